What follows belongs to an exercise in optimizing a design on an open flow for small area; a production flow would make more cautious choices. The RTL was checked by simulation tests, not by an equivalence proof against the original design. Runs are listed by start time; runs that overlapped did not see each other's results, and the first one shown may already differ from the original design. Not every run is shown, and edits may drop behaviour that the tests do not exercise. The clock cells of runs 5 to 12 come from the design's own scripts or RTL, not from TritonCTS. No driver is modelled on the clock port, so clock power and skew are understated where the tree is cut down; a real chip needs a root buffer or a tree. Power figures rest on the tool's default switching activity, not on a simulated workload.

--- run.sh ---
#!/bin/bash
# synth_recipe.tcl (not shown) runs the flow's synth.tcl, then flattens the netlist and writes it again
# the make line also repeats each setting of config.mk as NAME=value (left out here)
make -C /OpenROAD-flow-scripts/flow DESIGN_CONFIG=/design/flow/config.mk WORK_HOME=/design/flow/orfs CLKGATE_MAP_FILE= SYNTH_SCRIPT=/design/flow/synth_recipe.tcl finish
--- config.mk ---
export PLATFORM = sky130hd
export DESIGN_NAME = PadServo
export DESIGN_NICKNAME = PadServo
export VERILOG_FILES = /design/flow/design.v
export SDC_FILE = /design/flow/constraint.sdc
export NUM_CORES = 4
export LEC_CHECK = 0
export CAP_MARGIN = 20
export CORE_MARGIN = 2
export CORE_UTILIZATION = 40
export SLEW_MARGIN = 20
--- constraint.sdc ---
create_clock -name core_clock -period 10.0 [get_ports {clk_i}]
set_input_delay 2.0000 -clock core_clock [delete_from_list [all_inputs] [get_ports {clk_i}]]
set_output_delay 2.0000 -clock core_clock [all_outputs]
set_load 0.01 [all_outputs]
--- design.v ---
`timescale 1ns/1ps
module PadServo (
    input  clk_i,
    input  rst_i,
    output dclock_o,
    output dlatch_o,
    input  sdata_i,
    output srv_o
);
reg [13:0] h;
reg hp;
wire h_end = (h == 14'b01011011011101);
always @(posedge clk_i) begin
    if (rst_i)
        h <= 14'b10101011011011;
    else
        h <= {h[12:0], h[13] ^ h[12] ^ h[11] ^ h[1] ^ h_end};
    hp <= ~rst_i & h_end;
end
reg a;
reg [4:0] b;
always @(posedge clk_i)
    if (rst_i) begin
        a <= 1'b0;
        b <= 5'd0;
    end else if (hp) begin
        a <= ~a;
        if (a)
            b <= b[4] ? 5'd0 : b + 1'b1;
    end
assign dlatch_o = (b == 5'd0);
assign dclock_o = a & ~b[4] & (b != 5'd0);
reg s1, s2, t_dec, t_inc, v_inc, v_dec;
always @(posedge clk_i) begin
    s1 <= sdata_i;
    s2 <= s1;
    if (hp && a && b == 5'd6)
        t_dec <= s2;
    if (hp && a && b == 5'd7)
        t_inc <= s2;
end
always @(posedge clk_i)
    if (rst_i) begin
        v_inc <= 1'b0;
        v_dec <= 1'b0;
    end else if (hp && a && b[4]) begin
        v_inc <= t_inc;
        v_dec <= t_dec;
    end
wire en = v_inc ^ v_dec;
reg [23:0] c;
wire [23:0] e = c ^ {24{v_dec}};         
wire sat = &e;                           
wire [24:0] g;
assign g[0] = en & ~sat;
genvar i;
generate for (i = 0; i < 24; i = i + 1) begin : chain
    assign g[i+1] = g[i] & e[i];
end endgenerate
always @(posedge clk_i)
    if (rst_i)
        c <= 24'd0;
    else
        c <= c ^ g[23:0];
reg [6:0] lo;
reg [7:0] hi;
wire lo_end = (lo == 7'b1001100);
wire tick = (&hi) & lo[1] & lo[2];
always @(posedge clk_i)
    if (rst_i) begin
        hi <= 8'd255;
        lo <= 7'b0010100;
    end else begin
        if (lo_end | tick)
            hi <= hi + 1'b1;
        if (tick)
            lo <= 7'b0011000;
        else
            lo <= {lo[5:0], lo[6] ^ lo[5] ^ lo_end};
    end
reg [4:0] ph;
reg on;
wire ph_top = ph[4] & ph[1] & ph[0];     
always @(posedge clk_i)
    if (rst_i) begin
        ph <= 5'd17;
        on <= 1'b0;
    end else begin
        if (tick)
            ph <= ph_top ? 5'd0 : ph + 1'b1;
        on <= tick ? ph_top : (on & (hi < c[23:16]));
    end
assign srv_o = ph_top | on;
endmodule
==> results of run 1 <==
[per-stage QoR]
| step | instances | hold WS, ns |
|---|---|---|
| after floorplan | 391 | 0.3096 |
| after global placement | 486 | 0.3123 |
| after detailed placement | 486 | 0.3144 |
| after CTS | 502 | 0.3326 |
| after global routing | 502 | 0.3422 |
| final | 502 | 0.3313 |
[worst paths after layout]
path	start	endpoint	slack, ns	cells past startpoint
worst max register to register	v_dec$_SDFFE_PP0P_	c[13]$_SDFF_PP0_	7.02	7
worst max-delay path	b[0]$_SDFFE_PP0P_	dclock_o	6.08	5
worst min-delay path	s1$_DFF_P_	s2$_DFF_P_	0.33	0
worst min register to register	s1$_DFF_P_	s2$_DFF_P_	0.33	0
[cell families after synthesis]
kind of cell / share of synthesized area
buf+inv: 0.04209
simple gates: 0.2697
fa+ha+maj: 0.04560
mux: 0.02420
flops: 0.4097
compound gates: 0.1129
xor+xnor: 0.09576
[cell type report]
class	count	area, sq um	area share
multi-input combinational	285	1956	0.5057
timing repair buffer	7	60.06	0.01553
tap	108	135.1	0.03494
clock inverter	7	78.83	0.02038
clock buffer	9	123.9	0.03203
sequential	72	1461	0.3779
inverter	14	52.55	0.01359
[report_power, final]
group	leakage, nW	internal, mW	switching, mW
Sequential	0.590	0.298	0.00753
Combinational	0.739	0.0175	0.0164
Clock	0.106	0.118	0.116
Total	1.43	0.434	0.140
[metal layers]
metal / wire length (microns) / GRT usage / vias up
met3: 126 / 0.02837 / 10
met5: 0 / 0 / -
met1: 2999 / 0.1670 / 1222
met4: 101 / 0.05374 / 0
met2: 2676 / 0.2151 / 17
li1: - / - / 1342
[cells in the mapped netlist (5+ instances only)]
master | instances | area share
o21ai_0 | 7 | 0.0098
nor3_1 | 8 | 0.011
nand3b_1 | 5 | 0.011
ha_1 | 13 | 0.046
a21oi_1 | 25 | 0.035
nand2_1 | 17 | 0.018
dfxtp_1 | 70 | 0.39
nor2_1 | 45 | 0.047
xnor2_1 | 30 | 0.074
nand3_1 | 11 | 0.015
clkbuf_1 | 12 | 0.013
nor2b_1 | 10 | 0.018
inv_1 | 14 | 0.015
and3_1 | 10 | 0.018
nand2b_1 | 12 | 0.021
or2_2 | 11 | 0.019
xor2_1 | 9 | 0.022
[registers in the layout, indices dropped and copies added, names as in the netlist]
signal	flops
c	24
h	14
hi	8
lo	7
b	5
ph	5
a	1
hp	1
on	1
s1	1
s2	1
t_dec	1
t_inc	1
v_dec	1
v_inc	1
==> results.txt, run 1 <==
status=no timing/DRC/antenna violations; Fmax achieved=255.0 MHz; Core Rows=34; Die Ht=98.44 microns; setup TNS=0 ns; maximum VDD drop=0.00008355 V; HP Class=reg2reg; vias in the first global route=2453; Synth Net Count=407; Post-synth EDFFs=2; CTS tree=done; PwrDens=148.3 nW/um^2; post-layout net count=405; die width=98.44 microns; clk slew on worst S/H paths=0.08 ns; max_cap viols=0; Period minus WS final=3.921 ns; First-pass DRT Iterations=4; worst path bufs/invs=2; ys flop type=dfxtp_1; async set-reset flop share out of synthesis=0; Iter 0 DRT Violations=111; first-pass GRT wire length=10600 microns; CP Launch Type=flop; # clock sinks=72; most frequent cells in the layout=70 x dfxtp_1, 45 x nor2_1, 30 x xnor2_1; relative slew slack=0.4853; diodes inserted=0; sequential area share after synthesis=0.4097; fin crit share=0.3921; worst slew pin tran=0.7721 ns; Setup WS pre-CTS=6.458 ns; Placer Congestion=0.7476; via count=2591; Final Max Tran Viols=0; aggregate global-route resource usage=0.1307; Clk Latency, worst-skew pair=0.34 ns; H-tree depth=3; Max FO, Critical Path=5; # DRC=0; Tot Pwr=573.5 uW; core area=8678 sq um; DP HPWL=3879 microns; port bufs=5; largest net degree at the start of global routing=70; # hold bufs at CTS=0; CP top delay family=buffers and inverters; Worst Slack Setup Final=6.079 ns; FF+latch count, synth=72; Finished Core Util=0.4456; io pins=6; initial core utilization=0.4110; CP Capture Type=primary output; endpoints failing setup=0; fin area=3867 sq um; clk root buf=clkbuf_8; max incr delay on CP=0.56 ns; cell area after placement=3665 sq um; most common cell after layout, fill and taps aside=dfxtp_1; grt ovf=0; unrepaired setup endpoints after global routing=no; Final Skew=0.008055 ns; clk buf depth=2; Crit-path slowest cell=clkdlybuf4s50_1; Setup Crit Path Kind=reg2out; Final Hold Viols=0; synth warn=1; layout cells sized above 1=0.1294; cells along the critical path=inv_1, ha_1, nor4b_1, nor3b_1, clkdlybuf4s50_1; Routed Antenna Nets=0; Synth Instances=391; WL final=5905 microns; LEAKAGE=1.435 nW; Worst EP arrival=1.92 ns; filler instances=899; die area=9689 sq um; routed vias/inst=5.161; initial antenna violation count=0; Post-Syn Area per Cell=9.123 sq um; post-synthesis cell area=3567 sq um; wire length per cell=11.76 microns; CTS buffer count=9; synth unique cells=60; area delta synth->final=8.418%; PostCTS Resize Cnt=0; setup bufs post-CTS=0; Critical Path RT=8.00 ns
==> run 2: changes to the inputs <==
==> flow/run.sh (new file) <==
#!/bin/bash
# Own layout flow: the standard flow (standard.sh), with two changes:
#  - synthesis maps the logic with an area-oriented ABC script (flow/area.abc)
#    instead of the delay-oriented one; everything before ABC (and so every
#    register, its name and its cell) is the standard synthesis unchanged;
#  - clock tree synthesis uses smaller buffers and no dummy loads (flow/cts_args).
# Each tool's output is kept in flow_*.log in the work folder.
set -euo pipefail
W="$(cd "$(dirname "$0")/.." && pwd)"
F="$W/flow"
{
cat <<EOT
proc abc {args} {
  set i [lsearch -exact \$args -script]
  if {\$i >= 0} { set args [lreplace \$args [expr {\$i+1}] [expr {\$i+1}] {$F/area.abc}] }
  set j [lsearch -exact \$args -D]
  if {\$j >= 0} { set args [lreplace \$args \$j [expr {\$j+1}]] }
  yosys abc {*}\$args
}
EOT
cat "$W/synth_recipe.tcl"
} > "$W/area_synth.tcl"
CTS_ARGS="$(cat "$F/cts_args")"
sed -e "s#SYNTH_SCRIPT=[^ ]*#SYNTH_SCRIPT=$W/area_synth.tcl 'CTS_ARGS=$CTS_ARGS'#" "$W/standard.sh" > "$W/area_standard.sh"
cd "$W"
bash "$W/area_standard.sh" > "$W/flow_make.log" 2>&1
==> flow/area.abc (new file) <==
strash; dc2; dch -f; amap; topo
==> flow/cts_args (new file) <==
-sink_clustering_enable -repair_clock_nets -dont_use_dummy_load -buf_list sky130_fd_sc_hd__clkbuf_4
==> standard.sh (new file) <==
#!/bin/bash
# synth_recipe.tcl (not shown) runs the flow's synth.tcl, then flattens the netlist and writes it again
# the make line also repeats each setting of config.mk as NAME=value (left out here)
make -C /OpenROAD-flow-scripts/flow DESIGN_CONFIG=/design/flow/config.mk WORK_HOME=/design/flow/orfs CLKGATE_MAP_FILE= SYNTH_SCRIPT=/design/flow/synth_recipe.tcl "${@:-finish}"
removed: run.sh
==> run 2 against run 1 <==
Compared with the run above:
- non-clock buffer count down 1
- wire length down 7.3%
- global-route usage up 1.3 points
- register-to-register slack worse by 3.0 ns
- first-iteration DRC count down 19%
- final area down 15%
- combinational power down 29%
- worst setup slack worse by 2.0 ns
- synthesized cell count down 5.1%
- via count down 5.7%
- largest power group unchanged
- highest routed layer unchanged
==> results.txt, run 2 <==
core area=7331 sq um (was 8678 sq um); CP most frequent cell=clkinv_1; diodes inserted=0 (unchanged); async set-reset flop share out of synthesis=0 (unchanged); first-pass GRT wire length=9729 microns (was 10600 microns); worst path bufs/invs=13 (was 2); initial core utilization=0.4168 (was 0.4110); initial antenna violation count=0 (unchanged); filler instances=747 (was 899); most frequent cells in the layout=73 x nor2_1, 70 x dfxtp_1, 59 x clkinv_1 (was 70 x dfxtp_1, 45 x nor2_1, 30 x xnor2_1); clk slew on worst S/H paths=0.10 ns (was 0.08 ns); FF+latch count, synth=72 (unchanged); area delta synth->final=7.985% (was 8.418%); Placer Congestion=0.7468 (was 0.7476); clk buf depth=2 (unchanged); routed vias/inst=5.037 (was 5.161); biggest regs=c x24, h x14, hi x8 (unchanged); CP top delay family=simple AND/OR/NAND/NOR gates (was buffers and inverters); post-layout net count=404 (was 405); fin area=3299 sq um (was 3867 sq um); Fmax achieved=168.2 MHz (was 255.0 MHz); LEAKAGE=1.124 nW (was 1.435 nW); vias in the first global route=2244 (was 2453); Critical Path RT=10.31 ns (was 8.00 ns); Max FO, Critical Path=17 (was 5); status=no timing/DRC/antenna violations (unchanged); top-count cell post-synth=nor2_1 (was dfxtp_1); Synth Net Count=387 (was 407); io pins=6 (unchanged); PostCTS Resize Cnt=0 (unchanged); max_cap viols=0 (unchanged); unrepaired setup endpoints after global routing=no (unchanged); Int Power=347.5 uW (was 434.0 uW); cell area after placement=3232 sq um (was 3665 sq um); Core Rows=31 (was 34); power share of the sequential group=0.666 (was 0.533); maximum VDD drop=0.00009070 V (was 0.00008355 V); HP Class=reg2reg (unchanged); largest net degree at the start of global routing=51 (was 70); die width=91.40 microns (was 98.44 microns); sequential area share after synthesis=0.4783 (was 0.4097); Die Ht=91.40 microns (was 98.44 microns); WL final=5475 microns (was 5905 microns); Final Skew=0.02328 ns (was 0.008055 ns); First-pass DRT Iterations=4 (unchanged); Setup Crit Path Kind=reg2reg (was reg2out); Clock Power Share=0.281 (was 0.408); Post-Syn Area per Cell=8.236 sq um (was 9.123 sq um); Post-synth EDFFs=2 (unchanged); worst hold margin=0.3375 ns (was 0.3313 ns); Reg area=1461 sq um (unchanged); Net Sw Frac=0.2318 (was 0.2433); CTS tree=done (unchanged); H-tree depth=3 (unchanged); # DRC=0 (unchanged); relative slew slack=0.3865 (was 0.4853); grt ovf=0 (unchanged); Biggest register=c (unchanged); # hold bufs at CTS=0 (unchanged); layout cells sized above 1=0.02850 (was 0.1294); setup TNS=0 ns (unchanged); post-synth top area share=0.4586 (was 0.3928); cell taking the most area after synthesis=dfxtp_1 (unchanged); fin crit share=0.5944 (was 0.3921); DP HPWL=3889 microns (was 3879 microns); synth unique cells=33 (was 60); CP Capture Type=flop (was primary output); Synth Instances=371 (was 391); setup bufs post-CTS=0 (unchanged); Routed Antenna Nets=0 (unchanged); max incr delay on CP=0.70 ns (was 0.56 ns); die area=8354 sq um (was 9689 sq um); post-synthesis cell area=3055 sq um (was 3567 sq um); worst slew pin tran=0.9202 ns (was 0.7721 ns); aggregate global-route resource usage=0.1438 (was 0.1307); Period minus WS final=5.944 ns (was 3.921 ns); port bufs=5 (unchanged); synth warn=1 (unchanged); endpoints failing setup=0 (unchanged); Clk Latency, worst-skew pair=0.40 ns (was 0.34 ns); clk root buf=clkbuf_4 (was clkbuf_8); Post-synth top cells=73 x nor2_1, 70 x dfxtp_1, 59 x clkinv_1 (was 70 x dfxtp_1, 45 x nor2_1, 30 x xnor2_1); area of the multi-input gates=1373 sq um (was 1956 sq um); CP Launch Type=flop (unchanged); PwrDens=137.1 nW/um^2 (was 148.3 nW/um^2); ys flop type=dfxtp_1 (unchanged); Final Max Tran Viols=0 (unchanged); Iter 0 DRT Violations=90 (was 111); Sw Pwr=104.9 uW (was 139.5 uW); CTS buffer count=9 (unchanged); Final Hold Viols=0 (unchanged); Gate power share=0.053 (was 0.059); Worst EP arrival=6.25 ns (was 1.92 ns); max FFs per register=24 (unchanged); # clock sinks=72 (unchanged); most common cell after layout, fill and taps aside=nor2_1 (was dfxtp_1); wire length per cell=11.29 microns (was 11.76 microns); via count=2443 (was 2591); Crit-path slowest cell=dfxtp_1 (was clkdlybuf4s50_1); top cells by area, synth=dfxtp_1 46%, nor2_1 9.0%, clkinv_1 7.2% (was dfxtp_1 39%, xnor2_1 7.4%, nor2_1 4.7%)
run 2: cell count changes after synthesis, sizes merged, moves of 11 or more:
cell    before  now
a211oi       1   16
clkbuf      12    0
nor2        45   73
o21ai        8   19
inv         14    0
a221oi       0   11
clkinv       0   59
a21oi       28   12
xnor2       30    0
nand2b      12    1
run 2: cell type report:
type | count | area share
Clock buffer | 9 | 0.02048
Inverter | 59 | 0.06712
Multi-Input combinational cell | 240 | 0.4160
Sequential cell | 72 | 0.4429
Tap cell | 99 | 0.03754
Timing Repair Buffer | 6 | 0.01593
run 2: worst register-to-register path: cells and delay by family (launching register included):
family	cells	cell delay, ns
AO/OA/AOI/OAI	4	0.87
buffers and inverters	13	1.91
flip-flops	1	0.70
AND/OR/NAND/NOR	15	2.37
run 2: worst paths after layout:
path | start | end | slack [ns] | cells past startpoint
max | v_dec$_SDFFE_PP0P_ | c[23]$_SDFF_PP0_ | 4.06 | 32
min | s1$_DFF_P_ | s2$_DFF_P_ | 0.34 | 0
min reg2reg | s1$_DFF_P_ | s2$_DFF_P_ | 0.34 | 0
max reg2reg | v_dec$_SDFFE_PP0P_ | c[23]$_SDFF_PP0_ | 4.06 | 32
run 2: per-stage QoR:
step,power (mW),cells,util,setup slack (ns)
final,0.4524,485,0.4501,4.056
after global routing,0.4760,485,0.4501,3.071
after CTS,0.4601,485,0.4501,4.067
after detailed placement,0.3322,476,0.4409,4.172
after global placement,0.3315,476,0.4409,4.456
after floorplan,0.3231,371,-,5.201
run 2: power by group through the flow:
stage | registers [mW] | logic [mW] | clock network (mW)
floorplan | 0.307 | 0.0165 | 0
global placement | 0.308 | 0.0236 | 0
detailed placement | 0.308 | 0.0243 | 0
CTS | 0.301 | 0.0244 | 0.134
global route | 0.302 | 0.0284 | 0.145
finish | 0.301 | 0.0240 | 0.127
run 2: kinds of logic after synthesis:
kind of cell / after synthesis / synth area share
fa+ha+maj: 13 / 0.05324
simple gates: 136 / 0.1962
buf+inv: 59 / 0.07248
compound gates: 91 / 0.1998
flops: 72 / 0.4783
run 2: metal layers:
layer  global-route usage  vias to the layer above  part of all wire
li1                     -                     1333                 -
met3              0.02739                        9             0.030
met5                    0                        -                 0
met2               0.2145                       33              0.41
met4              0.07955                        0             0.020
met1               0.1946                     1068              0.53
==> run 3: changes to the inputs <==
==> flow/cts_args (replaced) <==
-sink_clustering_enable -repair_clock_nets -dont_use_dummy_load -sink_clustering_size 100 -sink_clustering_max_diameter 500 -buf_list sky130_fd_sc_hd__clkbuf_16
==> run 3 against run 2 <==
Compared with the run above:
- sequential power about the same
- clock skew down 0.011 ns
- sequential share of layout area decreased by 2.0 points
- power rose by 30%
- clock-buffer cell count stayed put
- via count up 0.16%
- synthesized cell count is the same
- synthesized area unchanged
- non-clock buffer count unchanged
- worst setup slack worse by 0.0027 ns
- core utilization grew 2.2 points
- critical path type unchanged
- critical endpoint unchanged
- highest routed layer unchanged
==> results.txt, run 3 <==
synth unique cells=33 (unchanged); hold endpoint=s2$_DFF_P_ (unchanged); setup TNS=0 ns (unchanged); setup bufs post-CTS=0 (unchanged); reg2reg end=c[23]$_SDFF_PP0_ (unchanged); CP most frequent cell=clkinv_1 (unchanged); Post-synth EDFFs=2 (unchanged); Post-Syn Area per Cell=8.236 sq um (unchanged); Adder-Cell Fraction of Synth Area=0.05324 (unchanged); endpoints failing setup=0 (unchanged); Tot Pwr=586.3 uW (was 452.4 uW); sequential area share after synthesis=0.4783 (unchanged); port bufs=5 (unchanged); first-pass GRT wire length=9798 microns (was 9729 microns); cell area after placement=3232 sq um (unchanged); # DRC=0 (unchanged); First-pass DRT Iterations=4 (unchanged); fin cells=485 (unchanged); unrepaired setup endpoints after global routing=no (unchanged); top cells by area, synth=dfxtp_1 46%, nor2_1 9.0%, clkinv_1 7.2% (unchanged); Placer Congestion=0.7468 (unchanged); fin crit share=0.5947 (was 0.5944); wire length per cell=11.51 microns (was 11.29 microns); diodes inserted=0 (unchanged); status=no timing/DRC/antenna violations (unchanged); post-synthesis cell area=3055 sq um (unchanged); Core Rows=31 (unchanged); ys flop type=dfxtp_1 (unchanged); setup slack, reg-to-reg=4.05 ns (was 4.06 ns); aggregate global-route resource usage=0.1443 (was 0.1438); Compound-Gate Fraction of Synth Area=0.1998 (unchanged); async set-reset flop share out of synthesis=0 (unchanged); Setup WS pre-CTS=4.172 ns (unchanged); die area=8354 sq um (unchanged); die width=91.40 microns (unchanged); CP Capture Type=flop (unchanged); initial core utilization=0.4168 (unchanged); Critical Path RT=10.23 ns (was 10.31 ns); post-layout net count=404 (unchanged); CTS tree=done (unchanged); post-synth top area share=0.4586 (unchanged); CP top delay family=simple AND/OR/NAND/NOR gates (unchanged); most common cell after layout, fill and taps aside=nor2_1 (unchanged); HP Class=reg2reg (unchanged); Post-Synth Simple-Gate Area=0.1962 (unchanged); Synth Area in XOR/XNOR=0 (unchanged); Synth Instances=371 (unchanged); cell taking the most area after synthesis=dfxtp_1 (unchanged); grt ovf=0 (unchanged); FF+latch count, synth=72 (unchanged); main combinational cell family by area after synthesis=compound AO/OA/AOI/OAI gates (unchanged); Clk Latency, worst-skew pair=0.32 ns (was 0.40 ns); clk slew on worst S/H paths=0.06 ns (was 0.10 ns); max FFs per register=24 (unchanged); PwrDens=169.6 nW/um^2 (was 137.1 nW/um^2); initial antenna violation count=0 (unchanged); Final Max Tran Viols=0 (unchanged); CP Launch Type=flop (unchanged); Synth Net Count=387 (unchanged); CTS buffer count=9 (unchanged); Iter 0 DRT Violations=127 (was 90); Period minus WS final=5.947 ns (was 5.944 ns); worst flop-to-flop path startpoint=v_dec$_SDFFE_PP0P_ (unchanged); DP HPWL=3889 microns (unchanged); via count=2447 (was 2443); Hold Startpoint=s1$_DFF_P_ (unchanged); biggest regs=c x24, h x14, hi x8 (unchanged); H-tree depth=3 (unchanged); synth warn=1 (unchanged); filler instances=737 (was 747); vias in the first global route=2248 (was 2244); PostCTS Resize Cnt=0 (unchanged); top-count cell post-synth=nor2_1 (unchanged); Routed Antenna Nets=0 (unchanged); post-synthesis mux area share=0 (unchanged); max_cap viols=0 (unchanged); relative slew slack=0.3786 (was 0.3865); worst path bufs/invs=13 (unchanged); Final Hold Viols=0 (unchanged); clk root buf=clkbuf_16 (was clkbuf_4); Worst Slack Setup Final=4.053 ns (was 4.056 ns); io pins=6 (unchanged); Max FO, Critical Path=17 (unchanged); Crit-path slowest cell=dfxtp_1 (unchanged); Die Ht=91.40 microns (unchanged); maximum VDD drop=0.00009339 V (was 0.00009070 V); # hold bufs at CTS=0 (unchanged); Post-synth top cells=73 x nor2_1, 70 x dfxtp_1, 59 x clkinv_1 (unchanged); area delta synth->final=13.15% (was 7.985%); clk buf depth=2 (unchanged); max incr delay on CP=0.69 ns (was 0.70 ns); Biggest register=c (unchanged); Final Skew=0.01257 ns (was 0.02328 ns); WL final=5583 microns (was 5475 microns); Setup Crit Path Kind=reg2reg (unchanged); Worst EP arrival=6.17 ns (was 6.25 ns); largest net degree at the start of global routing=51 (unchanged); most frequent cells in the layout=73 x nor2_1, 70 x dfxtp_1, 59 x clkinv_1 (unchanged); fin area=3457 sq um (was 3299 sq um); core area=7331 sq um (unchanged); routed vias/inst=5.045 (was 5.037); worst slew pin tran=0.9322 ns (was 0.9202 ns); # clock sinks=72 (unchanged); Placed Cells=476 (unchanged); layout cells sized above 1=0.02850 (unchanged); Fmax achieved=168.2 MHz (about the same); WHS Path Cells=0 (unchanged); R2R depth=32 (unchanged); LEAKAGE=1.194 nW (was 1.124 nW)
## run 3: report_power, final
| group | internal, mW | total, mW | switching, mW |
|---|---|---|---|
| combinational | 0.00936 | 0.0241 | 0.0147 |
| sequential | 0.297 | 0.302 | 0.00499 |
| clock | 0.157 | 0.260 | 0.103 |
## run 3: worst max-delay path by stage
| stage | startpoint | to | slack [ns] | cells past startpoint |
|---|---|---|---|---|
| after floorplan | v_dec$_SDFFE_PP0P_ | c[23]$_SDFF_PP0_ | 5.20 | 32 |
| after global placement | v_dec$_SDFFE_PP0P_ | c[23]$_SDFF_PP0_ | 4.46 | 32 |
| after detailed placement | v_dec$_SDFFE_PP0P_ | c[23]$_SDFF_PP0_ | 4.17 | 32 |
| after CTS | v_dec$_SDFFE_PP0P_ | c[23]$_SDFF_PP0_ | 4.11 | 32 |
| after global routing | v_dec$_SDFFE_PP0P_ | c[23]$_SDFF_PP0_ | 3.10 | 32 |
| final | v_dec$_SDFFE_PP0P_ | c[23]$_SDFF_PP0_ | 4.05 | 32 |
## run 3: metrics by stage
stage,hold slack [ns],util
after floorplan,0.3096,-
after detailed placement,0.3128,0.4409
after global routing,0.3543,0.4716
after CTS,0.3416,0.4716
after global placement,0.3131,0.4409
final,0.3546,0.4716
## run 3: final cells by class
cell class | count | area, sq um | share of cell area
clock buffers | 9 | 225.2 | 0.06515
inverters | 59 | 221.5 | 0.06406
multi-input cells | 240 | 1373 | 0.3970
flip-flops and latches | 72 | 1461 | 0.4227
well taps | 99 | 123.9 | 0.03583
repair buffers | 6 | 52.55 | 0.01520
## run 3: cell families after synthesis
family	count (synthesis)
flops	72
simple gates	136
buf+inv	59
compound gates	91
fa+ha+maj	13
## run 3: per-layer routing
metal / vias up / routed length, microns / global-route usage / share of wire
met5: - / 0 / 0 / 0
met4: 0 / 42 / 0.05682 / 0.0075
met3: 7 / 176 / 0.03734 / 0.032
met2: 32 / 2349 / 0.2151 / 0.42
met1: 1075 / 3015 / 0.1989 / 0.54
li1: 1333 / - / - / -
==> run 4: changes to the inputs <==
--- a/design.v
+++ b/design.v
@@ -26,18 +26,17 @@
     end else if (hp) begin
         a <= ~a;
         if (a)
-            b <= b[4] ? 5'd0 : b + 1'b1;
+            b <= b[4] ? 5'd0 : b ^ {&b[3:0], &b[2:0], &b[1:0], b[0], 1'b1};
     end
 assign dlatch_o = (b == 5'd0);
 assign dclock_o = a & ~b[4] & (b != 5'd0);
-reg s1, s2, t_dec, t_inc, v_inc, v_dec;
+reg s1, t_dec, t_inc, v_inc, v_dec;
 always @(posedge clk_i) begin
     s1 <= sdata_i;
-    s2 <= s1;
-    if (hp && a && b == 5'd6)
-        t_dec <= s2;
-    if (hp && a && b == 5'd7)
-        t_inc <= s2;
+    if (h_end && a && b == 5'd6)
+        t_dec <= s1;
+    if (h_end && a && b == 5'd7)
+        t_inc <= s1;
 end
 always @(posedge clk_i)
     if (rst_i) begin
@@ -66,13 +65,17 @@
 reg [7:0] hi;
 wire lo_end = (lo == 7'b1001100);
 wire tick = (&hi) & lo[1] & lo[2];
+wire [7:0] hi_t;                         
+assign hi_t[0] = lo_end | tick;
+generate for (i = 1; i < 8; i = i + 1) begin : hinc
+    assign hi_t[i] = hi_t[i-1] & hi[i-1];
+end endgenerate
 always @(posedge clk_i)
     if (rst_i) begin
         hi <= 8'd255;
         lo <= 7'b0010100;
     end else begin
-        if (lo_end | tick)
-            hi <= hi + 1'b1;
+        hi <= hi ^ hi_t;
         if (tick)
             lo <= 7'b0011000;
         else
@@ -87,7 +90,7 @@
         on <= 1'b0;
     end else begin
         if (tick)
-            ph <= ph_top ? 5'd0 : ph + 1'b1;
+            ph <= ph_top ? 5'd0 : ph ^ {&ph[3:0], &ph[2:0], &ph[1:0], ph[0], 1'b1};
         on <= tick ? ph_top : (on & (hi < c[23:16]));
     end
 assign srv_o = ph_top | on;
==> flow/run.sh (replaced) <==
#!/bin/bash
# Own layout flow: the standard flow (standard.sh) with these changes:
#  - synthesis maps the logic with an area-oriented ABC script (flow/area.abc)
#    and without the half/full-adder cell extraction, so ABC sees all of the
#    logic; everything that creates or maps registers is the standard
#    synthesis unchanged, so every register keeps its name and cell;
#  - clock tree synthesis uses small buffers and no dummy loads (flow/cts_args),
#    and a clock buffer whose registers would see a slow clock edge is then
#    upsized (flow/post_cts.tcl);
#  - the port buffers are the smallest buffer cell.
# The make output is kept in flow_make.log in the work folder; ORFS keeps each
# tool's log under orfs/logs/.
set -euo pipefail
W="$(cd "$(dirname "$0")/.." && pwd)"
F="$W/flow"
{
cat <<EOT
proc abc {args} {
  set i [lsearch -exact \$args -script]
  if {\$i >= 0} { set args [lreplace \$args [expr {\$i+1}] [expr {\$i+1}] {$F/area.abc}] }
  set j [lsearch -exact \$args -D]
  if {\$j >= 0} { set args [lreplace \$args \$j [expr {\$j+1}]] }
  yosys abc {*}\$args
}
proc extract_fa {args} {}
EOT
cat "$W/synth_recipe.tcl"
} > "$W/area_synth.tcl"
CTS_ARGS="$(cat "$F/cts_args")"
sed -e "s#SYNTH_SCRIPT=[^ ]*#SYNTH_SCRIPT=$W/area_synth.tcl 'CTS_ARGS=$CTS_ARGS' 'POST_CTS_TCL=$F/post_cts.tcl' 'BUFFER_PORTS_ARGS=-buffer_cell sky130_fd_sc_hd__buf_1'#" "$W/standard.sh" > "$W/area_standard.sh"
cd "$W"
bash "$W/area_standard.sh" > "$W/flow_make.log" 2>&1
==> flow/area.abc (replaced) <==
strash; dc2; dch -f; amap -F 3 -A 10; topo
==> flow/cts_args (replaced) <==
-sink_clustering_enable -repair_clock_nets -dont_use_dummy_load -buf_list sky130_fd_sc_hd__clkbuf_4
==> flow/post_cts.tcl (new file) <==
# Sourced by ORFS's cts.tcl after clock tree synthesis (POST_CTS_TCL): a
# clock buffer whose registers would see a clock edge slower than about
# 105 ps (placement estimate) is replaced by the next larger clock buffer.
set_propagated_clock [all_clocks]
estimate_parasitics -placement
set clock_fix_changed 0
foreach pin [get_pins -hierarchical */CLK] {
  set s [get_property $pin slew_max]
  if {$s > 0.105} {
    set net [get_nets -of_objects $pin]
    foreach d [get_pins -of_objects $net -filter "direction == output"] {
      set inst [get_cells -of_objects $d]
      set ref [get_property $inst ref_name]
      set big ""
      if {$ref eq "sky130_fd_sc_hd__clkbuf_2"} { set big sky130_fd_sc_hd__clkbuf_4 }
      if {$ref eq "sky130_fd_sc_hd__clkbuf_4"} { set big sky130_fd_sc_hd__clkbuf_8 }
      if {$ref eq "sky130_fd_sc_hd__clkbuf_8"} { set big sky130_fd_sc_hd__clkbuf_16 }
      if {$big ne ""} {
        replace_cell $inst $big
        incr clock_fix_changed
        puts "post_cts: [get_full_name $inst] $ref -> $big (clock pin slew [format %.3f $s] ns)"
      }
    }
  }
}
if {$clock_fix_changed > 0} {
  detailed_placement
  estimate_parasitics -placement
}
==> run 4 against run 3 <==
Compared with the run above:
- sequential share of layout area grew 4.3 points
- still clean on timing, DRC and antenna
- core utilization shrank 2.1 points
- register-to-register slack better by 0.32 ns
- worst setup slack improved by 0.32 ns
- clock-buffer cell count stayed put
- flip-flop and latch count fell by 1
- die area shrank 5.7%
- wire length decreased by 6.4%
- clock skew up 0.0028 ns
- global-route usage grew 0.84 points
- non-clock buffer count unchanged
==> results.txt, run 4 <==
area delta synth->final=7.709% (was 13.15%); Synth Instances=354 (was 371); maximum VDD drop=0.00009511 V (was 0.00009339 V); port bufs=5 (unchanged); core area=6869 sq um (was 7331 sq um); highest routed layer=met4 (unchanged); Fmax achieved=177.6 MHz (was 168.2 MHz); vias in the first global route=2146 (was 2248); fin crit share=0.5630 (was 0.5947); Core Rows=30 (was 31); max incr delay on CP=0.68 ns (was 0.69 ns); initial core utilization=0.4182 (was 0.4168); biggest regs=c x24, h x14, hi x8 (unchanged); Setup WS pre-CTS=4.402 ns (was 4.172 ns); Worst Slack Setup Final=4.370 ns (was 4.053 ns); top cells by area, synth=dfxtp_1 48%, nor2_1 9.1%, clkinv_1 8.8% (was dfxtp_1 46%, nor2_1 9.0%, clkinv_1 7.2%); layout cells sized above 1=0.02981 (was 0.02850); worst hold margin=0.4224 ns (was 0.3546 ns); CP Capture Type=flop (unchanged); most common cell after layout, fill and taps aside=nor2_1 (unchanged); fin area=3094 sq um (was 3457 sq um); setup TNS=0 ns (unchanged); Biggest register=c (unchanged); # clock sinks=71 (was 72); Worst EP arrival=5.90 ns (was 6.17 ns); Final Skew=0.01533 ns (was 0.01257 ns); HP Class=reg2reg (unchanged); Worst Setup EP=c[23]$_SDFF_PP0_ (unchanged); cell area after placement=3020 sq um (was 3232 sq um); FF+latch count, synth=71 (was 72); post-synthesis cell area=2873 sq um (was 3055 sq um); relative slew slack=0.4615 (was 0.3786); first-pass GRT wire length=9259 microns (was 9798 microns); Synth Net Count=357 (was 387); die width=88.75 microns (was 91.40 microns); aggregate global-route resource usage=0.1527 (was 0.1443); unrepaired setup endpoints after global routing=no (unchanged); CTS tree=done (unchanged); worst flop-to-flop path startpoint=v_dec$_SDFFE_PP0P_ (unchanged); met2 wire length=2184 microns (was 2349 microns); routed length on met3=232 microns (was 176 microns); Final Max Tran Viols=0 (unchanged); R2R depth=28 (was 32); synth unique cells=33 (unchanged); post-layout net count=374 (was 404); sequential area share after synthesis=0.5017 (was 0.4783); Crit. Startpoint=v_dec$_SDFFE_PP0P_ (unchanged); # DRC=0 (unchanged); CP most frequent cell=clkinv_1 (unchanged); First-pass DRT Iterations=4 (unchanged); routed vias/inst=5.116 (was 5.045); die area=7876 sq um (was 8354 sq um); Post-synth top cells=70 x nor2_1, 69 x dfxtp_1, 67 x clkinv_1 (was 73 x nor2_1, 70 x dfxtp_1, 59 x clkinv_1); max_cap viols=0 (unchanged); async set-reset flop share out of synthesis=0 (unchanged); diodes inserted=0 (unchanged); Final Hold Viols=0 (unchanged); Placer Congestion=0.7810 (was 0.7468); Critical Path RT=10.27 ns (was 10.23 ns); largest net degree at the start of global routing=50 (was 51); Post-Syn Area per Cell=8.115 sq um (was 8.236 sq um); most frequent cells in the layout=70 x nor2_1, 69 x dfxtp_1, 67 x clkinv_1 (was 73 x nor2_1, 70 x dfxtp_1, 59 x clkinv_1); top-count cell post-synth=nor2_1 (unchanged); max FFs per register=24 (unchanged); Iter 0 DRT Violations=104 (was 127); Setup Crit Path Kind=reg2reg (unchanged); via count=2379 (was 2447); WL final=5225 microns (was 5583 microns); met1 WL=2727 microns (was 3015 microns); Max FO, Critical Path=17 (unchanged); reg2reg end=c[23]$_SDFF_PP0_ (unchanged); status=no timing/DRC/antenna violations (unchanged); setup slack, reg-to-reg=4.37 ns (was 4.05 ns); ys flop type=dfxtp_1 (unchanged); endpoints failing setup=0 (unchanged); io pins=6 (unchanged); Die Ht=88.75 microns (was 91.40 microns); Crit-path slowest cell=dfxtp_1 (unchanged); wire length per cell=11.24 microns (was 11.51 microns); Period minus WS final=5.630 ns (was 5.947 ns); LEAKAGE=1.039 nW (was 1.194 nW); post-synth top area share=0.4808 (was 0.4586); Routed Antenna Nets=0 (unchanged); PwrDens=144.2 nW/um^2 (was 169.6 nW/um^2); cell taking the most area after synthesis=dfxtp_1 (unchanged); grt ovf=0 (unchanged); initial antenna violation count=0 (unchanged); Hold Startpoint=s1$_DFF_P_ (unchanged); synth warn=1 (unchanged); worst slew pin tran=0.8004 ns (was 0.9322 ns); Clk Latency, worst-skew pair=0.39 ns (was 0.32 ns); clk slew on worst S/H paths=0.09 ns (was 0.06 ns); Post-synth EDFFs=2 (unchanged); DP HPWL=3682 microns (was 3889 microns); CP Launch Type=flop (unchanged)
-- run 4: cell count changes in the layout (fill, tap and decap cells not counted), sizes merged, moves of 7 or more --
| cell | change |
|---|---|
| o21ai | +11 |
| o21a | -7 |
| a21oi | -7 |
| nand2 | -7 |
| ha | -13 |
| clkinv | +8 |
-- run 4: worst max-delay path: cells and delay by family, from the launching register on --
| family | cells | cell delay [ns] |
|---|---|---|
| buffers and inverters | 12 | 1.77 |
| and+or+nand+nor | 12 | 1.92 |
| DFF | 1 | 0.68 |
| AOI/OAI and AO/OA | 4 | 1.14 |
-- run 4: metrics by stage --
stage / util / total power [mW] / cells
2_1_floorplan: - / 0.3148 / 354
3_3_place_gp: 0.4397 / 0.3221 / 456
3_5_place_dp: 0.4397 / 0.3224 / 456
5_1_grt: 0.4505 / 0.4708 / 465
6_report: 0.4505 / 0.4462 / 465
-- run 4: area by class of cell --
cell class,instances,area (sq um)
Fill cell,670,3775
Sequential cell,71,1441
Multi-Input combinational cell,216,1180
Inverter,67,251.5
Tap cell,96,120.1
Clock buffer,9,73.82
Timing Repair Buffer,6,27.53
-- run 4: worst min-delay path by stage --
| stage | slack [ns] | end | cells past startpoint |
|---|---|---|---|
| 2_1_floorplan | 0.40 | h[10]$_SDFF_PP0_ | 2 |
| 3_3_place_gp | 0.42 | h[5]$_SDFF_PP0_ | 2 |
| 3_5_place_dp | 0.41 | h[10]$_SDFF_PP0_ | 2 |
| 5_1_grt | 0.45 | h[10]$_SDFF_PP0_ | 2 |
| 6_report | 0.42 | t_dec$_DFFE_PP_ | 0 |
-- run 4: per-layer routing --
layer  track usage  up-vias
li1              -     1289
met1        0.2024     1046
met2        0.2293       36
met3       0.05317        8
met4       0.05785        0
met5             0        -
-- run 4: kinds of logic (layout without fill, tap and decap cells) --
family / Yosys count / count (layout) / share of synthesized area
and+or+nand+nor: 121 / 121 / 0.1851
AOI/OAI and AO/OA: 95 / 95 / 0.2256
buffers and inverters: 67 / 82 / 0.08754
DFF: 71 / 71 / 0.5017
-- run 4: power breakdown --
part	total (mW)	internal [mW]	switching (mW)	leakage, nW
logic	0.0189	0.00648	0.0124	0.414
clock network	0.131	0.0462	0.0845	0.0440
registers	0.297	0.292	0.00481	0.581
==> run 5: changes to the inputs <==
--- a/flow/run.sh
+++ b/flow/run.sh
@@ -4,9 +4,9 @@
 #    and without the half/full-adder cell extraction, so ABC sees all of the
 #    logic; everything that creates or maps registers is the standard
 #    synthesis unchanged, so every register keeps its name and cell;
-#  - clock tree synthesis uses small buffers and no dummy loads (flow/cts_args),
-#    and a clock buffer whose registers would see a slow clock edge is then
-#    upsized (flow/post_cts.tcl);
+#  - the clock tree is one level of four clock buffers, one per quarter of
+#    the registers (flow/pre_cts.tcl); a clock buffer whose registers would
+#    see a slow clock edge is then upsized (flow/post_cts.tcl);
 #  - the port buffers are the smallest buffer cell.
 # The make output is kept in flow_make.log in the work folder; ORFS keeps each
 # tool's log under orfs/logs/.
@@ -26,7 +26,6 @@
 EOT
 cat "$W/synth_recipe.tcl"
 } > "$W/area_synth.tcl"
-CTS_ARGS="$(cat "$F/cts_args")"
-sed -e "s#SYNTH_SCRIPT=[^ ]*#SYNTH_SCRIPT=$W/area_synth.tcl 'CTS_ARGS=$CTS_ARGS' 'POST_CTS_TCL=$F/post_cts.tcl' 'BUFFER_PORTS_ARGS=-buffer_cell sky130_fd_sc_hd__buf_1'#" "$W/standard.sh" > "$W/area_standard.sh"
+sed -e "s#SYNTH_SCRIPT=[^ ]*#SYNTH_SCRIPT=$W/area_synth.tcl 'PRE_CTS_TCL=$F/pre_cts.tcl' 'POST_CTS_TCL=$F/post_cts.tcl' 'BUFFER_PORTS_ARGS=-buffer_cell sky130_fd_sc_hd__buf_1'#" "$W/standard.sh" > "$W/area_standard.sh"
 cd "$W"
 bash "$W/area_standard.sh" > "$W/flow_make.log" 2>&1
--- a/flow/post_cts.tcl
+++ b/flow/post_cts.tcl
@@ -1,12 +1,12 @@
 # Sourced by ORFS's cts.tcl after clock tree synthesis (POST_CTS_TCL): a
 # clock buffer whose registers would see a clock edge slower than about
-# 105 ps (placement estimate) is replaced by the next larger clock buffer.
+# 120 ps (placement estimate) is replaced by the next larger clock buffer.
 set_propagated_clock [all_clocks]
 estimate_parasitics -placement
 set clock_fix_changed 0
 foreach pin [get_pins -hierarchical */CLK] {
   set s [get_property $pin slew_max]
-  if {$s > 0.105} {
+  if {$s > 0.120} {
     set net [get_nets -of_objects $pin]
     foreach d [get_pins -of_objects $net -filter "direction == output"] {
       set inst [get_cells -of_objects $d]
==> flow/pre_cts.tcl (new file) <==
# Sourced by ORFS's cts.tcl before clock tree synthesis (PRE_CTS_TCL).
# The design has few registers, so the clock tree is a single level: the
# clock port drives four clock buffers, each placed at the centre of a
# quarter of the registers (split at the median x, then each half at its
# median y) and driving that quarter.  This replaces the tool's H-tree, whose
# root buffer and eight leaf buffers take more area.
proc quad_clock {clk_port cell} {
  set block [ord::get_db_block]
  set clk_net [[$block findBTerm $clk_port] getNet]
  set master [[ord::get_db] findMaster $cell]
  set sinks {}
  foreach iterm [$clk_net getITerms] {
    set box [[$iterm getInst] getBBox]
    lappend sinks [list $iterm [expr {([$box xMin] + [$box xMax]) / 2}] \
      [expr {([$box yMin] + [$box yMax]) / 2}]]
  }
  set n [llength $sinks]
  set byx [lsort -integer -index 1 $sinks]
  set h [expr {$n / 2}]
  set groups {}
  foreach half [list [lrange $byx 0 [expr {$h - 1}]] [lrange $byx $h end]] {
    set byy [lsort -integer -index 2 $half]
    set q [expr {[llength $byy] / 2}]
    lappend groups [lrange $byy 0 [expr {$q - 1}]] [lrange $byy $q end]
  }
  set k 0
  foreach g $groups {
    set buf [odb::dbInst_create $block $master clkbuf_q$k]
    set net [odb::dbNet_create $block clknet_q$k]
    $net setSigType CLOCK
    [$buf findITerm A] connect $clk_net
    [$buf findITerm X] connect $net
    set xs 0
    set ys 0
    foreach s $g {
      [lindex $s 0] disconnect
      [lindex $s 0] connect $net
      set xs [expr {$xs + [lindex $s 1]}]
      set ys [expr {$ys + [lindex $s 2]}]
    }
    set c [llength $g]
    $buf setLocation [expr {$xs / $c}] [expr {$ys / $c}]
    $buf setPlacementStatus PLACED
    puts "quad_clock: clkbuf_q$k ($cell) drives $c registers"
    incr k
  }
  set_propagated_clock [all_clocks]
}
proc clock_tree_synthesis {args} {
  quad_clock clk_i sky130_fd_sc_hd__clkbuf_8
}
removed: flow/cts_args
==> run 5 against run 4 <==
Compared with the run above:
- still clean
- wire length fell by 0.94%
- core utilization fell by 0.27 points
- synthesized area did not move
- maximum frequency rose by 0.16%
- sequential power barely moved
- clock power fell by 18%
- hold slack improved by 0.0040 ns
- final area fell by 0.61%
- clock skew fell by 0.0063 ns
- critical path type unchanged
- largest cell class unchanged
==> results.txt, run 5 <==
status=no timing/DRC/antenna violations (unchanged); top cells by area, synth=dfxtp_1 48%, nor2_1 9.1%, clkinv_1 8.8% (unchanged); Post-synth EDFFs=2 (unchanged); Net Sw Frac=0.2067 (was 0.2278); fin crit share=0.5621 (was 0.5630); fin cells=460 (was 465); First-pass DRT Iterations=4 (unchanged); area delta synth->final=7.056% (was 7.709%); Synth Instances=354 (unchanged); sequential area share after synthesis=0.5017 (unchanged); Crit-path slowest cell=dfxtp_1 (unchanged); ys flop type=dfxtp_1 (unchanged); via count=2347 (was 2379); Clock Power Share=0.254 (was 0.293); most frequent cells in the layout=70 x nor2_1, 69 x dfxtp_1, 67 x clkinv_1 (unchanged); Core Rows=30 (unchanged); Post-synth top cells=70 x nor2_1, 69 x dfxtp_1, 67 x clkinv_1 (unchanged); maximum VDD drop=0.0001115 V (was 0.00009511 V); worst slew pin tran=0.8273 ns (was 0.8004 ns); Setup Crit Path Kind=reg2reg (unchanged); DP HPWL=3682 microns (unchanged); CP top delay family=simple AND/OR/NAND/NOR gates (unchanged); endpoints failing setup=0 (unchanged); vias in the first global route=2131 (was 2146); area of the multi-input gates=1180 sq um (unchanged); Final Hold Viols=0 (unchanged); Routed Antenna Nets=0 (unchanged); Compound-Gate Fraction of Synth Area=0.2256 (unchanged); layout cells sized above 1=0.01648 (was 0.02981); CP Capture Type=flop (unchanged); Placed Cells=456 (unchanged); Adder-Cell Fraction of Synth Area=0 (unchanged); post-layout net count=369 (was 374); largest net degree at the start of global routing=50 (unchanged); Synth Area in XOR/XNOR=0 (unchanged); max FFs per register=24 (unchanged); initial antenna violation count=0 (unchanged); Max FO, Critical Path=17 (unchanged); cell taking the most area after synthesis=dfxtp_1 (unchanged); port bufs=5 (unchanged); main combinational cell family by area after synthesis=compound AO/OA/AOI/OAI gates (unchanged); Final Max Tran Viols=0 (unchanged); diodes inserted=0 (unchanged); # DRC=0 (unchanged); post-synthesis mux area share=0 (unchanged); LEAKAGE=1.024 nW (was 1.039 nW); most common cell after layout, fill and taps aside=nor2_1 (unchanged); Die Ht=88.75 microns (unchanged); relative slew slack=0.4434 (was 0.4615); Int Power=335.8 uW (was 344.5 uW); Fmax achieved=177.9 MHz (was 177.6 MHz); Synth Net Count=357 (unchanged); Iter 0 DRT Violations=92 (was 104); wire length per cell=11.25 microns (was 11.24 microns); biggest regs=c x24, h x14, hi x8 (unchanged); initial core utilization=0.4182 (unchanged); CP most frequent cell=clkinv_1 (unchanged); Gate power share=0.045 (was 0.042); clk slew on worst S/H paths=0.11 ns (was 0.09 ns); Reg area=1441 sq um (unchanged); Tot Pwr=423.3 uW (was 446.2 uW); Critical Path RT=10.07 ns (was 10.27 ns); Clk Latency, worst-skew pair=0.17 ns (was 0.39 ns); power share of the sequential group=0.701 (was 0.665); WL final=5176 microns (was 5225 microns); post-synthesis cell area=2873 sq um (unchanged); Post-Syn Area per Cell=8.115 sq um (unchanged); Post-Synth Simple-Gate Area=0.1851 (unchanged); synth warn=1 (unchanged); Finished Core Util=0.4477 (was 0.4505); CP Launch Type=flop (unchanged); first-pass GRT wire length=9190 microns (was 9259 microns); fin area=3075 sq um (was 3094 sq um); Worst Slack Setup Final=4.379 ns (was 4.370 ns); Sw Pwr=87.51 uW (was 101.6 uW); Biggest register=c (unchanged); io pins=6 (unchanged); filler instances=667 (was 670); Final Skew=0.009082 ns (was 0.01533 ns); die area=7876 sq um (unchanged); grt ovf=0 (unchanged); worst hold margin=0.4264 ns (was 0.4224 ns); setup TNS=0 ns (unchanged); max incr delay on CP=0.69 ns (was 0.68 ns); post-synth top area share=0.4808 (unchanged); unrepaired setup endpoints after global routing=no (unchanged); worst path bufs/invs=12 (unchanged); synth unique cells=33 (unchanged); core area=6869 sq um (unchanged); routed vias/inst=5.102 (was 5.116); Setup WS pre-CTS=4.402 ns (unchanged); aggregate global-route resource usage=0.1388 (was 0.1527); FF+latch count, synth=71 (unchanged); Worst EP arrival=5.69 ns (was 5.90 ns); Placer Congestion=0.7810 (unchanged); cell area after placement=3020 sq um (unchanged); max_cap viols=0 (unchanged); die width=88.75 microns (unchanged); HP Class=reg2reg (unchanged); async set-reset flop share out of synthesis=0 (unchanged); top-count cell post-synth=nor2_1 (unchanged); PwrDens=137.6 nW/um^2 (was 144.2 nW/um^2); Period minus WS final=5.621 ns (was 5.630 ns)
run 5: layout make-up:
| type | count | share of cell area |
|---|---|---|
| tap | 96 | 0.03906 |
| multi-input combinational | 216 | 0.3836 |
| sequential | 71 | 0.4687 |
| buffer | 4 | 0.01790 |
| timing repair buffer | 6 | 0.008950 |
| inverter | 67 | 0.08177 |
run 5: cells by family (layout without fill, tap and decap cells):
| kind of cell | count (synthesis) | after routing |
|---|---|---|
| and+or+nand+nor | 121 | 121 |
| AOI/OAI and AO/OA | 95 | 95 |
| DFF | 71 | 71 |
| buffers and inverters | 67 | 77 |
run 5: per-layer routing:
| metal | routed length, microns | vias to the layer above | part of all wire | track usage |
|---|---|---|---|---|
| met1 | 2691 | 1032 | 0.52 | 0.1955 |
| met5 | 0 | - | 0 | 0 |
| met3 | 194 | 8 | 0.037 | 0.01213 |
| met4 | 94 | 0 | 0.018 | 0.02066 |
| li1 | - | 1272 | - | - |
| met2 | 2196 | 35 | 0.42 | 0.2368 |
run 5: worst paths after layout:
check	to	startpoint	cells after the start	slack [ns]
worst min-delay path	h[5]$_SDFF_PP0_	h[4]$_SDFF_PP1_	2	0.43
worst max-delay path	c[23]$_SDFF_PP0_	v_dec$_SDFFE_PP0P_	28	4.38
worst min register to register	h[5]$_SDFF_PP0_	h[4]$_SDFF_PP1_	2	0.43
worst max register to register	c[23]$_SDFF_PP0_	v_dec$_SDFFE_PP0P_	28	4.38
run 5: power by group through the flow:
stage	registers [mW]	clock network (mW)	logic [mW]
floorplan	0.302	0	0.0127
global placement	0.303	0	0.0188
detailed placement	0.303	0	0.0191
global route	0.298	0.123	0.0223
finish	0.297	0.108	0.0189
run 5: worst register-to-register path, delay by kind of cell (launching register included):
family          cells  cell delay (ns)
simple gates       12             1.94
flops               1             0.69
buf+inv            12             1.79
compound gates      4             1.14
==> run 6: changes to the inputs <==
==> flow/run.sh (replaced) <==
#!/bin/bash
# Own layout flow: the standard flow (standard.sh) with these changes:
#  - synthesis maps the logic with area-oriented ABC scripts and keeps the
#    smallest mapping, and skips the half/full-adder cell extraction so that
#    ABC sees all of the logic (flow/synth_abc.tcl, flow/abc_scripts.txt);
#    everything that creates or maps registers is the standard synthesis
#    unchanged, so every register keeps its name and cell;
#  - the clock tree is one level of four clock buffers, one per quarter of
#    the registers (flow/pre_cts.tcl); a clock buffer whose registers would
#    see a slow clock edge is then upsized (flow/post_cts.tcl);
#  - the port buffers are the smallest buffer cell.
# The make output is kept in flow_make.log in the work folder; ORFS keeps each
# tool's log under orfs/logs/.
set -euo pipefail
W="$(cd "$(dirname "$0")/.." && pwd)"
F="$W/flow"
{
  echo "set ::area_abc_dir {$F}"
  echo "source {$F/synth_abc.tcl}"
  cat "$W/synth_recipe.tcl"
} > "$W/area_synth.tcl"
sed -e "s#SYNTH_SCRIPT=[^ ]*#SYNTH_SCRIPT=$W/area_synth.tcl 'PRE_CTS_TCL=$F/pre_cts.tcl' 'POST_CTS_TCL=$F/post_cts.tcl' 'BUFFER_PORTS_ARGS=-buffer_cell sky130_fd_sc_hd__buf_1'#" "$W/standard.sh" > "$W/area_standard.sh"
cd "$W"
bash "$W/area_standard.sh" > "$W/flow_make.log" 2>&1
==> flow/abc_scripts.txt (new file) <==
strash; dc2; dch -f; amap -F 3 -A 10; topo
strash; dc2; dch -f -p; amap -m; topo
strash; dc2; dch -f; amap -m -F 2 -A 8; topo
strash; dc2; dch -f; map -a; topo; amap; topo
strash; dc2; dch; amap -Q 0.1; topo
strash; dc2; dc2; dch -f; amap -F 3 -A 10; topo
strash; dc2; dc2; dch -f -p; amap -m; topo
strash; dc2; dc2; dch -f; amap -m -F 2 -A 8; topo
strash; dc2; dc2; dch -f; map -a; topo; amap; topo
strash; dc2; dc2; dch; amap -Q 0.1; topo
strash; resub; rewrite; refactor; balance; dch -f; amap -F 3 -A 10; topo
strash; resub; rewrite; refactor; balance; dch -f -p; amap -m; topo
strash; resub; rewrite; refactor; balance; dch -f; amap -m -F 2 -A 8; topo
strash; resub; rewrite; refactor; balance; dch -f; map -a; topo; amap; topo
strash; resub; rewrite; refactor; balance; dch; amap -Q 0.1; topo
strash; dch -f; dch -f; amap -F 3 -A 10; topo
strash; dch -f; dch -f -p; amap -m; topo
strash; dch -f; dch -f; amap -m -F 2 -A 8; topo
strash; dch -f; dch -f; map -a; topo; amap; topo
strash; dch -f; dch; amap -Q 0.1; topo
strash; &get -n; &st; &syn2; &put; dch -f; amap -F 3 -A 10; topo
strash; &get -n; &st; &syn2; &put; dch -f -p; amap -m; topo
strash; &get -n; &st; &syn2; &put; dch -f; amap -m -F 2 -A 8; topo
strash; &get -n; &st; &syn2; &put; dch -f; map -a; topo; amap; topo
strash; &get -n; &st; &syn2; &put; dch; amap -Q 0.1; topo
strash; &get -n; &st; &dc2; &put; dch -f; amap -F 3 -A 10; topo
strash; &get -n; &st; &dc2; &put; dch -f -p; amap -m; topo
strash; &get -n; &st; &dc2; &put; dch -f; amap -m -F 2 -A 8; topo
strash; &get -n; &st; &dc2; &put; dch -f; map -a; topo; amap; topo
strash; &get -n; &st; &dc2; &put; dch; amap -Q 0.1; topo
strash; ifraig; dc2; dch -f; amap -F 3 -A 10; topo
strash; ifraig; dc2; dch -f -p; amap -m; topo
strash; ifraig; dc2; dch -f; amap -m -F 2 -A 8; topo
strash; ifraig; dc2; dch -f; map -a; topo; amap; topo
strash; ifraig; dc2; dch; amap -Q 0.1; topo
==> flow/synth_abc.tcl (new file) <==
# Sourced by the synthesis script before ORFS's synth.tcl.
# abc: ORFS calls it once, to map the combinational logic to cells. Here it
# maps the logic with each area-oriented ABC script in flow/abc_scripts.txt
# (one per line) in turn, without ORFS's delay target, and keeps the
# smallest result. Registers are
# not touched by ABC.
# extract_fa: skipped, so that ABC sees all of the logic (no half/full-adder
# cells fixed before mapping).
proc abc {args} {
  set i [lsearch -exact $args -script]
  if {$i >= 0} { set args [lreplace $args $i [expr {$i+1}]] }
  set j [lsearch -exact $args -D]
  if {$j >= 0} { set args [lreplace $args $j [expr {$j+1}]] }
  set libs {}
  set k [lsearch -exact $args -liberty]
  if {$k >= 0} { set libs [lindex $args [expr {$k+1}]] }
  yosys design -save my_pre_abc
  set best_area ""
  set best_script ""
  set fh [open $::area_abc_dir/abc_scripts.txt r]
  set lines [split [string trim [read $fh]] "\n"]
  close $fh
  set n 0
  foreach line $lines {
    incr n
    set scr [file join $::env(OBJECTS_DIR) area_abc_$n.abc]
    set fo [open $scr w]
    puts $fo $line
    close $fo
    yosys design -load my_pre_abc
    yosys abc -script $scr {*}$args
    set out [yosys tee -q -s result.string stat -liberty $libs]
    regexp {Chip area for module[^:]*:\s*([0-9.]+)} $out -> area
    puts "abc script $n ($line): area $area"
    if {$best_area eq "" || $area < $best_area} {
      set best_area $area
      set best_script $n
      yosys design -save my_best_abc
    }
  }
  puts "abc: kept script $best_script (area $best_area)"
  yosys design -load my_best_abc
}
proc extract_fa {args} {}
removed: flow/area.abc
==> run 6 against run 5 <==
Compared with the run above:
- sequential power barely moved
- hold slack lost 0.010 ns
- via count grew 0.43%
- largest power group unchanged
==> results.txt, run 6 <==
top-count cell post-synth=nor2_1 (unchanged); biggest regs=c x24, h x14, hi x8 (unchanged); cell area after placement=2989 sq um (was 3020 sq um); Post-synth top cells=70 x nor2_1, 69 x dfxtp_1, 61 x clkinv_1 (was 70 x nor2_1, 69 x dfxtp_1, 67 x clkinv_1); wire length per cell=11.34 microns (was 11.25 microns); Clk Latency, worst-skew pair=0.16 ns (was 0.17 ns); WHS Path Cells=2 (unchanged); Final Hold Viols=0 (unchanged); Routed Antenna Nets=0 (unchanged); initial core utilization=0.4161 (was 0.4182); sequential area share after synthesis=0.5070 (was 0.5017); Iter 0 DRT Violations=138 (was 92); Placed Cells=457 (was 456); Post-synth EDFFs=2 (unchanged); First-pass DRT Iterations=4 (unchanged); maximum VDD drop=0.0001084 V (was 0.0001115 V); Die Ht=88.30 microns (was 88.75 microns); initial antenna violation count=0 (unchanged); post-layout net count=370 (was 369); die width=88.30 microns (was 88.75 microns); post-synthesis cell area=2843 sq um (was 2873 sq um); CP Launch Type=flop (unchanged); max FFs per register=24 (unchanged); synth unique cells=27 (was 33); Biggest register=c (unchanged); fin crit share=0.5569 (was 0.5621); PwrDens=139.3 nW/um^2 (was 137.6 nW/um^2); fin area=3044 sq um (was 3075 sq um); cell taking the most area after synthesis=dfxtp_1 (unchanged); CP Capture Type=flop (unchanged); setup TNS=0 ns (unchanged); max_cap viols=0 (unchanged); Synth Net Count=358 (was 357); FF+latch count, synth=71 (unchanged); LEAKAGE=1.022 nW (was 1.024 nW); async set-reset flop share out of synthesis=0 (unchanged); ys flop type=dfxtp_1 (unchanged); Critical Path RT=10.06 ns (was 10.07 ns); Worst EP arrival=5.63 ns (was 5.69 ns); Post-Syn Area per Cell=8.008 sq um (was 8.115 sq um); relative slew slack=0.5051 (was 0.4434); max incr delay on CP=0.66 ns (was 0.69 ns); diodes inserted=0 (unchanged); DP HPWL=3649 microns (was 3682 microns); Crit-path slowest cell=dfxtp_1 (unchanged); largest net degree at the start of global routing=42 (was 50); Tot Pwr=424.0 uW (was 423.3 uW); most frequent cells in the layout=70 x nor2_1, 69 x dfxtp_1, 61 x clkinv_1 (was 70 x nor2_1, 69 x dfxtp_1, 67 x clkinv_1); most common cell after layout, fill and taps aside=nor2_1 (unchanged); routed vias/inst=5.113 (was 5.102); top cells by area, synth=dfxtp_1 49%, nor2_1 9.2%, clkinv_1 8.1% (was dfxtp_1 48%, nor2_1 9.1%, clkinv_1 8.8%); first-pass GRT wire length=9363 microns (was 9190 microns); R2R depth=28 (unchanged); port bufs=5 (unchanged); Period minus WS final=5.569 ns (was 5.621 ns); Finished Core Util=0.4456 (was 0.4477); filler instances=706 (was 667); endpoints failing setup=0 (unchanged); area delta synth->final=7.086% (was 7.056%); unrepaired setup endpoints after global routing=no (unchanged); worst hold margin=0.4160 ns (was 0.4264 ns); worst slew pin tran=0.7378 ns (was 0.8273 ns); die area=7797 sq um (was 7876 sq um); core area=6832 sq um (was 6869 sq um); HP Class=reg2reg (unchanged); via count=2357 (was 2347); Core Rows=30 (unchanged); clk slew on worst S/H paths=0.11 ns (about the same); Max FO, Critical Path=15 (was 17); Final Max Tran Viols=0 (unchanged); fin cells=461 (was 460); io pins=6 (unchanged); Worst Slack Setup Final=4.431 ns (was 4.379 ns); Setup Crit Path Kind=reg2reg (unchanged); layout cells sized above 1=0.01370 (was 0.01648); Placer Congestion=0.7901 (was 0.7810); vias in the first global route=2184 (was 2131); Final Skew=0.01193 ns (was 0.009082 ns); # DRC=0 (unchanged); WL final=5226 microns (was 5176 microns); post-synth top area share=0.4859 (was 0.4808); aggregate global-route resource usage=0.1410 (was 0.1388); synth warn=1 (unchanged); Setup WS pre-CTS=4.505 ns (was 4.402 ns); status=no timing/DRC/antenna violations (unchanged); grt ovf=0 (unchanged); Synth Instances=355 (was 354); Fmax achieved=179.6 MHz (was 177.9 MHz)
==> run 6: changes by cell type after synthesis, moves of 5 or more <==
cell      delta
and3_1       +5
a21oi_1      +7
clkinv_1     -6
o21ai_0      +7
a22oi_1      -6
a211oi_1     -6
==> run 6: worst paths after layout <==
path / slack (ns) / end / from
worst min-delay path: 0.42 / h[10]$_SDFF_PP0_ / h[9]$_SDFF_PP1_
worst min register to register: 0.42 / h[10]$_SDFF_PP0_ / h[9]$_SDFF_PP1_
worst max register to register: 4.43 / c[23]$_SDFF_PP0_ / v_dec$_SDFFE_PP0P_
worst max-delay path: 4.43 / c[23]$_SDFF_PP0_ / v_dec$_SDFFE_PP0P_
==> run 6: where the power goes <==
group	switching, mW	internal, mW	leakage [nW]
registers	0.00499	0.292	0.581
clock network	0.0700	0.0373	0.0288
logic	0.0126	0.00707	0.412
==> run 6: per-layer routing <==
layer  wire, microns  global-route usage
met1            2753              0.2042
met2            2245              0.2351
met3             156             0.01213
met4              70             0.02204
met5               0                   0
==> run 6: worst max-delay path: cells and delay by family (launching register included) <==
family | cells | cell delay, ns
AND/OR/NAND/NOR | 13 | 2.17
flip-flops | 1 | 0.66
AO/OA/AOI/OAI | 4 | 0.98
buffers and inverters | 11 | 1.64
==> run 6: kinds of logic (layout without fill, tap and decap cells) <==
group | count (synthesis) | count (layout) | synth area share
AND/OR/NAND/NOR | 128 | 128 | 0.2011
AO/OA/AOI/OAI | 95 | 95 | 0.2113
flip-flops | 71 | 71 | 0.5070
buffers and inverters | 61 | 71 | 0.08055
==> run 6: layout make-up <==
cell class	count	area (sq um)	area share
timing repair buffer	6	26.28	0.008631
tap	96	120.1	0.03946
multi-input combinational	223	1172	0.3851
sequential	71	1441	0.4735
inverter	61	229.0	0.07522
buffer	4	55.05	0.01808
==> run 7: changes to the inputs <==
--- a/design.v
+++ b/design.v
@@ -8,15 +8,12 @@
     output srv_o
 );
 reg [13:0] h;
-reg hp;
-wire h_end = (h == 14'b01011011011101);
-always @(posedge clk_i) begin
+wire hp = (h == 14'b01011011011101);
+always @(posedge clk_i)
     if (rst_i)
-        h <= 14'b10101011011011;
+        h <= 14'b01010101101101;
     else
-        h <= {h[12:0], h[13] ^ h[12] ^ h[11] ^ h[1] ^ h_end};
-    hp <= ~rst_i & h_end;
-end
+        h <= {h[12:0], h[13] ^ h[12] ^ h[11] ^ h[1] ^ hp};
 reg a;
 reg [4:0] b;
 always @(posedge clk_i)
@@ -30,13 +27,14 @@
     end
 assign dlatch_o = (b == 5'd0);
 assign dclock_o = a & ~b[4] & (b != 5'd0);
-reg s1, t_dec, t_inc, v_inc, v_dec;
+reg s1, s2, t_dec, t_inc, v_inc, v_dec;
 always @(posedge clk_i) begin
     s1 <= sdata_i;
-    if (h_end && a && b == 5'd6)
-        t_dec <= s1;
-    if (h_end && a && b == 5'd7)
-        t_inc <= s1;
+    s2 <= s1;
+    if (hp && a && b == 5'd6)
+        t_dec <= s2;
+    if (hp && a && b == 5'd7)
+        t_inc <= s2;
 end
 always @(posedge clk_i)
     if (rst_i) begin
==> run 7 against run 6 <==
Compared with the run above:
- synthesized cell count is 1.1% lower
- final cell count shrank 0.87%
- power up 2.2%
- synthesized area unchanged
- global-route usage is essentially flat
- hold slack got worse by 0.086 ns
- critical path depth up 2
- worst setup slack lost 0.17 ns
- clock power up 8%
- sequential share of layout area is 0.19 points lower
- die area is the same
- still clean
==> results.txt, run 7 <==
synth warn=1 (unchanged); synth unique cells=31 (was 27); endpoints failing setup=0 (unchanged); Fmax achieved=174.3 MHz (was 179.6 MHz); Synth Net Count=354 (was 358); CP Launch Type=flop (unchanged); PwrDens=141.7 nW/um^2 (was 139.3 nW/um^2); Crit-path slowest cell=dfxtp_1 (unchanged); Die Ht=88.30 microns (unchanged); maximum VDD drop=0.0001003 V (was 0.0001084 V); Setup WS pre-CTS=4.345 ns (was 4.505 ns); post-synth top area share=0.4859 (unchanged); fin crit share=0.5738 (was 0.5569); routed vias/inst=5.085 (was 5.113); die width=88.30 microns (unchanged); Post-synth EDFFs=2 (unchanged); diodes inserted=0 (unchanged); Critical Path RT=10.08 ns (was 10.06 ns); clk slew on worst S/H paths=0.11 ns (about the same); Clock Power Share=0.268 (was 0.253); FF+latch count, synth=71 (unchanged); initial core utilization=0.4161 (unchanged); LEAKAGE=1.014 nW (was 1.022 nW); area of the multi-input gates=1176 sq um (was 1172 sq um); Clk Latency, worst-skew pair=0.16 ns (about the same); filler instances=730 (was 706); top-count cell post-synth=nor2_1 (unchanged); async set-reset flop share out of synthesis=0 (unchanged); relative slew slack=0.3540 (was 0.5051); Biggest register=c (unchanged); initial antenna violation count=0 (unchanged); power share of the sequential group=0.687 (was 0.701); highest routed layer=met4 (unchanged); Final Skew=0.02006 ns (was 0.01193 ns); post-synthesis cell area=2843 sq um (unchanged); HP Class=reg2reg (unchanged); post-layout net count=366 (was 370); port bufs=5 (unchanged); vias in the first global route=2197 (was 2184); DP HPWL=3652 microns (was 3649 microns); Post-synth top cells=76 x nor2_1, 69 x dfxtp_1, 60 x clkinv_1 (was 70 x nor2_1, 69 x dfxtp_1, 61 x clkinv_1); layout cells sized above 1=0.01662 (was 0.01370); # DRC=0 (unchanged); worst flop-to-flop path startpoint=v_dec$_SDFFE_PP0P_ (unchanged); met2 wire length=2279 microns (was 2245 microns); status=no timing/DRC/antenna violations (unchanged); met1 WL=2638 microns (was 2753 microns); Period minus WS final=5.738 ns (was 5.569 ns); max FFs per register=24 (unchanged); Reg area=1441 sq um (unchanged); First-pass DRT Iterations=6 (was 4); Final Hold Viols=0 (unchanged); worst path bufs/invs=12 (was 11); biggest regs=c x24, h x14, hi x8 (unchanged); most common cell after layout, fill and taps aside=nor2_1 (unchanged); area delta synth->final=7.526% (was 7.086%); wire length per cell=11.37 microns (was 11.34 microns); Core Rows=30 (unchanged); core area=6832 sq um (unchanged); sequential area share after synthesis=0.5070 (unchanged); Net Sw Frac=0.2011 (was 0.2065); Sw Pwr=87.13 uW (was 87.55 uW); top cells by area, synth=dfxtp_1 49%, nor2_1 10%, clkinv_1 7.9% (was dfxtp_1 49%, nor2_1 9.2%, clkinv_1 8.1%); Final Max Tran Viols=0 (unchanged); CP Capture Type=flop (unchanged); Worst Slack Setup Final=4.262 ns (was 4.431 ns); Routed Antenna Nets=0 (unchanged); io pins=6 (unchanged); Post-Syn Area per Cell=8.099 sq um (was 8.008 sq um); setup TNS=0 ns (unchanged); aggregate global-route resource usage=0.1412 (was 0.1410); first-pass GRT wire length=9411 microns (was 9363 microns); Int Power=346.0 uW (was 336.4 uW); via count=2324 (was 2357); Placer Congestion=0.7877 (was 0.7901); Max FO, Critical Path=19 (was 15); Hold Startpoint=s1$_DFF_P_ (was h[9]$_SDFF_PP1_); Worst EP arrival=5.82 ns (was 5.63 ns); grt ovf=0 (unchanged); max incr delay on CP=0.74 ns (was 0.66 ns); routed length on met3=164 microns (was 156 microns); die area=7797 sq um (unchanged); Synth Instances=351 (was 355); worst slew pin tran=0.9602 ns (was 0.7378 ns); max_cap viols=0 (unchanged); largest net degree at the start of global routing=50 (was 42); ys flop type=dfxtp_1 (unchanged); unrepaired setup endpoints after global routing=no (unchanged); most frequent cells in the layout=76 x nor2_1, 69 x dfxtp_1, 60 x clkinv_1 (was 70 x nor2_1, 69 x dfxtp_1, 61 x clkinv_1); Crit. Startpoint=v_dec$_SDFFE_PP0P_ (unchanged); cell taking the most area after synthesis=dfxtp_1 (unchanged); WL final=5194 microns (was 5226 microns); Iter 0 DRT Violations=93 (was 138); CP top delay family=simple AND/OR/NAND/NOR gates (unchanged); Gate power share=0.045 (was 0.046); Setup Crit Path Kind=reg2reg (unchanged)
run 7: power by group through the flow:
stage | combinational [mW] | clock [mW] | sequential, mW
detailed placement | 0.0198 | 0 | 0.304
global placement | 0.0195 | 0 | 0.304
floorplan | 0.0133 | 0 | 0.303
finish | 0.0195 | 0.116 | 0.297
global route | 0.0232 | 0.132 | 0.299
run 7: final cells by class:
class,count,share of cell area
flip-flops and latches,71,0.4716
plain buffers,4,0.02169
multi-input cells,220,0.3848
repair buffers,6,0.009005
inverters,60,0.07368
well taps,96,0.03930
run 7: kinds of logic (layout without fill, tap and decap cells):
family,Yosys count,count (layout),share of synthesized area
DFF,71,71,0.5070
AOI/OAI and AO/OA,83,83,0.1954
and+or+nand+nor,136,136,0.2152
buffers and inverters,60,70,0.07923
xor gates and xnor gates,1,1,0.003082
run 7: worst reg2reg max path: cells and delay by family (launching register included):
family / cells / cell delay [ns]
compound gates: 5 / 0.95
buf+inv: 12 / 1.87
simple gates: 13 / 2.09
flops: 1 / 0.74
run 7: metrics by stage:
step           std cells  hold slack [ns]    util  instance area, sq um  power [mW]
3_3_place_gp         453           0.3136  0.4377                  2990      0.3234
2_1_floorplan        351           0.3096       -                  2843      0.3161
3_5_place_dp         453           0.3128  0.4377                  2990      0.3239
5_1_grt              457           0.3441  0.4474                  3057      0.4539
6_report             457           0.3296  0.4474                  3057      0.4332
run 7: worst paths after layout:
| kind | cells after the start | to | slack, ns |
|---|---|---|---|
| hold / removal | 0 | s2$_DFF_P_ | 0.33 |
| setup / recovery | 30 | c[23]$_SDFF_PP0_ | 4.26 |
| setup reg to reg | 30 | c[23]$_SDFF_PP0_ | 4.26 |
| hold reg to reg | 0 | s2$_DFF_P_ | 0.33 |
run 7: per-layer routing:
metal  up-vias  global-route usage
met1      1037              0.2067
met5         -                   0
met4         0             0.03030
met2        33              0.2310
li1       1246                   -
met3         8            0.008396
==> run 8: changes to the inputs <==
--- a/flow/abc_scripts.txt
+++ b/flow/abc_scripts.txt
@@ -33,3 +33,180 @@
 strash; ifraig; dc2; dch -f; amap -m -F 2 -A 8; topo
 strash; ifraig; dc2; dch -f; map -a; topo; amap; topo
 strash; ifraig; dc2; dch; amap -Q 0.1; topo
+strash; dc2; dch -f; amap -F 5 -A 20; topo
+strash; dc2; dch -f; amap -F 3 -A 10 -Q 0.2; topo
+strash; dc2; dch -f -x; amap; topo
+strash; dc2; dch -f; amap -m -F 3 -A 10; topo
+strash; dc2; dc2; dch -f; amap -F 5 -A 20; topo
+strash; dc2; dc2; dch -f; amap -F 3 -A 10 -Q 0.2; topo
+strash; dc2; dc2; dch -f -x; amap; topo
+strash; dc2; dc2; dch -f; amap -m -F 3 -A 10; topo
+strash; dc2; dc2; dc2; dch -f; amap -F 3 -A 10; topo
+strash; dc2; dc2; dc2; dch -f; amap -F 5 -A 20; topo
+strash; dc2; dc2; dc2; dch -f -p; amap -m; topo
+strash; dc2; dc2; dc2; dch -f; amap -F 3 -A 10 -Q 0.2; topo
+strash; dc2; dc2; dc2; dch -f -x; amap; topo
+strash; dc2; dc2; dc2; dch -f; amap -m -F 3 -A 10; topo
+strash; dch -f; dc2; dch -f; amap -F 3 -A 10; topo
+strash; dch -f; dc2; dch -f; amap -F 5 -A 20; topo
+strash; dch -f; dc2; dch -f -p; amap -m; topo
+strash; dch -f; dc2; dch -f; amap -F 3 -A 10 -Q 0.2; topo
+strash; dch -f; dc2; dch -f -x; amap; topo
+strash; dch -f; dc2; dch -f; amap -m -F 3 -A 10; topo
+strash; balance; dc2; dc2; dch -f; amap -F 3 -A 10; topo
+strash; balance; dc2; dc2; dch -f; amap -F 5 -A 20; topo
+strash; balance; dc2; dc2; dch -f -p; amap -m; topo
+strash; balance; dc2; dc2; dch -f; amap -F 3 -A 10 -Q 0.2; topo
+strash; balance; dc2; dc2; dch -f -x; amap; topo
+strash; balance; dc2; dc2; dch -f; amap -m -F 3 -A 10; topo
+strash; &get -n; &st; &dc2; &dc2; &put; dch -f; amap -F 3 -A 10; topo
+strash; &get -n; &st; &dc2; &dc2; &put; dch -f; amap -F 5 -A 20; topo
+strash; &get -n; &st; &dc2; &dc2; &put; dch -f -p; amap -m; topo
+strash; &get -n; &st; &dc2; &dc2; &put; dch -f; amap -F 3 -A 10 -Q 0.2; topo
+strash; &get -n; &st; &dc2; &dc2; &put; dch -f -x; amap; topo
+strash; &get -n; &st; &dc2; &dc2; &put; dch -f; amap -m -F 3 -A 10; topo
+strash; dc2; resub -K 8; dc2; dch -f; amap -F 3 -A 10; topo
+strash; dc2; resub -K 8; dc2; dch -f; amap -F 5 -A 20; topo
+strash; dc2; resub -K 8; dc2; dch -f -p; amap -m; topo
+strash; dc2; resub -K 8; dc2; dch -f; amap -F 3 -A 10 -Q 0.2; topo
+strash; dc2; resub -K 8; dc2; dch -f -x; amap; topo
+strash; dc2; resub -K 8; dc2; dch -f; amap -m -F 3 -A 10; topo
+strash; dc2; rewrite -z; refactor -z; dc2; dch -f; amap -F 3 -A 10; topo
+strash; dc2; rewrite -z; refactor -z; dc2; dch -f; amap -F 5 -A 20; topo
+strash; dc2; rewrite -z; refactor -z; dc2; dch -f -p; amap -m; topo
+strash; dc2; rewrite -z; refactor -z; dc2; dch -f; amap -F 3 -A 10 -Q 0.2; topo
+strash; dc2; rewrite -z; refactor -z; dc2; dch -f -x; amap; topo
+strash; dc2; rewrite -z; refactor -z; dc2; dch -f; amap -m -F 3 -A 10; topo
+strash; ifraig; dc2; dc2; dch -f; amap -F 3 -A 10; topo
+strash; ifraig; dc2; dc2; dch -f; amap -F 5 -A 20; topo
+strash; ifraig; dc2; dc2; dch -f -p; amap -m; topo
+strash; ifraig; dc2; dc2; dch -f; amap -F 3 -A 10 -Q 0.2; topo
+strash; ifraig; dc2; dc2; dch -f -x; amap; topo
+strash; ifraig; dc2; dc2; dch -f; amap -m -F 3 -A 10; topo
+strash; dc2; dc2; balance; dch -f; amap -F 3 -A 10; topo
+strash; dc2; dc2; balance; dch -f; amap -F 5 -A 20; topo
+strash; dc2; dc2; balance; dch -f -p; amap -m; topo
+strash; dc2; dc2; balance; dch -f; amap -F 3 -A 10 -Q 0.2; topo
+strash; dc2; dc2; balance; dch -f -x; amap; topo
+strash; dc2; dc2; balance; dch -f; amap -m -F 3 -A 10; topo
+strash; dch -f -x; amap; topo
+strash; dch -f -x; amap -F 3 -A 10; topo
+strash; dch -f -x; amap -m; topo
+strash; dch -f -x -p; amap; topo
+strash; dch -x; amap; topo
+strash; dch -f -x; amap -F 2 -A 6; topo
+strash; dch -f -x; amap -Q 0.1; topo
+strash; dch -f -x -p; amap -m -F 3 -A 10; topo
+strash; dc2; dch -f -x; amap -F 3 -A 10; topo
+strash; dc2; dch -f -x; amap -m; topo
+strash; dc2; dch -f -x -p; amap; topo
+strash; dc2; dch -x; amap; topo
+strash; dc2; dch -f -x; amap -F 2 -A 6; topo
+strash; dc2; dch -f -x; amap -Q 0.1; topo
+strash; dc2; dch -f -x -p; amap -m -F 3 -A 10; topo
+strash; dc2; dc2; dch -f -x; amap -F 3 -A 10; topo
+strash; dc2; dc2; dch -f -x; amap -m; topo
+strash; dc2; dc2; dch -f -x -p; amap; topo
+strash; dc2; dc2; dch -x; amap; topo
+strash; dc2; dc2; dch -f -x; amap -F 2 -A 6; topo
+strash; dc2; dc2; dch -f -x; amap -Q 0.1; topo
+strash; dc2; dc2; dch -f -x -p; amap -m -F 3 -A 10; topo
+strash; ifraig; dc2; dc2; dch -f -x; amap -F 3 -A 10; topo
+strash; ifraig; dc2; dc2; dch -f -x; amap -m; topo
+strash; ifraig; dc2; dc2; dch -f -x -p; amap; topo
+strash; ifraig; dc2; dc2; dch -x; amap; topo
+strash; ifraig; dc2; dc2; dch -f -x; amap -F 2 -A 6; topo
+strash; ifraig; dc2; dc2; dch -f -x; amap -Q 0.1; topo
+strash; ifraig; dc2; dc2; dch -f -x -p; amap -m -F 3 -A 10; topo
+strash; ifraig; dc2; dch -f -x; amap; topo
+strash; ifraig; dc2; dch -f -x; amap -F 3 -A 10; topo
+strash; ifraig; dc2; dch -f -x; amap -m; topo
+strash; ifraig; dc2; dch -f -x -p; amap; topo
+strash; ifraig; dc2; dch -x; amap; topo
+strash; ifraig; dc2; dch -f -x; amap -F 2 -A 6; topo
+strash; ifraig; dc2; dch -f -x; amap -Q 0.1; topo
+strash; ifraig; dc2; dch -f -x -p; amap -m -F 3 -A 10; topo
+strash; balance; dc2; dch -f -x; amap; topo
+strash; balance; dc2; dch -f -x; amap -F 3 -A 10; topo
+strash; balance; dc2; dch -f -x; amap -m; topo
+strash; balance; dc2; dch -f -x -p; amap; topo
+strash; balance; dc2; dch -x; amap; topo
+strash; balance; dc2; dch -f -x; amap -F 2 -A 6; topo
+strash; balance; dc2; dch -f -x; amap -Q 0.1; topo
+strash; balance; dc2; dch -f -x -p; amap -m -F 3 -A 10; topo
+strash; &get -n; &st; &dc2; &put; dch -f -x; amap; topo
+strash; &get -n; &st; &dc2; &put; dch -f -x; amap -F 3 -A 10; topo
+strash; &get -n; &st; &dc2; &put; dch -f -x; amap -m; topo
+strash; &get -n; &st; &dc2; &put; dch -f -x -p; amap; topo
+strash; &get -n; &st; &dc2; &put; dch -x; amap; topo
+strash; &get -n; &st; &dc2; &put; dch -f -x; amap -F 2 -A 6; topo
+strash; &get -n; &st; &dc2; &put; dch -f -x; amap -Q 0.1; topo
+strash; &get -n; &st; &dc2; &put; dch -f -x -p; amap -m -F 3 -A 10; topo
+strash; dc2; dc2; dc2; dch -f -x; amap -F 3 -A 10; topo
+strash; dc2; dc2; dc2; dch -f -x; amap -m; topo
+strash; dc2; dc2; dc2; dch -f -x -p; amap; topo
+strash; dc2; dc2; dc2; dch -x; amap; topo
+strash; dc2; dc2; dc2; dch -f -x; amap -F 2 -A 6; topo
+strash; dc2; dc2; dc2; dch -f -x; amap -Q 0.1; topo
+strash; dc2; dc2; dc2; dch -f -x -p; amap -m -F 3 -A 10; topo
+strash; ifraig; dc2; dc2; dch -f -x; amap -F 4 -A 15; topo
+strash; ifraig; dc2; dc2; dch -f -x; amap -F 3 -A 10 -m; topo
+strash; ifraig; dc2; dc2; dch -f -x -p; amap -F 3 -A 10; topo
+strash; ifraig; dc2; dc2; dch -f -x; amap -F 6 -A 30; topo
+strash; ifraig; dc2; dc2; dch -f -x -C 2000; amap -F 3 -A 10; topo
+strash; ifraig; dc2; dc2; dch -f -x -W 16; amap -F 3 -A 10; topo
+strash; dc2; dc2; dch -f -x; amap -F 4 -A 15; topo
+strash; dc2; dc2; dch -f -x; amap -F 3 -A 10 -m; topo
+strash; dc2; dc2; dch -f -x -p; amap -F 3 -A 10; topo
+strash; dc2; dc2; dch -f -x; amap -F 6 -A 30; topo
+strash; dc2; dc2; dch -f -x -C 2000; amap -F 3 -A 10; topo
+strash; dc2; dc2; dch -f -x -W 16; amap -F 3 -A 10; topo
+strash; ifraig; dc2; dc2; dc2; dch -f -x; amap -F 3 -A 10; topo
+strash; ifraig; dc2; dc2; dc2; dch -f -x; amap -F 4 -A 15; topo
+strash; ifraig; dc2; dc2; dc2; dch -f -x; amap -F 3 -A 10 -m; topo
+strash; ifraig; dc2; dc2; dc2; dch -f -x -p; amap -F 3 -A 10; topo
+strash; ifraig; dc2; dc2; dc2; dch -f -x; amap -F 6 -A 30; topo
+strash; ifraig; dc2; dc2; dc2; dch -f -x -C 2000; amap -F 3 -A 10; topo
+strash; ifraig; dc2; dc2; dc2; dch -f -x -W 16; amap -F 3 -A 10; topo
+strash; ifraig; dc2; dc2; dc2; dc2; dch -f -x; amap -F 3 -A 10; topo
+strash; ifraig; dc2; dc2; dc2; dc2; dch -f -x; amap -F 4 -A 15; topo
+strash; ifraig; dc2; dc2; dc2; dc2; dch -f -x; amap -F 3 -A 10 -m; topo
+strash; ifraig; dc2; dc2; dc2; dc2; dch -f -x -p; amap -F 3 -A 10; topo
+strash; ifraig; dc2; dc2; dc2; dc2; dch -f -x; amap -F 6 -A 30; topo
+strash; ifraig; dc2; dc2; dc2; dc2; dch -f -x -C 2000; amap -F 3 -A 10; topo
+strash; ifraig; dc2; dc2; dc2; dc2; dch -f -x -W 16; amap -F 3 -A 10; topo
+strash; ifraig; dc2; ifraig; dc2; dch -f -x; amap -F 3 -A 10; topo
+strash; ifraig; dc2; ifraig; dc2; dch -f -x; amap -F 4 -A 15; topo
+strash; ifraig; dc2; ifraig; dc2; dch -f -x; amap -F 3 -A 10 -m; topo
+strash; ifraig; dc2; ifraig; dc2; dch -f -x -p; amap -F 3 -A 10; topo
+strash; ifraig; dc2; ifraig; dc2; dch -f -x; amap -F 6 -A 30; topo
+strash; ifraig; dc2; ifraig; dc2; dch -f -x -C 2000; amap -F 3 -A 10; topo
+strash; ifraig; dc2; ifraig; dc2; dch -f -x -W 16; amap -F 3 -A 10; topo
+strash; ifraig; dc2; dc2; balance; dc2; dch -f -x; amap -F 3 -A 10; topo
+strash; ifraig; dc2; dc2; balance; dc2; dch -f -x; amap -F 4 -A 15; topo
+strash; ifraig; dc2; dc2; balance; dc2; dch -f -x; amap -F 3 -A 10 -m; topo
+strash; ifraig; dc2; dc2; balance; dc2; dch -f -x -p; amap -F 3 -A 10; topo
+strash; ifraig; dc2; dc2; balance; dc2; dch -f -x; amap -F 6 -A 30; topo
+strash; ifraig; dc2; dc2; balance; dc2; dch -f -x -C 2000; amap -F 3 -A 10; topo
+strash; ifraig; dc2; dc2; balance; dc2; dch -f -x -W 16; amap -F 3 -A 10; topo
+strash; ifraig; rewrite; dc2; dc2; dch -f -x; amap -F 3 -A 10; topo
+strash; ifraig; rewrite; dc2; dc2; dch -f -x; amap -F 4 -A 15; topo
+strash; ifraig; rewrite; dc2; dc2; dch -f -x; amap -F 3 -A 10 -m; topo
+strash; ifraig; rewrite; dc2; dc2; dch -f -x -p; amap -F 3 -A 10; topo
+strash; ifraig; rewrite; dc2; dc2; dch -f -x; amap -F 6 -A 30; topo
+strash; ifraig; rewrite; dc2; dc2; dch -f -x -C 2000; amap -F 3 -A 10; topo
+strash; ifraig; rewrite; dc2; dc2; dch -f -x -W 16; amap -F 3 -A 10; topo
+strash; ifraig; dc2; resub; dc2; dch -f -x; amap -F 3 -A 10; topo
+strash; ifraig; dc2; resub; dc2; dch -f -x; amap -F 4 -A 15; topo
+strash; ifraig; dc2; resub; dc2; dch -f -x; amap -F 3 -A 10 -m; topo
+strash; ifraig; dc2; resub; dc2; dch -f -x -p; amap -F 3 -A 10; topo
+strash; ifraig; dc2; resub; dc2; dch -f -x; amap -F 6 -A 30; topo
+strash; ifraig; dc2; resub; dc2; dch -f -x -C 2000; amap -F 3 -A 10; topo
+strash; ifraig; dc2; resub; dc2; dch -f -x -W 16; amap -F 3 -A 10; topo
+strash; dc2; ifraig; dc2; dch -f -x; amap -F 3 -A 10; topo
+strash; dc2; ifraig; dc2; dch -f -x; amap -F 4 -A 15; topo
+strash; dc2; ifraig; dc2; dch -f -x; amap -F 3 -A 10 -m; topo
+strash; dc2; ifraig; dc2; dch -f -x -p; amap -F 3 -A 10; topo
+strash; dc2; ifraig; dc2; dch -f -x; amap -F 6 -A 30; topo
+strash; dc2; ifraig; dc2; dch -f -x -C 2000; amap -F 3 -A 10; topo
+strash; dc2; ifraig; dc2; dch -f -x -W 16; amap -F 3 -A 10; topo
--- a/flow/post_cts.tcl
+++ b/flow/post_cts.tcl
@@ -1,12 +1,12 @@
 # Sourced by ORFS's cts.tcl after clock tree synthesis (POST_CTS_TCL): a
 # clock buffer whose registers would see a clock edge slower than about
-# 120 ps (placement estimate) is replaced by the next larger clock buffer.
+# 125 ps (placement estimate) is replaced by the next larger clock buffer.
 set_propagated_clock [all_clocks]
 estimate_parasitics -placement
 set clock_fix_changed 0
 foreach pin [get_pins -hierarchical */CLK] {
   set s [get_property $pin slew_max]
-  if {$s > 0.120} {
+  if {$s > 0.125} {
     set net [get_nets -of_objects $pin]
     foreach d [get_pins -of_objects $net -filter "direction == output"] {
       set inst [get_cells -of_objects $d]
==> run 8 against run 7 <==
Compared with the run above:
- synthesized area down 1.4%
- hold slack better by 0.0084 ns
- core utilization down 0.51 points
- first-iteration DRC count up 12%
- largest power group unchanged
- largest cell class unchanged
- via count down 2.2%
- final cell count down 1.5%
- wire length down 2.1%
==> results.txt, run 8 <==
CP most frequent cell=clkinv_1; post-layout net count=359 (was 366); Net Sw Frac=0.2060 (was 0.2011); wire length per cell=11.30 microns (was 11.37 microns); first-pass GRT wire length=9287 microns (was 9411 microns); grt ovf=0 (unchanged); worst slew pin tran=0.8293 ns (was 0.9602 ns); aggregate global-route resource usage=0.1413 (was 0.1412); FF+latch count, synth=71 (unchanged); Sw Pwr=87.32 uW (was 87.13 uW); clk slew on worst S/H paths=0.12 ns (was 0.11 ns); layout cells sized above 1=0.01412 (was 0.01662); max_cap viols=0 (unchanged); Int Power=336.5 uW (was 346.0 uW); Biggest register=c (unchanged); hold endpoint=s2$_DFF_P_ (unchanged); largest net degree at the start of global routing=36 (was 50); filler instances=680 (was 730); vias in the first global route=2150 (was 2197); Final Skew=0.01338 ns (was 0.02006 ns); ys flop type=dfxtp_1 (unchanged); synth warn=1 (unchanged); cell taking the most area after synthesis=dfxtp_1 (unchanged); Post-synth top cells=69 x dfxtp_1, 59 x nor2_1, 56 x clkinv_1 (was 76 x nor2_1, 69 x dfxtp_1, 60 x clkinv_1); core area=6794 sq um (was 6832 sq um); async set-reset flop share out of synthesis=0 (unchanged); Placed Cells=446 (was 453); diodes inserted=0 (unchanged); initial core utilization=0.4127 (was 0.4161); routed vias/inst=5.049 (was 5.085); Final Max Tran Viols=0 (unchanged); CP Capture Type=flop (unchanged); Final Hold Viols=0 (unchanged); Period minus WS final=5.260 ns (was 5.738 ns); fin crit share=0.5260 (was 0.5738); biggest regs=c x24, h x14, hi x8 (unchanged); Die Ht=87.73 microns (was 88.30 microns); synth unique cells=29 (was 31); Iter 0 DRT Violations=104 (was 93); Reg area=1441 sq um (unchanged); Core Rows=30 (unchanged); CP top delay family=simple AND/OR/NAND/NOR gates (unchanged); io pins=6 (unchanged); Synth Instances=344 (was 351); endpoints failing setup=0 (unchanged); CP Launch Type=flop (unchanged); power share of the sequential group=0.701 (was 0.687); top cells by area, synth=dfxtp_1 49%, nor2_1 7.9%, clkinv_1 7.5% (was dfxtp_1 49%, nor2_1 10%, clkinv_1 7.9%); initial antenna violation count=0 (unchanged); # DRC=0 (unchanged); LEAKAGE=1.012 nW (was 1.014 nW); Gate power share=0.044 (was 0.045); PwrDens=141.0 nW/um^2 (was 141.7 nW/um^2); HP Class=reg2reg (unchanged); WL final=5083 microns (was 5194 microns); fin cells=450 (was 457); Max FO, Critical Path=17 (was 19); Post-Syn Area per Cell=8.151 sq um (was 8.099 sq um); most common cell after layout, fill and taps aside=dfxtp_1 (was nor2_1); Post-synth EDFFs=2 (unchanged); Setup Crit Path Kind=reg2reg (unchanged); post-synth top area share=0.4926 (was 0.4859); max incr delay on CP=0.68 ns (was 0.74 ns); die area=7696 sq um (was 7797 sq um); area delta synth->final=7.184% (was 7.526%); Crit path depth=23 (was 30); cells along the critical path=clkinv_1, a31oi_1, clkinv_1, o221ai_1, nor4_1, a221oi_1, nor2b_1, clkinv_1, nor2_1, clkinv_1, nor2_1, clkinv_1, nor2_1, nand2_1, nor2_1, o21ai_0, nor2_1, clkinv_1, nor2_1, clkinv_1, nor2_1, clkinv_1, o311a_1; setup slack, reg-to-reg=4.74 ns (was 4.26 ns); worst path bufs/invs=8 (was 12); reg2reg end=c[23]$_SDFF_PP0_ (unchanged); most frequent cells in the layout=69 x dfxtp_1, 59 x nor2_1, 56 x clkinv_1 (was 76 x nor2_1, 69 x dfxtp_1, 60 x clkinv_1); First-pass DRT Iterations=4 (was 6); Critical Path RT=10.07 ns (was 10.08 ns); worst flop-to-flop path startpoint=v_dec$_SDFFE_PP0P_ (unchanged); Placer Congestion=0.7735 (was 0.7877); maximum VDD drop=0.00009693 V (was 0.0001003 V); die width=87.73 microns (was 88.30 microns); DP HPWL=3562 microns (was 3652 microns); status=no timing/DRC/antenna violations (unchanged); setup TNS=0 ns (unchanged); Fmax achieved=190.1 MHz (was 174.3 MHz); Synth Net Count=347 (was 354); max FFs per register=24 (unchanged); Clk Latency, worst-skew pair=0.17 ns (was 0.16 ns); WHS Path Cells=0 (unchanged); Hold Startpoint=s1$_DFF_P_ (unchanged); Crit-path slowest cell=dfxtp_1 (unchanged); relative slew slack=0.4437 (was 0.3540); via count=2272 (was 2324); unrepaired setup endpoints after global routing=no (unchanged); Worst EP arrival=5.33 ns (was 5.82 ns); port bufs=5 (unchanged); sequential area share after synthesis=0.5141 (was 0.5070); Routed Antenna Nets=0 (unchanged); post-synthesis cell area=2804 sq um (was 2843 sq um); Clock Power Share=0.255 (was 0.268); area of the multi-input gates=1152 sq um (was 1176 sq um); R2R depth=23 (was 30); top-count cell post-synth=dfxtp_1 (was nor2_1)
[run 8: kinds of logic (layout without fill, tap and decap cells)]
group                  after synthesis  in the layout  share of synthesized area
and+or+nand+nor                    117            117                     0.1905
DFF                                 71             71                     0.5141
AOI/OAI and AO/OA                  100            100                     0.2204
buffers and inverters               56             66                    0.07497
[run 8: layout make-up]
type,instances,share of cell area
flip-flops and latches,71,0.4796
multi-input cells,217,0.3834
inverters,56,0.06994
well taps,96,0.03997
plain buffers,4,0.01832
repair buffers,6,0.008743
[run 8: per-stage QoR]
step	area, sq um	utilization	hold slack [ns]	power, mW	setup slack (ns)
floorplan	2804	-	0.3096	0.3155	5.744
global placement	2950	0.4343	0.3153	0.3222	5.036
detailed placement	2950	0.4343	0.3164	0.3227	4.850
global route	3005	0.4424	0.3467	0.4411	3.973
finish	3005	0.4424	0.3380	0.4238	4.740
[run 8: worst max path at each step]
stage                       endpoint          startpoint  slack [ns]
floorplan           c[23]$_SDFF_PP0_  v_dec$_SDFFE_PP0P_        5.74
global placement    c[23]$_SDFF_PP0_  v_dec$_SDFFE_PP0P_        5.04
detailed placement  c[23]$_SDFF_PP0_  v_dec$_SDFFE_PP0P_        4.85
global route        c[23]$_SDFF_PP0_  v_dec$_SDFFE_PP0P_        3.97
finish              c[23]$_SDFF_PP0_  v_dec$_SDFFE_PP0P_        4.74
[run 8: worst reg2reg max path, stage by stage, from the launching register on]
cell and delay [ns]:
dfxtp_1 0.68, clkinv_1 0.57, a31oi_1 0.35, clkinv_1 0.09
o221ai_1 0.11, nor4_1 0.10, a221oi_1 0.39, nor2b_1 0.24
clkinv_1 0.14, nor2_1 0.19, clkinv_1 0.11, nor2_1 0.18
clkinv_1 0.11, nor2_1 0.22, nand2_1 0.14, nor2_1 0.16
o21ai_0 0.19, nor2_1 0.23, clkinv_1 0.11, nor2_1 0.17
clkinv_1 0.11, nor2_1 0.14, clkinv_1 0.11, o311a_1 0.33
[run 8: power groups by stage]
| stage | registers, mW | logic, mW | clock network [mW] |
|---|---|---|---|
| final | 0.297 | 0.0186 | 0.108 |
| after floorplan | 0.303 | 0.0129 | 0 |
| after global routing | 0.299 | 0.0218 | 0.121 |
| after detailed placement | 0.304 | 0.0188 | 0 |
| after global placement | 0.304 | 0.0184 | 0 |
[run 8: metal layers]
metal	part of all wire	global-route usage	vias to the layer above	routed length, microns
met2	0.46	0.2528	18	2348
met1	0.50	0.1944	1022	2547
met5	0	0	-	0
met4	0.017	0.01818	0	84
li1	-	-	1226	-
met3	0.020	0.006598	6	102
==> run 9: changes to the inputs <==
--- a/design.v
+++ b/design.v
@@ -8,12 +8,13 @@
     output srv_o
 );
 reg [13:0] h;
-wire hp = (h == 14'b01011011011101);
+wire [13:0] hx = h ^ 14'b10101010101010;
+wire hp = (hx == 14'b01011011011101);
 always @(posedge clk_i)
     if (rst_i)
-        h <= 14'b01010101101101;
+        h <= 14'b11111111000111;
     else
-        h <= {h[12:0], h[13] ^ h[12] ^ h[11] ^ h[1] ^ hp};
+        h <= {hx[12:0], hx[13] ^ hx[12] ^ hx[11] ^ hx[1] ^ hp} ^ 14'b10101010101010;
 reg a;
 reg [4:0] b;
 always @(posedge clk_i)
@@ -59,10 +60,11 @@
         c <= 24'd0;
     else
         c <= c ^ g[23:0];
-reg [6:0] lo;
+reg [6:0] lo;                            
+wire [6:0] lx = lo ^ 7'b1010101;
 reg [7:0] hi;
-wire lo_end = (lo == 7'b1001100);
-wire tick = (&hi) & lo[1] & lo[2];
+wire lo_end = (lx == 7'b1001100);
+wire tick = (&hi) & lx[1] & lx[2];
 wire [7:0] hi_t;                         
 assign hi_t[0] = lo_end | tick;
 generate for (i = 1; i < 8; i = i + 1) begin : hinc
@@ -71,13 +73,13 @@
 always @(posedge clk_i)
     if (rst_i) begin
         hi <= 8'd255;
-        lo <= 7'b0010100;
+        lo <= 7'b1000001;
     end else begin
         hi <= hi ^ hi_t;
         if (tick)
-            lo <= 7'b0011000;
+            lo <= 7'b1001101;
         else
-            lo <= {lo[5:0], lo[6] ^ lo[5] ^ lo_end};
+            lo <= {lx[5:0], lx[6] ^ lx[5] ^ lo_end} ^ 7'b1010101;
     end
 reg [4:0] ph;
 reg on;
==> run 9 against run 8 <==
Compared with the run above:
- worst setup slack worse by 0.51 ns
- hold slack better by 0.0022 ns
- critical path depth is 8 higher
- synthesized area is 1.5% lower
- flip-flop and latch count stayed put
- synthesized cell count is 1.7% lower
- combinational power is 9% lower
- final area is 2.1% lower
- critical path type unchanged
- critical endpoint unchanged
==> results.txt, run 9 <==
Sw Pwr=85.93 uW (was 87.32 uW); Post-Syn Area per Cell=8.170 sq um (was 8.151 sq um); cell area after placement=2888 sq um (was 2950 sq um); FF+latch count, synth=71 (unchanged); setup slack, reg-to-reg=4.23 ns (was 4.74 ns); Routed Antenna Nets=0 (unchanged); endpoints failing setup=0 (unchanged); post-synth top area share=0.5002 (was 0.4926); layout cells sized above 1=0.01437 (was 0.01412); aggregate global-route resource usage=0.1411 (was 0.1413); Die Ht=87.09 microns (was 87.73 microns); top cells by area, synth=dfxtp_1 50%, nor2_1 9.8%, clkinv_1 6.1% (was dfxtp_1 49%, nor2_1 7.9%, clkinv_1 7.5%); WL final=5082 microns (was 5083 microns); Finished Core Util=0.4380 (was 0.4424); Placed Cells=424 (was 446); Fmax achieved=173.4 MHz (was 190.1 MHz); synth warn=1 (unchanged); CP Launch Type=flop (unchanged); max_cap viols=0 (unchanged); worst slew pin tran=0.7361 ns (was 0.8293 ns); Max FO, Critical Path=18 (was 17); sequential area share after synthesis=0.5220 (was 0.5141); initial antenna violation count=0 (unchanged); die width=87.09 microns (was 87.73 microns); # DRC=0 (unchanged); routed vias/inst=5.250 (was 5.049); cell taking the most area after synthesis=dfxtp_1 (unchanged); die area=7584 sq um (was 7696 sq um); Clk Latency, worst-skew pair=0.17 ns (about the same); First-pass DRT Iterations=4 (unchanged); LEAKAGE=0.9933 nW (was 1.012 nW); fin cells=428 (was 450); status=no timing/DRC/antenna violations (unchanged); Core Rows=30 (unchanged); HP Class=reg2reg (unchanged); Final Skew=0.01562 ns (was 0.01338 ns); vias in the first global route=2191 (was 2150); grt ovf=0 (unchanged); biggest regs=c x24, h x14, hi x8 (unchanged); Iter 0 DRT Violations=36 (was 104); Final Hold Viols=0 (unchanged); largest net degree at the start of global routing=32 (was 36); PwrDens=143.5 nW/um^2 (was 141.0 nW/um^2); CP most frequent cell=nor2_1 (was clkinv_1); max FFs per register=24 (unchanged); Clock Power Share=0.252 (was 0.255); Synth Net Count=341 (was 347); wire length per cell=11.87 microns (was 11.30 microns); maximum VDD drop=0.00008963 V (was 0.00009693 V); area delta synth->final=6.570% (was 7.184%); diodes inserted=0 (unchanged); DP HPWL=3635 microns (was 3562 microns); Final Max Tran Viols=0 (unchanged); post-synthesis cell area=2761 sq um (was 2804 sq um); Worst EP arrival=5.86 ns (was 5.33 ns); Synth Instances=338 (was 344); Period minus WS final=5.766 ns (was 5.260 ns); initial core utilization=0.4110 (was 0.4127); fin area=2943 sq um (was 3005 sq um); ys flop type=dfxtp_1 (unchanged); Int Power=336.4 uW (was 336.5 uW); unrepaired setup endpoints after global routing=no (unchanged); relative slew slack=0.5023 (was 0.4437); first-pass GRT wire length=9218 microns (was 9287 microns); most frequent cells in the layout=72 x nor2_1, 69 x dfxtp_1, 45 x clkinv_1 (was 69 x dfxtp_1, 59 x nor2_1, 56 x clkinv_1); clk slew on worst S/H paths=0.11 ns (was 0.12 ns); via count=2247 (was 2272); power share of the sequential group=0.708 (was 0.701); Post-synth EDFFs=2 (unchanged); async set-reset flop share out of synthesis=0 (unchanged); max incr delay on CP=0.71 ns (was 0.68 ns); fin crit share=0.5766 (was 0.5260); top-count cell post-synth=nor2_1 (was dfxtp_1); CP Capture Type=flop (unchanged); io pins=6 (unchanged); Tot Pwr=422.3 uW (was 423.8 uW); filler instances=667 (was 680); most common cell after layout, fill and taps aside=nor2_1 (was dfxtp_1); Critical Path RT=10.09 ns (was 10.07 ns); core area=6719 sq um (was 6794 sq um); Biggest register=c (unchanged); synth unique cells=27 (was 29); port bufs=5 (unchanged); CP top delay family=simple AND/OR/NAND/NOR gates (unchanged); Setup Crit Path Kind=reg2reg (unchanged); worst path bufs/invs=11 (was 8); Gate power share=0.040 (was 0.044); setup TNS=0 ns (unchanged); Post-synth top cells=72 x nor2_1, 69 x dfxtp_1, 45 x clkinv_1 (was 69 x dfxtp_1, 59 x nor2_1, 56 x clkinv_1); Placer Congestion=0.7613 (was 0.7735); Crit-path slowest cell=dfxtp_1 (unchanged); post-layout net count=353 (was 359); Net Sw Frac=0.2035 (was 0.2060)
## run 9: cell types whose count changed in the layout (fill, tap and decap cells not counted), sizes merged, moves of 6 or more
cell and change:
a211oi +10, a21oi -9, clkinv -11, nand2 +10, nor2 +13, o21ai -8, o221ai -6
## run 9: cell type report
type	count	area [sq um]	area share
Timing Repair Buffer	6	26.28	0.008929
Buffer	4	55.05	0.01871
Sequential cell	71	1441	0.4898
Inverter	45	168.9	0.05740
Tap cell	80	100.1	0.03401
Multi-Input combinational cell	222	1151	0.3912
## run 9: kinds of logic after synthesis
logic type                count (synthesis)  share of synthesized area
and+or+nand+nor                         132                     0.2089
AOI/OAI and AO/OA                        89                     0.2048
DFF                                      71                     0.5220
buffers and inverters                    45                    0.06117
xor gates and xnor gates                  1                   0.003172
## run 9: worst reg2reg max path, delay by kind of cell, from the launching register on
family | cells | cell delay (ns)
and+or+nand+nor | 15 | 2.25
buffers and inverters | 11 | 1.72
AOI/OAI and AO/OA | 5 | 1.01
DFF | 1 | 0.71
## run 9: path summary, 6_finish.rpt
kind	start	endpoint	depth (start not counted)
worst max register to register	v_dec$_SDFFE_PP0P_	c[23]$_SDFF_PP0_	31
worst min register to register	s1$_DFF_P_	s2$_DFF_P_	0
worst max-delay path	v_dec$_SDFFE_PP0P_	c[23]$_SDFF_PP0_	31
worst min-delay path	s1$_DFF_P_	s2$_DFF_P_	0
## run 9: power groups by stage
| stage | registers, mW | clock network [mW] | logic [mW] |
|---|---|---|---|
| 2_1_floorplan | 0.304 | 0 | 0.0119 |
| 3_3_place_gp | 0.305 | 0 | 0.0172 |
| 3_5_place_dp | 0.305 | 0 | 0.0175 |
| 5_1_grt | 0.300 | 0.121 | 0.0200 |
| 6_report | 0.299 | 0.106 | 0.0170 |
## run 9: metal layers
layer,up-vias,global-route usage,part of all wire
met5,-,0,0
met4,0,0.02699,0.012
met1,1018,0.1978,0.52
li1,1208,-,-
met3,7,0.005687,0.025
met2,14,0.2436,0.44
## run 9: per-stage QoR
| stage | setup slack [ns] | hold slack [ns] |
|---|---|---|
| final | 4.234 | 0.3402 |
| after global routing | 3.272 | 0.3554 |
| after detailed placement | 4.240 | 0.3179 |
| after floorplan | 5.290 | 0.3096 |
| after global placement | 4.543 | 0.3149 |
==> run 10: changes to the inputs <==
--- a/config.mk
+++ b/config.mk
@@ -7,5 +7,6 @@
 export LEC_CHECK = 0
 export CAP_MARGIN = 20
 export CORE_MARGIN = 2
-export CORE_UTILIZATION = 40
+export CORE_UTILIZATION = 70
+export GPL_TIMING_DRIVEN = 0
 export SLEW_MARGIN = 20
==> run 10 against run 9 <==
Compared with the run above:
- hold slack improved by 0.0034 ns
- clock skew barely moved
- first-iteration DRC count grew to 3.5 times the previous value
- synthesized area did not move
- worst setup slack worse by 0.13 ns
- combinational power barely moved
- largest cell class unchanged
- largest power group unchanged
==> results.txt, run 10 <==
area delta synth->final=4.894% (was 6.570%); max incr delay on CP=0.74 ns (was 0.71 ns); max_cap viols=0 (unchanged); power share of the sequential group=0.709 (was 0.708); vias in the first global route=2075 (was 2191); Crit-path slowest cell=dfxtp_1 (unchanged); Gate power share=0.041 (was 0.040); die width=66.81 microns (was 87.09 microns); aggregate global-route resource usage=0.2358 (was 0.1411); Synth Net Count=341 (unchanged); CP most frequent cell=nor2_1 (unchanged); setup TNS=0 ns (unchanged); post-synth top area share=0.5002 (unchanged); Final Max Tran Viols=0 (unchanged); Biggest register=c (unchanged); worst flop-to-flop path startpoint=v_dec$_SDFFE_PP0P_ (unchanged); clk slew on worst S/H paths=0.11 ns (about the same); Finished Core Util=0.7795 (was 0.4380); initial antenna violation count=0 (unchanged); Setup WS pre-CTS=4.162 ns (was 4.240 ns); synth warn=1 (unchanged); WL final=4828 microns (was 5082 microns); Clk Latency, worst-skew pair=0.17 ns (about the same); most common cell after layout, fill and taps aside=nor2_1 (unchanged); filler instances=277 (was 667); grt ovf=0 (unchanged); Sw Pwr=85.39 uW (was 85.93 uW); Clock Power Share=0.250 (was 0.252); maximum VDD drop=0.0001242 V (was 0.00008963 V); Synth Instances=338 (unchanged); Die Ht=66.81 microns (was 87.09 microns); Iter 0 DRT Violations=125 (was 36); most frequent cells in the layout=72 x nor2_1, 69 x dfxtp_1, 45 x clkinv_1 (unchanged); Worst Slack Setup Final=4.106 ns (was 4.234 ns); Core Rows=22 (was 30); top cells by area, synth=dfxtp_1 50%, nor2_1 9.8%, clkinv_1 6.1% (unchanged); io pins=6 (unchanged); post-synthesis cell area=2761 sq um (unchanged); diodes inserted=0 (unchanged); unrepaired setup endpoints after global routing=no (unchanged); LEAKAGE=0.9912 nW (was 0.9933 nW); relative slew slack=0.4252 (was 0.5023); async set-reset flop share out of synthesis=0 (unchanged); Fmax achieved=169.7 MHz (was 173.4 MHz); wire length per cell=12.22 microns (was 11.87 microns); Post-synth EDFFs=2 (unchanged); R2R depth=31 (unchanged); cell taking the most area after synthesis=dfxtp_1 (unchanged); First-pass DRT Iterations=5 (was 4); endpoints failing setup=0 (unchanged); FF+latch count, synth=71 (unchanged); status=no timing/DRC/antenna violations (unchanged); Hold Startpoint=s1$_DFF_P_ (unchanged); worst slew pin tran=0.8502 ns (was 0.7361 ns); largest net degree at the start of global routing=32 (unchanged); first-pass GRT wire length=8542 microns (was 9218 microns); layout cells sized above 1=0.01441 (was 0.01437); CP Capture Type=flop (unchanged); Post-synth top cells=72 x nor2_1, 69 x dfxtp_1, 45 x clkinv_1 (unchanged); routed vias/inst=5.792 (was 5.250); Period minus WS final=5.894 ns (was 5.766 ns); port bufs=5 (unchanged); via count=2288 (was 2247); post-layout net count=352 (was 353); Int Power=336.2 uW (was 336.4 uW); Critical Path RT=10.09 ns (about the same); DP HPWL=3495 microns (was 3635 microns); die area=4464 sq um (was 7584 sq um); ys flop type=dfxtp_1 (unchanged); Final Skew=0.01588 ns (was 0.01562 ns); Routed Antenna Nets=0 (unchanged); Final Hold Viols=0 (unchanged); Worst EP arrival=5.99 ns (was 5.86 ns); initial core utilization=0.7431 (was 0.4110); reg2reg end=c[23]$_SDFF_PP0_ (unchanged); Net Sw Frac=0.2025 (was 0.2035); HP Class=reg2reg (unchanged); biggest regs=c x24, h x14, hi x8 (unchanged); core area=3716 sq um (was 6719 sq um); # DRC=0 (unchanged); PwrDens=145.5 nW/um^2 (was 143.5 nW/um^2); sequential area share after synthesis=0.5220 (unchanged); top-count cell post-synth=nor2_1 (unchanged); synth unique cells=27 (unchanged); Post-Syn Area per Cell=8.170 sq um (unchanged); max FFs per register=24 (unchanged); CP Launch Type=flop (unchanged); Placer Congestion=0.7563 (was 0.7613); WHS Path Cells=0 (unchanged); Max FO, Critical Path=18 (unchanged); fin crit share=0.5894 (was 0.5766); setup slack, reg-to-reg=4.11 ns (was 4.23 ns); Setup Crit Path Kind=reg2reg (unchanged); hold endpoint=s2$_DFF_P_ (unchanged)
run 10: cell counts after synthesis:
No cell type changed its count.
run 10: how the worst max path moves through the flow:
stage          slack [ns]  depth (start not counted)                from          endpoint
2_1_floorplan        5.29                         31  v_dec$_SDFFE_PP0P_  c[23]$_SDFF_PP0_
3_3_place_gp         4.21                         31  v_dec$_SDFFE_PP0P_  c[23]$_SDFF_PP0_
3_5_place_dp         4.16                         31  v_dec$_SDFFE_PP0P_  c[23]$_SDFF_PP0_
5_1_grt              3.18                         31  v_dec$_SDFFE_PP0P_  c[23]$_SDFF_PP0_
6_report             4.11                         31  v_dec$_SDFFE_PP0P_  c[23]$_SDFF_PP0_
run 10: per-layer routing:
| layer | wire length (microns) | global-route usage |
|---|---|---|
| met4 | 46 | 0.04337 |
| met1 | 2417 | 0.3402 |
| met3 | 141 | 0.01014 |
| met5 | 0 | 0 |
| met2 | 2222 | 0.3975 |
run 10: worst max-delay path: cells and delay by family (launching register included):
family                 cells  cell delay [ns]
AO/OA/AOI/OAI              5             1.00
buffers and inverters     11             1.74
flip-flops                 1             0.74
AND/OR/NAND/NOR           15             2.35
run 10: layout make-up:
class                      instances  area, sq um  share of cell area
sequential                        71         1441              0.4976
buffer                             4        55.05             0.01901
multi-input combinational        222         1151              0.3974
tap                               48        60.06             0.02073
inverter                          45        168.9             0.05832
timing repair buffer               5        20.02            0.006911
run 10: kinds of logic after synthesis:
family / share of synthesized area
compound gates: 0.2048
simple gates: 0.2089
buf+inv: 0.06117
xor+xnor: 0.003172
flops: 0.5220
run 10: power groups by stage:
stage	Sequential [mW]	Clock, mW	Combinational [mW]
after floorplan	0.304	0	0.0119
after global placement	0.305	0	0.0164
after detailed placement	0.305	0	0.0172
after global routing	0.300	0.117	0.0198
final	0.299	0.106	0.0171
run 10: through the flow:
| stage | instance area, sq um | hold WS, ns | power [mW] | instances |
|---|---|---|---|---|
| floorplan | 2761 | 0.3096 | 0.3157 | 338 |
| global placement | 2840 | 0.3194 | 0.3214 | 391 |
| detailed placement | 2841 | 0.3279 | 0.3225 | 391 |
| global route | 2897 | 0.3434 | 0.4368 | 395 |
| finish | 2897 | 0.3435 | 0.4216 | 395 |
==> run 11: changes to the inputs <==
--- a/config.mk
+++ b/config.mk
@@ -7,6 +7,6 @@
 export LEC_CHECK = 0
 export CAP_MARGIN = 20
 export CORE_MARGIN = 2
-export CORE_UTILIZATION = 70
+export CORE_UTILIZATION = 55
 export GPL_TIMING_DRIVEN = 0
 export SLEW_MARGIN = 20
==> run 11 against run 10 <==
Compared with the run above:
- first-iteration DRC count is 27% lower
- sequential power barely moved
- largest power group unchanged
- global-route usage down 5.8 points
- wire length shrank 0.81%
- clock skew shrank 0.00091 ns
- die area increased by 26%
- clock power hardly changed
- synthesized cell count is the same
==> results.txt, run 11 <==
CP Capture Type=flop (unchanged); clk slew on worst S/H paths=0.11 ns (about the same); maximum VDD drop=0.0001112 V (was 0.0001242 V); top-count cell post-synth=nor2_1 (unchanged); worst flop-to-flop path startpoint=v_dec$_SDFFE_PP0P_ (unchanged); # DRC=0 (unchanged); Max FO, Critical Path=18 (unchanged); via count=2264 (was 2288); port bufs=5 (unchanged); Final Hold Viols=0 (unchanged); setup slack, reg-to-reg=4.12 ns (was 4.11 ns); Tot Pwr=421.2 uW (was 421.6 uW); setup TNS=0 ns (unchanged); CP Launch Type=flop (unchanged); WHS Path Cells=0 (unchanged); vias in the first global route=1902 (was 2075); Worst EP arrival=5.96 ns (was 5.99 ns); synth warn=1 (unchanged); Post-synth EDFFs=2 (unchanged); WL final=4789 microns (was 4828 microns); endpoints failing setup=0 (unchanged); post-synth top area share=0.5002 (unchanged); cell taking the most area after synthesis=dfxtp_1 (unchanged); Synth Instances=338 (unchanged); Final Skew=0.01497 ns (was 0.01588 ns); Core Rows=25 (was 22); fin area=2920 sq um (was 2897 sq um); largest net degree at the start of global routing=32 (unchanged); Die Ht=74.86 microns (was 66.81 microns); die width=74.86 microns (was 66.81 microns); synth unique cells=27 (unchanged); initial core utilization=0.5770 (was 0.7431); status=no timing/DRC/antenna violations (unchanged); aggregate global-route resource usage=0.1775 (was 0.2358); Period minus WS final=5.878 ns (was 5.894 ns); Post-synth top cells=72 x nor2_1, 69 x dfxtp_1, 45 x clkinv_1 (unchanged); io pins=6 (unchanged); fin cells=414 (was 395); LEAKAGE=0.9912 nW (unchanged); Final Max Tran Viols=0 (unchanged); max incr delay on CP=0.74 ns (about the same); Iter 0 DRT Violations=91 (was 125); Synth Net Count=341 (unchanged); first-pass GRT wire length=8266 microns (was 8542 microns); die area=5603 sq um (was 4464 sq um); FF+latch count, synth=71 (unchanged); unrepaired setup endpoints after global routing=no (unchanged); Clk Latency, worst-skew pair=0.16 ns (was 0.17 ns); post-synthesis cell area=2761 sq um (unchanged); Placed Cells=410 (was 391); biggest regs=c x24, h x14, hi x8 (unchanged); async set-reset flop share out of synthesis=0 (unchanged); DP HPWL=3388 microns (was 3495 microns); post-layout net count=352 (unchanged); max_cap viols=0 (unchanged); Crit-path slowest cell=dfxtp_1 (unchanged); sequential area share after synthesis=0.5220 (unchanged); Setup Crit Path Kind=reg2reg (unchanged); diodes inserted=0 (unchanged); PwrDens=144.2 nW/um^2 (was 145.5 nW/um^2); top cells by area, synth=dfxtp_1 50%, nor2_1 9.8%, clkinv_1 6.1% (unchanged); CP most frequent cell=nor2_1 (unchanged); R2R depth=31 (unchanged); HP Class=reg2reg (unchanged); Routed Antenna Nets=0 (unchanged); max FFs per register=24 (unchanged); Post-Syn Area per Cell=8.170 sq um (unchanged); grt ovf=0 (unchanged); wire length per cell=11.57 microns (was 12.22 microns); layout cells sized above 1=0.01441 (unchanged); area delta synth->final=5.754% (was 4.894%); cell area after placement=2865 sq um (was 2841 sq um); Fmax achieved=170.1 MHz (was 169.7 MHz); routed vias/inst=5.469 (was 5.792); fin crit share=0.5878 (was 0.5894); worst slew pin tran=0.7665 ns (was 0.8502 ns); Hold Startpoint=s1$_DFF_P_ (unchanged); worst hold margin=0.3554 ns (was 0.3435 ns); most frequent cells in the layout=72 x nor2_1, 69 x dfxtp_1, 45 x clkinv_1 (unchanged); filler instances=427 (was 277); First-pass DRT Iterations=4 (was 5); core area=4786 sq um (was 3716 sq um); initial antenna violation count=0 (unchanged); hold endpoint=s2$_DFF_P_ (unchanged); reg2reg end=c[23]$_SDFF_PP0_ (unchanged); Biggest register=c (unchanged); Critical Path RT=10.08 ns (was 10.09 ns); most common cell after layout, fill and taps aside=nor2_1 (unchanged); relative slew slack=0.4818 (was 0.4252); Placer Congestion=0.7480 (was 0.7563); ys flop type=dfxtp_1 (unchanged)
-- run 11: cell counts after synthesis --
Identical to the previous run, type by type.
-- run 11: layout make-up --
cell class | count | area, sq um | area share
Sequential cell | 71 | 1441 | 0.4936
Timing Repair Buffer | 5 | 20.02 | 0.006855
Buffer | 4 | 55.05 | 0.01885
Multi-Input combinational cell | 222 | 1151 | 0.3942
Inverter | 45 | 168.9 | 0.05784
Tap cell | 67 | 83.83 | 0.02871
-- run 11: kinds of logic (layout without fill, tap and decap cells) --
logic type | Yosys count | after routing | synth area share
buffers and inverters | 45 | 54 | 0.06117
AO/OA/AOI/OAI | 89 | 89 | 0.2048
XOR/XNOR | 1 | 1 | 0.003172
AND/OR/NAND/NOR | 132 | 132 | 0.2089
flip-flops | 71 | 71 | 0.5220
-- run 11: where the power goes --
| part | leakage, nW | total [mW] | internal, mW | switching (mW) |
|---|---|---|---|---|
| clock network | 0.0288 | 0.105 | 0.0372 | 0.0681 |
| registers | 0.582 | 0.299 | 0.293 | 0.00612 |
| logic | 0.381 | 0.0170 | 0.00613 | 0.0108 |
-- run 11: layer usage --
layer | wire length [microns] | vias to the layer above | track usage
met2 | 2112 | 14 | 0.2865
li1 | - | 1208 | -
met5 | 0 | - | 0
met4 | 43 | 0 | 0.01389
met1 | 2560 | 1039 | 0.2713
met3 | 73 | 3 | 0.01606
-- run 11: worst max path at each step --
stage	start	end	slack [ns]	cells after the start
floorplan	v_dec$_SDFFE_PP0P_	c[23]$_SDFF_PP0_	5.29	31
global placement	v_dec$_SDFFE_PP0P_	c[23]$_SDFF_PP0_	4.09	31
detailed placement	v_dec$_SDFFE_PP0P_	c[23]$_SDFF_PP0_	4.12	31
global route	v_dec$_SDFFE_PP0P_	c[23]$_SDFF_PP0_	3.17	31
finish	v_dec$_SDFFE_PP0P_	c[23]$_SDFF_PP0_	4.12	31
-- run 11: worst max-delay path, delay by kind of cell, from the launching register on --
family	cells	cell delay (ns)
DFF	1	0.74
AOI/OAI and AO/OA	5	1.02
buffers and inverters	11	1.74
and+or+nand+nor	15	2.29
-- run 11: per-stage QoR --
| step | setup WS [ns] | utilization |
|---|---|---|
| 2_1_floorplan | 5.290 | - |
| 3_3_place_gp | 4.088 | 0.5984 |
| 3_5_place_dp | 4.118 | 0.5987 |
| 5_1_grt | 3.166 | 0.6102 |
| 6_report | 4.122 | 0.6102 |
==> run 12: changes to the inputs <==
--- a/config.mk
+++ b/config.mk
@@ -7,6 +7,6 @@
 export LEC_CHECK = 0
 export CAP_MARGIN = 20
 export CORE_MARGIN = 2
-export CORE_UTILIZATION = 55
+export CORE_UTILIZATION = 40
 export GPL_TIMING_DRIVEN = 0
 export SLEW_MARGIN = 20
==> run 12 against run 11 <==
Compared with the run above:
- highest routed layer unchanged
- critical path type unchanged
- hold slack got worse by 0.014 ns
- final area grew 0.56%
- core utilization shrank 17 points
==> results.txt, run 12 <==
status=no timing/DRC/antenna violations (unchanged); Critical Path RT=10.09 ns (was 10.08 ns); Synth Net Count=341 (unchanged); CP most frequent cell=nor2_1 (unchanged); CP Capture Type=flop (unchanged); Iter 0 DRT Violations=119 (was 91); sequential area share after synthesis=0.5220 (unchanged); wire length per cell=11.58 microns (was 11.57 microns); max_cap viols=0 (unchanged); setup TNS=0 ns (unchanged); Final Skew=0.01497 ns (about the same); Setup Crit Path Kind=reg2reg (unchanged); setup slack, reg-to-reg=4.03 ns (was 4.12 ns); initial antenna violation count=0 (unchanged); top-count cell post-synth=nor2_1 (unchanged); Hold Startpoint=s1$_DFF_P_ (unchanged); # DRC=0 (unchanged); most frequent cells in the layout=72 x nor2_1, 69 x dfxtp_1, 45 x clkinv_1 (unchanged); Clock Power Share=0.256 (was 0.250); CP Launch Type=flop (unchanged); via count=2199 (was 2264); Net Sw Frac=0.2079 (was 0.2019); area delta synth->final=6.344% (was 5.754%); WL final=4946 microns (was 4789 microns); first-pass GRT wire length=8832 microns (was 8266 microns); max incr delay on CP=0.76 ns (was 0.74 ns); WHS Path Cells=0 (unchanged); synth warn=1 (unchanged); Biggest register=c (unchanged); Post-synth top cells=72 x nor2_1, 69 x dfxtp_1, 45 x clkinv_1 (unchanged); PwrDens=144.6 nW/um^2 (was 144.2 nW/um^2); post-synth top area share=0.5002 (unchanged); HP Class=reg2reg (unchanged); Crit-path slowest cell=dfxtp_1 (unchanged); Worst EP arrival=6.06 ns (was 5.96 ns); Clk Latency, worst-skew pair=0.17 ns (was 0.16 ns); post-synthesis cell area=2761 sq um (unchanged); async set-reset flop share out of synthesis=0 (unchanged); filler instances=659 (was 427); Final Max Tran Viols=0 (unchanged); R2R depth=31 (unchanged); Core Rows=30 (was 25); Int Power=336.3 uW (was 336.2 uW); core area=6719 sq um (was 4786 sq um); fin crit share=0.5967 (was 0.5878); reg2reg end=c[23]$_SDFF_PP0_ (unchanged); aggregate global-route resource usage=0.1341 (was 0.1775); layout cells sized above 1=0.01441 (unchanged); top cells by area, synth=dfxtp_1 50%, nor2_1 9.8%, clkinv_1 6.1% (unchanged); io pins=6 (unchanged); Final Hold Viols=0 (unchanged); Die Ht=87.09 microns (was 74.86 microns); Placer Congestion=0.7540 (was 0.7480); ys flop type=dfxtp_1 (unchanged); relative slew slack=0.4674 (was 0.4818); maximum VDD drop=0.0001199 V (was 0.0001112 V); Synth Instances=338 (unchanged); worst path bufs/invs=11 (unchanged); max FFs per register=24 (unchanged); synth unique cells=27 (unchanged); die area=7584 sq um (was 5603 sq um); initial core utilization=0.4110 (was 0.5770); largest net degree at the start of global routing=32 (unchanged); endpoints failing setup=0 (unchanged); DP HPWL=3400 microns (was 3388 microns); LEAKAGE=0.9912 nW (unchanged); First-pass DRT Iterations=4 (unchanged); Period minus WS final=5.967 ns (was 5.878 ns); Post-Syn Area per Cell=8.170 sq um (unchanged); worst hold margin=0.3413 ns (was 0.3554 ns); Fmax achieved=167.6 MHz (was 170.1 MHz); most common cell after layout, fill and taps aside=nor2_1 (unchanged); CP top delay family=simple AND/OR/NAND/NOR gates (unchanged); port bufs=5 (unchanged); power share of the sequential group=0.704 (was 0.710); Sw Pwr=88.29 uW (was 85.03 uW); unrepaired setup endpoints after global routing=no (unchanged); FF+latch count, synth=71 (unchanged); Routed Antenna Nets=0 (unchanged); routed vias/inst=5.150 (was 5.469); worst flop-to-flop path startpoint=v_dec$_SDFFE_PP0P_ (unchanged); worst slew pin tran=0.7940 ns (was 0.7665 ns); cell taking the most area after synthesis=dfxtp_1 (unchanged); Post-synth EDFFs=2 (unchanged); clk slew on worst S/H paths=0.11 ns (about the same); vias in the first global route=2057 (was 1902); biggest regs=c x24, h x14, hi x8 (unchanged); die width=87.09 microns (was 74.86 microns); Max FO, Critical Path=18 (unchanged); Gate power share=0.040 (about the same); post-layout net count=352 (unchanged); diodes inserted=0 (unchanged); hold endpoint=s2$_DFF_P_ (unchanged); grt ovf=0 (unchanged); Finished Core Util=0.4371 (was 0.6102)
## run 12: cell counts after synthesis
No cell type changed its count.
## run 12: how the worst max path moves through the flow
stage,startpoint,to,slack [ns],depth (start not counted)
2_1_floorplan,v_dec$_SDFFE_PP0P_,c[23]$_SDFF_PP0_,5.29,31
3_3_place_gp,v_dec$_SDFFE_PP0P_,c[23]$_SDFF_PP0_,4.08,31
3_5_place_dp,v_dec$_SDFFE_PP0P_,c[23]$_SDFF_PP0_,4.05,31
5_1_grt,v_dec$_SDFFE_PP0P_,c[23]$_SDFF_PP0_,2.96,31
6_report,v_dec$_SDFFE_PP0P_,c[23]$_SDFF_PP0_,4.03,31
## run 12: layout make-up
| cell class | instances | area (sq um) | share of cell area |
|---|---|---|---|
| timing repair buffer | 5 | 20.02 | 0.006817 |
| multi-input combinational | 222 | 1151 | 0.3920 |
| sequential | 71 | 1441 | 0.4908 |
| tap | 80 | 100.1 | 0.03409 |
| buffer | 4 | 55.05 | 0.01875 |
| inverter | 45 | 168.9 | 0.05752 |
## run 12: metrics by stage
stage	cells	instance area, sq um	worst slack (ns)	total power, mW
floorplan	338	2761	5.290	0.3157
global placement	423	2880	4.075	0.3221
detailed placement	423	2882	4.055	0.3225
global route	427	2937	2.955	0.4418
finish	427	2937	4.033	0.4246
## run 12: per-layer routing
layer,wire length [microns],global-route usage
met5,0,0
met4,57,0.01420
met3,111,0.01043
met2,2169,0.2290
met1,2609,0.1918
## run 12: power groups by stage
stage | Sequential, mW | Clock (mW) | Combinational (mW)
6_report | 0.299 | 0.109 | 0.0170
5_1_grt | 0.300 | 0.122 | 0.0198
3_5_place_dp | 0.305 | 0 | 0.0172
3_3_place_gp | 0.305 | 0 | 0.0169
2_1_floorplan | 0.304 | 0 | 0.0119
## run 12: kinds of logic (layout without fill, tap and decap cells)
family          count (synthesis)  after routing  synth area share
compound gates                 89             89            0.2048
xor+xnor                        1              1          0.003172
flops                          71             71            0.5220
buf+inv                        45             54           0.06117
simple gates                  132            132            0.2089

re-timing with driven ports:
No port has a modelled driver above. Below, the same layouts with a new extraction and two added sets of constraints. Step 1 sets driving cells, clkbuf_16 on the clock port and buf_2 on the other inputs (assumed; they add their load-dependent delay and slew). Step 2 also shifts input and output timing later by t, the mid clock arrival at the registers, as if the neighbouring blocks saw the same clock. Slacks: ideal / step 1 / step 2; pairs: ideal / step 1.
run | t, ns | setup slack, ns | worst hold slack (ns) | latest minus earliest clock arrival (ns) | worst register clock-pin slew, ns
run 1 | 0.367 | 6.079 / 6.050 / 6.418 | 0.331 / 0.331 / 0.331 | 0.009 / 0.009 | 0.08 / 0.08
run 2 | 0.416 | 4.056 / 4.056 / 4.056 | 0.338 / 0.338 / 0.338 | 0.025 / 0.026 | 0.11 / 0.11
run 3 | 0.349 | 4.053 / 4.053 / 4.053 | 0.355 / 0.355 / 0.355 | 0.014 / 0.014 | 0.06 / 0.06
run 4 | 0.409 | 4.370 / 4.370 / 4.370 | 0.422 / 0.422 / 0.422 | 0.019 / 0.019 | 0.10 / 0.10
run 5 | 0.220 | 4.379 / 4.379 / 4.379 | 0.426 / 0.426 / 0.426 | 0.011 / 0.011 | 0.11 / 0.11
run 6 | 0.215 | 4.431 / 4.431 / 4.431 | 0.416 / 0.416 / 0.416 | 0.012 / 0.012 | 0.11 / 0.11
run 7 | 0.216 | 4.262 / 4.262 / 4.262 | 0.330 / 0.329 / 0.329 | 0.020 / 0.021 | 0.11 / 0.11
run 8 | 0.221 | 4.740 / 4.740 / 4.740 | 0.338 / 0.338 / 0.338 | 0.014 / 0.015 | 0.12 / 0.12
run 9 | 0.221 | 4.234 / 4.234 / 4.234 | 0.340 / 0.340 / 0.340 | 0.017 / 0.017 | 0.11 / 0.11
run 10 | 0.213 | 4.106 / 4.106 / 4.106 | 0.344 / 0.343 / 0.343 | 0.017 / 0.016 | 0.11 / 0.11
run 11 | 0.211 | 4.122 / 4.122 / 4.122 | 0.355 / 0.355 / 0.355 | 0.015 / 0.015 | 0.11 / 0.11
run 12 | 0.221 | 4.033 / 4.033 / 4.033 | 0.341 / 0.341 / 0.341 | 0.015 / 0.015 | 0.11 / 0.11
After both steps setup and hold are still met in every run listed.
